Context: an optimization exercise on an open-source flow, tuned for a short achievable clock period and few clock cycles. The choices shown serve that exercise and are no tape-out recipe. In this exercise RTL edits were held to simulation tests only and were not proved equivalent to the original. Order is by start time. A run may have started before the one above it ended, and the first run may already hold edits. Some runs may be left out. An edit can pass the tests and still lose a function that they never use. Power figures rest on the tool's default switching activity, not on a simulated workload.

**flow/constraint.sdc**
```tcl
create_clock -name core_clock -period 10.0 [get_ports {clk_in}]
set_input_delay 2.0000 -clock core_clock [delete_from_list [all_inputs] [get_ports {clk_in}]]
set_output_delay 2.0000 -clock core_clock [all_outputs]
set_load 0.01 [all_outputs]
```
**flow/config.mk**
```make
export PLATFORM = sky130hd
export DESIGN_NAME = cpu
export DESIGN_NICKNAME = cpu
export VERILOG_FILES = /design/flow/design.v
export SDC_FILE = /design/flow/constraint.sdc
export NUM_CORES = 4
export LEC_CHECK = 0
export CAP_MARGIN = 20
export CORE_MARGIN = 2
export CORE_UTILIZATION = 40
export SLEW_MARGIN = 20
```
**flow/run.sh**
```bash
#!/bin/bash
# synth_recipe.tcl (not shown) runs the flow's synth.tcl, then flattens the netlist and writes it again
# the make line also repeats each setting of config.mk as NAME=value (left out here)
make -C /OpenROAD-flow-scripts/flow DESIGN_CONFIG=/design/flow/config.mk WORK_HOME=/design/flow/orfs CLKGATE_MAP_FILE= SYNTH_SCRIPT=/design/flow/synth_recipe.tcl finish
```
**flow/design.v**
```verilog
module pc_if(
    input wire clk,
    input wire rst,
    input wire rdy,
    input wire if_done_i,
    output wire if_o,
    output wire[31:0] pc_o,
    input wire mem_busy_i,
    input wire finish_i,
    input wire jump_i,
    input wire[31:0] pc_i
);
localparam S_REQ = 3'd0, S_FETCH = 3'd1, S_ID = 3'd2, S_EX = 3'd3, S_MEM = 3'd4;
reg[2:0] state;
reg[31:0] pc;
reg jump;
reg[31:0] pc_jump;
assign if_o = (state == S_REQ);
assign pc_o = pc;
    always@(posedge clk) begin
        if(rst == 1'b1) begin
            state <= S_REQ;
            pc <= 32'h0;
            jump <= 1'b0;
            pc_jump <= 32'h0;
        end else if(rdy == 1'b1) begin
            if(jump_i == 1'b1) begin
                jump <= 1'b1;
                pc_jump <= pc_i;
            end
            case(state)
            S_REQ: state <= S_FETCH;
            S_FETCH: if(if_done_i == 1'b1) state <= S_ID;
            S_ID: state <= S_EX;
            S_EX: state <= S_MEM;
            S_MEM: begin
                if(mem_busy_i == 1'b0 || finish_i == 1'b1) begin
                    state <= S_REQ;
                    jump <= 1'b0;
                    if(jump == 1'b1) begin
                        pc <= pc_jump;
                    end else begin
                        pc <= pc + 32'h4;
                    end
                end
            end
            default: state <= S_REQ;
            endcase
        end
    end
endmodule
module mem_controller(
    input wire clk,
    input wire rst,
    input wire rdy,
    input wire[7:0] mem_data_i,
    output reg[31:0] mem_addr_o,
    output reg[7:0] mem_data_o,
    output wire mem_wr_o,
    input wire if_i,
    input wire[31:0] if_addr_i,
    output reg if_done_o,
    output reg[31:0] if_data_o,
    input wire[2:0] read_i,          
    input wire[1:0] write_i,         
    input wire[31:0] addr_i,
    input wire[31:0] write_data_i,
    output reg finish,
    output reg[31:0] read_data_o
);
localparam IDLE = 2'd0, FETCH = 2'd1, READ = 2'd2, WRITE = 2'd3;
reg[1:0] op;
reg[2:0] cnt;        
reg[2:0] len;        
reg[31:0] base;
reg[31:0] data_reg;
reg wr_q;
assign mem_wr_o = wr_q & rdy;
wire[2:0] read_len = (read_i == 3'b001 || read_i == 3'b100) ? 3'd1 :
                     (read_i == 3'b010 || read_i == 3'b101) ? 3'd2 : 3'd4;
wire[2:0] write_len = (write_i == 2'b01) ? 3'd1 : (write_i == 2'b10) ? 3'd2 : 3'd4;
    always@(posedge clk) begin
        if(rst == 1'b1) begin
            op <= IDLE;
            cnt <= 3'd0;
            len <= 3'd0;
            base <= 32'h0;
            data_reg <= 32'h0;
            wr_q <= 1'b0;
            mem_addr_o <= 32'h0;
            mem_data_o <= 8'h0;
            if_done_o <= 1'b0;
            if_data_o <= 32'h0;
            finish <= 1'b0;
            read_data_o <= 32'h0;
        end else if(rdy == 1'b1) begin
            if_done_o <= 1'b0;
            finish <= 1'b0;
            case(op)
            IDLE: begin
                wr_q <= 1'b0;
                if(read_i != 3'b0) begin
                    op <= READ;
                    len <= read_len;
                    base <= addr_i;
                    mem_addr_o <= addr_i;
                    cnt <= 3'd1;
                    data_reg <= 32'h0;
                end else if(write_i != 2'b0) begin
                    op <= WRITE;
                    len <= write_len;
                    base <= addr_i;
                    data_reg <= write_data_i;
                    mem_addr_o <= addr_i;
                    mem_data_o <= write_data_i[7:0];
                    wr_q <= 1'b1;
                    cnt <= 3'd1;
                end else if(if_i == 1'b1) begin
                    op <= FETCH;
                    len <= 3'd4;
                    base <= if_addr_i;
                    mem_addr_o <= if_addr_i;
                    cnt <= 3'd1;
                    data_reg <= 32'h0;
                end
            end
            FETCH, READ: begin
                case(cnt)
                3'd2: data_reg[7:0] <= mem_data_i;
                3'd3: data_reg[15:8] <= mem_data_i;
                3'd4: data_reg[23:16] <= mem_data_i;
                default: ;
                endcase
                if(cnt < len) begin
                    mem_addr_o <= base + {29'h0, cnt};
                end
                if(cnt <= len) begin
                    cnt <= cnt + 3'd1;
                end else begin
                    op <= IDLE;
                    cnt <= 3'd0;
                    if(op == FETCH) begin
                        if_done_o <= 1'b1;
                        if_data_o <= {mem_data_i, data_reg[23:0]};
                    end else begin
                        finish <= 1'b1;
                        case(len)
                        3'd1: read_data_o <= {24'h0, mem_data_i};
                        3'd2: read_data_o <= {16'h0, mem_data_i, data_reg[7:0]};
                        default: read_data_o <= {mem_data_i, data_reg[23:0]};
                        endcase
                    end
                end
            end
            WRITE: begin
                if(cnt < len) begin
                    mem_addr_o <= base + {29'h0, cnt};
                    case(cnt)
                    3'd1: mem_data_o <= data_reg[15:8];
                    3'd2: mem_data_o <= data_reg[23:16];
                    default: mem_data_o <= data_reg[31:24];
                    endcase
                    cnt <= cnt + 3'd1;
                end else begin
                    wr_q <= 1'b0;
                    op <= IDLE;
                    cnt <= 3'd0;
                    finish <= 1'b1;
                end
            end
            endcase
        end
    end
endmodule
module if_id(
    input wire clk,
    input wire rst,
    input wire rdy,
    input wire if_done_i,
    input wire[31:0] if_pc,
    input wire[31:0] if_inst,
    output reg[31:0] id_pc,
    output reg[31:0] id_inst
);
    always@(posedge clk) begin
        if(rst == 1'b1) begin
            id_pc <= 32'h0;
            id_inst <= 32'h0;
        end else if(rdy == 1'b1) begin
            if(if_done_i == 1'b1) begin
                id_pc <= if_pc;
                id_inst <= if_inst;
            end else begin
                id_pc <= 32'h0;
                id_inst <= 32'h0;
            end
        end
    end
endmodule
module id(
    input wire rst,
    input wire[31:0] pc_i,
    input wire[31:0] inst_i,
    input wire[31:0] reg1_data_i,
    input wire[31:0] reg2_data_i,
    output reg reg1_read_o,
    output reg[4:0] reg1_addr_o,
    output reg reg2_read_o,
    output reg[4:0] reg2_addr_o,
    output reg[31:0] pc_o,
    output reg[31:0] reg1_o,
    output reg[31:0] reg2_o,
    output reg[6:0] opcode,
    output reg[2:0] funct,
    output reg wreg_o,
    output reg[4:0] wd_o,
    output reg[31:0] imm_o,
    input wire jump_i,
    output reg jump_o,
    output reg[31:0] jump_addr_o
);
integer i;
reg[31:0] imm_reg;
    always@(*) begin
        if(rst == 1'b1) begin
            reg1_read_o = 1'b0;
            reg1_addr_o = 5'h0;
            reg2_read_o = 1'b0;
            reg2_addr_o = 5'h0;
            opcode = 7'h0;
            funct = 3'h0;
            wreg_o = 1'b0;
            wd_o = 5'h0;
            imm_reg = 32'h0;
            imm_o = 32'h0;
        end else begin
            reg1_read_o = 1'b0;
            reg1_addr_o = inst_i[19:15];
            reg2_read_o = 1'b0;
            reg2_addr_o = inst_i[24:20];
            opcode = inst_i[6:0];
            funct = inst_i[14:12];
            wreg_o = 1'b0;
            wd_o = inst_i[11:7];
            imm_reg = 32'h0;
            imm_o = 32'h0;
            case(opcode)
            7'b0110111: begin
                reg1_read_o = 1'b0;
                reg2_read_o = 1'b0;
                wreg_o = 1'b1;
                imm_reg = {inst_i[31:12] , 12'h0};
            end
            7'b0010111: begin
                reg1_read_o = 1'b0;
                reg2_read_o = 1'b0;
                wreg_o = 1'b1;
                imm_reg = {inst_i[31:12] , 12'h0};
            end
            7'b1101111: begin 
                reg1_read_o = 1'b0;
                reg2_read_o = 1'b0;
                wreg_o = 1'b1;
                imm_reg = {{11{inst_i[31]}} , inst_i[31] , inst_i[19:12] , inst_i[20] , inst_i[30:21] , 1'b0};
            end
            7'b1100111: begin
                reg1_read_o = 1'b1;
                reg2_read_o = 1'b0;
                wreg_o = 1'b1;
                imm_reg = {{20{inst_i[31]}} , inst_i[31:20]};
            end
            7'b1100011: begin
                reg1_read_o = 1'b1;
                reg2_read_o = 1'b1;
                wreg_o = 1'b0;
                imm_reg = {{19{inst_i[31]}} , inst_i[31] , inst_i[7] , inst_i[30:25] , inst_i[11:8] , 1'b0};
            end
            7'b0000011: begin
                reg1_read_o = 1'b1;
                reg2_read_o = 1'b0;
                wreg_o = 1'b1;
                imm_reg = {{20{inst_i[31]}} , inst_i[31:20]};
            end
            7'b0100011: begin
                reg1_read_o = 1'b1;
                reg2_read_o = 1'b1;
                wreg_o = 1'b0;
                imm_reg = {{20{inst_i[31]}} , inst_i[31:25] , inst_i[11:7]};
            end
            7'b0010011: begin
                reg1_read_o = 1'b1;
                reg2_read_o = 1'b0;
                wreg_o = 1'b1;
                imm_reg = {{20{inst_i[31]}} , inst_i[31:20]};
            end
            7'b0110011: begin
                reg1_read_o = 1'b1;
                reg2_read_o = 1'b1;
                wreg_o = 1'b1;
                imm_reg = {25'h0 , inst_i[31:26]};
            end
            endcase
            imm_o = imm_reg;
        end
    end
    always@(*) begin
        if(rst == 1'b1) begin 
            jump_o = 1'b0;
            jump_addr_o = 32'h0;
            reg1_o = 32'h0;
            reg2_o = 32'h0;
            pc_o = 32'h0;
        end else begin
            jump_o = 1'b0;
            jump_addr_o = 32'h0;
            reg1_o = 32'h0;
            reg2_o = 32'h0;
            pc_o = pc_i;
            if(reg1_read_o == 1'b1) begin
                reg1_o = reg1_data_i;
            end
            if(reg2_read_o == 1'b1) begin
                reg2_o = reg2_data_i;
            end
            if(jump_i == 1'b1) begin 
                if(opcode == 7'b1101111) begin
                    jump_o = 1'b1;
                    jump_addr_o = pc_i + imm_reg;
                end
                if(opcode == 7'b1100111) begin
                    jump_o = 1'b1;
                    jump_addr_o = reg1_o + imm_reg;
                    jump_addr_o[0] = 1'b0;
                end
                if(opcode == 7'b1100011) begin
                    if(funct == 3'b000) begin
                        if(reg1_o == reg2_o) begin
                            jump_o = 1'b1;
                            jump_addr_o = pc_i + imm_reg;
                        end else begin
                            jump_o = 1'b0;
                            jump_addr_o = 32'h0;
                        end
                    end
                    if(funct == 3'b001) begin 
                        if(reg1_o != reg2_o) begin 
                            jump_o = 1'b1;
                            jump_addr_o = pc_i + imm_reg;
                        end else begin
                            jump_o = 1'b0;
                            jump_addr_o = 32'h0;
                        end
                    end
                    if(funct == 3'b100) begin
                       if($signed(reg1_o) < $signed(reg2_o)) begin
                            jump_o = 1'b1;
                            jump_addr_o = pc_i + imm_reg;
                        end else begin
                            jump_o = 1'b0;
                            jump_addr_o = 32'h0;
                        end
                    end
                    if(funct == 3'b110) begin
                        if(reg1_o < reg2_o) begin
                             jump_o = 1'b1;
                             jump_addr_o = pc_i + imm_reg;
                        end else begin
                             jump_o = 1'b0;
                             jump_addr_o = 32'h0;
                        end
                    end
                    if(funct == 3'b101) begin
                        if($signed(reg1_o) < $signed(reg2_o)) begin
                            jump_o = 1'b0;
                            jump_addr_o = 32'h0;
                        end else begin
                            jump_o = 1'b1;
                            jump_addr_o = pc_i + imm_reg;
                        end
                    end
                    if(funct == 3'b111) begin
                       if(reg1_o < reg2_o) begin
                            jump_o = 1'b0;
                            jump_addr_o = 32'h0;
                        end else begin
                            jump_o = 1'b1;
                            jump_addr_o = pc_i + imm_reg;
                        end
                    end
                end
            end else begin
                jump_o = 1'b0;
                jump_addr_o = 32'h0;
            end
        end
    end
endmodule
module regfile(
    input wire clk,
    input wire rst,
    input wire rdy,
    input wire we,
    input wire[4:0] waddr,
    input wire[31:0] wdata,
    input wire re1,
    input wire[4:0] raddr1,
    output reg[31:0] rdata1,
    input wire re2,
    input wire[4:0] raddr2,
    output reg[31:0] rdata2
);
integer i;
reg[31:0] regs[31:0];
    always@(posedge clk) begin
        if(rst == 1'b0) begin
            if(rdy == 1'b1 && we != 1'b0 && waddr != 5'b0) begin
                regs[waddr] <= wdata;
            end
        end else begin
            for(i = 0 ; i < 32 ; i = i + 1) begin
                regs[i] <= 32'h0;
            end
        end
    end
    always@(*) begin
        if(rst == 1'b1) begin
            rdata1 = 32'h0;
        end else if((raddr1 == waddr) && (re1 == 1'b1) && (we == 1'b1)) begin
            rdata1 = wdata;
        end else if(re1 == 1'b1) begin
            rdata1 = regs[raddr1];
        end else begin
            rdata1 = 32'h0;
        end
    end
    always@(*) begin
        if(rst == 1'b1) begin
            rdata2 = 32'h0;
        end else if((raddr2 == waddr) && (re2 == 1'b1) && (we == 1'b1)) begin
            rdata2 = wdata;
        end else if(re2 == 1'b1) begin
            rdata2 = regs[raddr2];
        end else begin
            rdata2 = 32'h0;
        end
    end
endmodule
module id_ex(
    input wire clk,
    input wire rst,
    input wire rdy,
    input wire[31:0] id_pc,
    input wire[31:0] id_reg1,
    input wire[31:0] id_reg2,
    input wire[6:0] id_opcode,
    input wire[2:0] id_funct,
    input wire[4:0] id_wd,
    input wire id_wreg,
    input wire[31:0] id_imm,
    output reg[31:0] ex_pc,
    output reg[31:0] ex_reg1,
    output reg[31:0] ex_reg2,
    output reg[6:0] ex_opcode,
    output reg[2:0] ex_funct,
    output reg[4:0] ex_wd,
    output reg ex_wreg,
    output reg[31:0] ex_imm
);
    always @(posedge clk) begin
        if(rst == 1'b1) begin
            ex_pc <= 32'h0;
            ex_reg1 <= 32'h0;
            ex_reg2 <= 32'h0;
            ex_opcode <= 7'b0;
            ex_funct <= 3'b0;
            ex_wd <= 5'b0;
            ex_wreg <= 1'b0;
            ex_imm <= 32'h0;
        end else if(rdy == 1'b1) begin
            ex_pc <= id_pc;
            ex_reg1 <= id_reg1;
            ex_reg2 <= id_reg2;
            ex_opcode <= id_opcode;
            ex_funct <= id_funct;
            ex_wd <= id_wd;
            ex_wreg <= id_wreg;
            ex_imm <= id_imm;
        end
    end
endmodule
module ex(
    input wire rst,
    input wire[31:0] pc_i,
    input wire[31:0] reg1_i,
    input wire[31:0] reg2_i,
    input wire[6:0] opcode_i,
    input wire[2:0] funct_i,
    input wire[4:0] wd_i,
    input wire wreg_i,
    input wire[31:0] imm_i,
    output reg[2:0] read_o, 
    output reg[1:0] write_o, 
    output reg[4:0] wd_o,
    output reg wreg_o,
    output reg[31:0] waddr_o, 
    output reg[31:0] wdata_o
);
    always@(*) begin
        if(rst == 1'b1) begin
            wd_o = 5'b0;
            wreg_o = 1'b0;
            waddr_o = 32'h0;
            wdata_o = 32'h0;
            read_o = 3'b0;
            write_o = 2'b0;
        end else begin
            wd_o = wd_i;
            wreg_o = wreg_i;
            waddr_o = 32'h0;
            wdata_o = 32'h0;
            read_o = 3'b0;
            write_o = 2'b0;
            case(opcode_i)
            7'b0110111:
                wdata_o = imm_i;
            7'b0010111:
                wdata_o = imm_i + pc_i;
            7'b1101111: 
                wdata_o = pc_i + 4'h4;
            7'b1100111: 
                wdata_o = pc_i + 4'h4;
            7'b0000011:begin
                waddr_o = imm_i + reg1_i;
                wdata_o = 32'h0;
                case(funct_i)
                3'b000:
                    read_o = 3'b001;
                3'b001:
                    read_o = 3'b010;
                3'b010:
                    read_o = 3'b011;
                3'b100:
                    read_o = 3'b100;
                3'b101:
                    read_o = 3'b101;
                endcase
            end
            7'b0100011:begin
                wdata_o = reg2_i;
                waddr_o = imm_i + reg1_i;
                case(funct_i)
                3'b000:
                    write_o = 2'b01;
                3'b001:
                    write_o = 2'b10;
                3'b010:
                    write_o = 2'b11;
                endcase
            end
            7'b0010011: begin
                case(funct_i)
                3'b000:
                    wdata_o = imm_i + reg1_i;
                3'b010:
                    if($signed(reg1_i) < $signed(imm_i)) begin
                        wdata_o = 32'h1;
                    end else begin 
                        wdata_o = 32'h0;
                    end
                3'b011:
                   if(reg1_i < imm_i) begin
                        wdata_o = 32'h1;
                    end else begin 
                        wdata_o = 32'h0;
                    end
                3'b100:
                    wdata_o = reg1_i ^ imm_i;
                3'b110:
                    wdata_o = reg1_i | imm_i;
                3'b111:
                    wdata_o = reg1_i & imm_i;
                3'b001:begin
                    wdata_o = reg1_i << imm_i[4:0];
                end
                3'b101: begin
                    if(imm_i[10] == 1'b1) begin
                        wdata_o = $signed(reg1_i) >>> imm_i[4:0];
                    end else begin
                        wdata_o = reg1_i >> imm_i[4:0];
                    end
                end
                endcase
            end
            7'b0110011:begin
                case(funct_i)
                3'b000: begin
                    if(imm_i == 7'b0) begin
                        wdata_o = reg1_i + reg2_i;
                    end
                    if(imm_i != 7'b0) begin
                        wdata_o = reg1_i - reg2_i;
                    end
                end
                3'b001: begin
                    wdata_o = reg1_i << reg2_i[4:0];
                end
                3'b010: begin
                    wdata_o = ($signed(reg1_i) < $signed(reg2_i));
                end
                3'b011: begin
                    wdata_o = (reg1_i < reg2_i);
                end
                3'b101: begin
                    if(imm_i[4] == 1'b1) begin
                        wdata_o = $signed(reg1_i) >>> reg2_i[4:0];
                    end else begin
                        wdata_o = reg1_i >> reg2_i[4:0];
                    end
                end
                3'b111:
                    wdata_o = reg1_i & reg2_i;
                3'b110:
                    wdata_o = reg1_i | reg2_i;
                3'b100:
                    wdata_o = reg1_i ^ reg2_i;
                endcase
            end
            endcase
        end
    end
endmodule
module ex_mem(
    input wire clk,
    input wire rst,
    input wire rdy,
    input wire[2:0] ex_read,
    input wire[1:0] ex_write,
    input wire[4:0] ex_wd,
    input wire ex_wreg,
    input wire[31:0] ex_waddr,
    input wire[31:0] ex_wdata,
    output reg[2:0] mem_read,
    output reg[1:0] mem_write,
    output reg[4:0] mem_wd,
    output reg mem_wreg,
    output reg[31:0] mem_waddr,
    output reg[31:0] mem_wdata
);
    always@(posedge clk) begin
        if(rst == 1'b1) begin
            mem_read <= 3'b0;
            mem_write <= 2'b0;
            mem_wd <= 5'h0;
            mem_wreg <= 1'b0;
            mem_waddr <= 32'h0;
            mem_wdata <= 32'h0;
        end else if(rdy == 1'b1) begin
            mem_read <= ex_read;
            mem_write <= ex_write;
            mem_wd <= ex_wd;
            mem_wreg <= ex_wreg;
            mem_waddr <= ex_waddr;
            mem_wdata <= ex_wdata;
        end
    end
endmodule
module mem(
    input wire clk,
    input wire rst,
    input wire rdy,
    input wire[2:0] read_i,
    input wire[1:0] write_i,
    input wire[4:0] wd_i,
    input wire wreg_i,
    input wire[31:0] waddr_i,
    input wire[31:0] wdata_i,
    output wire[2:0] read_o,
    output wire[1:0] write_o,
    output wire[31:0] addr_o,
    output wire[31:0] write_data_o,
    input wire finish,
    input wire[31:0] read_data_i,
    output wire busy_o,
    output reg[4:0] wd_o,
    output reg wreg_o,
    output reg[31:0] wdata_o
);
reg pending;
reg[2:0] rtype;
reg[4:0] wd_reg;
reg wreg_reg;
wire request = (pending == 1'b0) && (read_i != 3'b0 || write_i != 2'b0);
assign read_o = pending ? 3'b0 : read_i;
assign write_o = pending ? 2'b0 : write_i;
assign addr_o = waddr_i;
assign write_data_o = wdata_i;
assign busy_o = pending || request;
    always@(posedge clk) begin
        if(rst == 1'b1) begin
            pending <= 1'b0;
            rtype <= 3'b0;
            wd_reg <= 5'h0;
            wreg_reg <= 1'b0;
        end else if(rdy == 1'b1) begin
            if(request == 1'b1) begin
                pending <= 1'b1;
                rtype <= read_i;
                wd_reg <= wd_i;
                wreg_reg <= wreg_i && (read_i != 3'b0);
            end else if(finish == 1'b1) begin
                pending <= 1'b0;
            end
        end
    end
    always@(*) begin
        wd_o = 5'h0;
        wreg_o = 1'b0;
        wdata_o = 32'h0;
        if(pending == 1'b1) begin
            if(finish == 1'b1) begin
                wd_o = wd_reg;
                wreg_o = wreg_reg;
                case(rtype)
                3'b001: wdata_o = {{24{read_data_i[7]}}, read_data_i[7:0]};
                3'b010: wdata_o = {{16{read_data_i[15]}}, read_data_i[15:0]};
                default: wdata_o = read_data_i;
                endcase
            end
        end else if(request == 1'b0) begin
            wd_o = wd_i;
            wreg_o = wreg_i;
            wdata_o = wdata_i;
        end
    end
endmodule
module mem_wb(
    input wire clk,
    input wire rst,
    input wire rdy,
    input wire[4:0] mem_wd,
    input wire mem_wreg,
    input wire[31:0] mem_wdata,
    output reg wb_wreg,
    output reg[4:0] wb_wd,
    output reg[31:0] wb_wdata
);
    always@(posedge clk) begin
        if(rst == 1'b1) begin
            wb_wreg <= 1'b0;
            wb_wd <= 5'b0;
            wb_wdata <= 32'h0;
        end else if(rdy == 1'b1) begin
            wb_wd <= mem_wd;
            wb_wreg <= mem_wreg;
            wb_wdata <= mem_wdata;
        end
    end
endmodule
module wb(
    input wire rst,
    input wire[4:0] wd_i,
    input wire wreg_i,
    input wire[31:0] wdata_i,
    output reg[4:0] wd_o,
    output reg wreg_o,
    output reg[31:0] wdata_o
);
    always@(*) begin
        if(rst == 1'b1) begin
            wd_o = 5'b0;
            wreg_o = 1'b0;
            wdata_o = 32'h0;
        end else begin 
            wd_o = wd_i;
            wreg_o = wreg_i;
            wdata_o = wdata_i;
        end
    end
endmodule
module cpu(
    input  wire                 clk_in,			 
    input  wire                 rst_in,			 
    input  wire                 rdy_in,			 
    input  wire [ 7:0]          mem_din,		 
    output wire [ 7:0]          mem_dout,		 
    output wire [31:0]          mem_a,			 
    output wire                 mem_wr			 
);
wire if_en_wire;
wire [31:0] if_pc_wire;
wire jump_wire;
wire [31:0] jump_pc_wire;
wire if_done_wire;
wire [31:0] if_data_wire;
wire mem_busy_wire;
wire finish_wire;
pc_if pc_if_mod(
  .clk(clk_in),
  .rst(rst_in),
  .rdy(rdy_in),
  .if_done_i(if_done_wire),
  .if_o(if_en_wire),
  .pc_o(if_pc_wire),
  .mem_busy_i(mem_busy_wire),
  .finish_i(finish_wire),
  .jump_i(jump_wire),
  .pc_i(jump_pc_wire)
);
wire[2:0] read_en_wire;
wire[1:0] write_en_wire;
wire[31:0] mem_addr_wire;
wire[31:0] write_data_wire;
wire[31:0] read_data_wire;
mem_controller mem_controller_mod(
  .clk(clk_in),
  .rst(rst_in),
  .rdy(rdy_in),
  .mem_data_i(mem_din),
  .mem_addr_o(mem_a),
  .mem_data_o(mem_dout),
  .mem_wr_o(mem_wr),
  .if_i(if_en_wire),
  .if_addr_i(if_pc_wire),
  .if_done_o(if_done_wire),
  .if_data_o(if_data_wire),
  .read_i(read_en_wire),
  .write_i(write_en_wire),
  .addr_i(mem_addr_wire),
  .write_data_i(write_data_wire),
  .finish(finish_wire),
  .read_data_o(read_data_wire)
);
wire[31:0] ifid_pc_wire;
wire[31:0] ifid_inst_wire;
if_id if_id_mod(
  .clk(clk_in),
  .rst(rst_in),
  .rdy(rdy_in),
  .if_done_i(if_done_wire),
  .if_pc(if_pc_wire),
  .if_inst(if_data_wire),
  .id_pc(ifid_pc_wire),
  .id_inst(ifid_inst_wire)
);
wire[31:0] regfile_reg1_data_wire;
wire[31:0] regfile_reg2_data_wire;
wire regfile_reg1_en_wire;
wire regfile_reg2_en_wire;
wire[4:0] regfile_reg1_addr_wire;
wire[4:0] regfile_reg2_addr_wire;
wire[31:0] id_pc_wire;
wire[31:0] id_reg1_wire;
wire[31:0] id_reg2_wire;
wire[6:0] id_opcode_wire;
wire[2:0] id_funct_wire;
wire id_wreg_wire;
wire[4:0] id_wd_wire;
wire[31:0] id_imm_wire;
wire wb_en_wire;
wire[4:0] wb_addr_wire;
id id_mod(
  .rst(rst_in),
  .pc_i(ifid_pc_wire),
  .inst_i(ifid_inst_wire),
  .reg1_data_i(regfile_reg1_data_wire),
  .reg2_data_i(regfile_reg2_data_wire),
  .reg1_read_o(regfile_reg1_en_wire),
  .reg2_read_o(regfile_reg2_en_wire),
  .reg1_addr_o(regfile_reg1_addr_wire),
  .reg2_addr_o(regfile_reg2_addr_wire),
  .pc_o(id_pc_wire),
  .reg1_o(id_reg1_wire),
  .reg2_o(id_reg2_wire),
  .opcode(id_opcode_wire),
  .funct(id_funct_wire),
  .wreg_o(id_wreg_wire),
  .wd_o(id_wd_wire),
  .imm_o(id_imm_wire),
  .jump_o(jump_wire),
  .jump_addr_o(jump_pc_wire),
  .jump_i(1'b1)
);
wire[31:0] wb_data_wire;
regfile regfile_mod(
  .clk(clk_in),
  .rst(rst_in),
  .rdy(rdy_in),
  .we(wb_en_wire),
  .waddr(wb_addr_wire),
  .wdata(wb_data_wire),
  .re1(regfile_reg1_en_wire),
  .raddr1(regfile_reg1_addr_wire),
  .rdata1(regfile_reg1_data_wire),
  .re2(regfile_reg2_en_wire),
  .raddr2(regfile_reg2_addr_wire),
  .rdata2(regfile_reg2_data_wire)
);
wire[31:0] idex_pc_wire;
wire[31:0] idex_reg1_wire;
wire[31:0] idex_reg2_wire;
wire[6:0] idex_opcode_wire;
wire[2:0] idex_funct_wire;
wire[4:0] idex_wd_wire;
wire idex_wreg_wire;
wire[31:0] idex_imm_wire;
id_ex id_ex_mod(
  .clk(clk_in),
  .rst(rst_in),
  .rdy(rdy_in),
  .id_pc(id_pc_wire),
  .id_reg1(id_reg1_wire),
  .id_reg2(id_reg2_wire),
  .id_opcode(id_opcode_wire),
  .id_funct(id_funct_wire),
  .id_wd(id_wd_wire),
  .id_wreg(id_wreg_wire),
  .id_imm(id_imm_wire),
  .ex_pc(idex_pc_wire),
  .ex_reg1(idex_reg1_wire),
  .ex_reg2(idex_reg2_wire),
  .ex_opcode(idex_opcode_wire),
  .ex_funct(idex_funct_wire),
  .ex_wd(idex_wd_wire),
  .ex_wreg(idex_wreg_wire),
  .ex_imm(idex_imm_wire)
);
wire[2:0] ex_read_wire;
wire[1:0] ex_write_wire;
wire[4:0] ex_wd_wire;
wire ex_wreg_wire;
wire[31:0] ex_waddr_wire;
wire[31:0] ex_wdata_wire;
ex ex_mod(
  .rst(rst_in),
  .pc_i(idex_pc_wire),
  .reg1_i(idex_reg1_wire),
  .reg2_i(idex_reg2_wire),
  .opcode_i(idex_opcode_wire),
  .funct_i(idex_funct_wire),
  .wd_i(idex_wd_wire),
  .wreg_i(idex_wreg_wire),
  .imm_i(idex_imm_wire),
  .read_o(ex_read_wire),
  .write_o(ex_write_wire),
  .wd_o(ex_wd_wire),
  .wreg_o(ex_wreg_wire),
  .waddr_o(ex_waddr_wire),
  .wdata_o(ex_wdata_wire)
);
wire[2:0] exmem_read_wire;
wire[1:0] exmem_write_wire;
wire[4:0] exmem_wd_wire;
wire exmem_wreg_wire;
wire[31:0] exmem_waddr_wire;
wire[31:0] exmem_wdata_wire;
ex_mem ex_mem(
  .clk(clk_in),
  .rst(rst_in),
  .rdy(rdy_in),
  .ex_read(ex_read_wire),
  .ex_write(ex_write_wire),
  .ex_wd(ex_wd_wire),
  .ex_wreg(ex_wreg_wire),
  .ex_waddr(ex_waddr_wire),
  .ex_wdata(ex_wdata_wire),
  .mem_read(exmem_read_wire),
  .mem_write(exmem_write_wire),
  .mem_wd(exmem_wd_wire),
  .mem_wreg(exmem_wreg_wire),
  .mem_waddr(exmem_waddr_wire),
  .mem_wdata(exmem_wdata_wire)
);
wire[4:0] mem_wd_wire;
wire mem_wreg_wire;
wire[31:0] mem_wdata_wire;
mem mem_mod(
  .clk(clk_in),
  .rst(rst_in),
  .rdy(rdy_in),
  .read_i(exmem_read_wire),
  .write_i(exmem_write_wire),
  .wd_i(exmem_wd_wire),
  .wreg_i(exmem_wreg_wire),
  .waddr_i(exmem_waddr_wire),
  .wdata_i(exmem_wdata_wire),
  .read_o(read_en_wire),
  .write_o(write_en_wire),
  .addr_o(mem_addr_wire),
  .write_data_o(write_data_wire),
  .finish(finish_wire),
  .read_data_i(read_data_wire),
  .busy_o(mem_busy_wire),
  .wd_o(mem_wd_wire),
  .wreg_o(mem_wreg_wire),
  .wdata_o(mem_wdata_wire)
);
wire memwb_wreg_wire;
wire[4:0] memwb_wd_wire;
wire[31:0] memwb_wdata_wire;
mem_wb me_wb_mod(
  .clk(clk_in),
  .rst(rst_in),
  .rdy(rdy_in),
  .mem_wd(mem_wd_wire),
  .mem_wreg(mem_wreg_wire),
  .mem_wdata(mem_wdata_wire),
  .wb_wreg(memwb_wreg_wire),
  .wb_wd(memwb_wd_wire),
  .wb_wdata(memwb_wdata_wire)
);
wb wb_mod(
  .rst(rst_in),
  .wd_i(memwb_wd_wire),
  .wreg_i(memwb_wreg_wire),
  .wdata_i(memwb_wdata_wire),
  .wreg_o(wb_en_wire),
  .wd_o(wb_addr_wire),
  .wdata_o(wb_data_wire)
);
endmodule
```
==> summary.txt, run 1 <==
Logic synthesis
  • Ys flop type: dfxtp_1
  • Synth async-reset ratio: 0%
  • Synthesized instance count: 12,800
  • EDFF count, synth: 0
  • Synthesis Warnings: 11
  • Synth cell types: 119
  • Syn avg cell area: 7.89 sq um
  • Seq/Total Area, Yosys: 31.9%
  • Mux cell area share after synthesis: 15.6%
  • Adder-cell share of the synthesized area: 4.28%
  • XOR/XNOR Fraction of Synth Area: 1.83%
  • Synth Area in Compound Gates: 19.9%
  • Synthesized flop and latch total: 1,602
  • Simple-gate share of the synthesized area: 21.1%
  • Synthesized area: 0.101 sq mm
  • Largest family of logic cells by synthesized area: simple AND/OR/NAND/NOR gates

Place
  • Setup Slack @ Placement: 1.26 ns
  • Area post-placement: 0.105 sq mm
  • PortBufs: 51
  • Hpwl dp: 443 mm
  • Gpl congestion: 1.07

Floorplanning
  • Die Y: 505 um
  • DIE AREA: 0.255 sq mm
  • Initial Util: 40.1%
  • Core Footprint: 0.251 sq mm
  • Die X: 505 um
  • I/O pins: 52
  • # rows: 184

Worst setup path
  • R2R Path End: pc_if_mod.pc_jump[8]
  • Critical path class: input port to register
  • CP required: 10.75 ns
  • Worst R2R Path Depth: 21
  • Worst EP arrival: 9.03 ns
  • RR Startpoint: if_id_mod.id_inst[15]
  • Worst Path Max Fanout: 54
  • Critical Path End Type: register
  • Startpoint Class: input port
  • Flop2flop setup slack: 2.41 ns

Outcome
  • Status: timing/DRC/antenna clean

Finish
  • # fillers: 24,900
  • Number of flip-flops in the largest register: 1,024
  • Layout cells sized above 1: 12.1%
  • Nets: 12,600
  • Final core occ: 44.4%
  • Final Cell Area: 0.111 sq mm
  • Layout area overhead: 10.7%
  • Most flop-heavy register: regfile_mod.regs

Global route
  • Total track usage: 45.5%
  • First-pass GRT wire length: 817 mm
  • Initial antenna violation count: 69
  • Grt total ovfl: 0
  • Vias in the first global route: 95,700
  • Largest net degree at the start of global routing: 242

Power and ir drop
  • Leakage power total: 0.0384 uW
  • Worst vdd ir: 0.176 mV
  • Flop pwr share: 44.5%
  • Combinational share of power: 5.3%
  • Pint: 10,800 uW
  • Switch Pwr: 3840 uW
  • Power Dens Cells: 131 mW/mm^2
  • Clk pwr share: 50.2%
  • Switching Fraction: 26.3%

STA
  • Period utilisation layout: 82.8%
  • Worst-margin pin slew: 1.37 ns
  • Slew Limit Fails: 0
  • Fin Setup TNS: 0 ns
  • Fmax achieved: 0.121 GHz
  • Slew HR: 8.44%
  • Worst Slack Setup Final: 1.72 ns
  • Tmin final: 8.28 ns
  • Final setup viols: 0
  • Clk_skew: 0.0801 ns
  • Worst hold slack: 0.453 ns
  • Final hold violations: 0
  • RSZ-0062 raised after global routing: no

Clock network
  • Post-CTS Setup Repair Bufs: 0
  • Clock Latency Late Sink: 0.90 ns
  • CTS Buffer Depth: 3
  • Post-CTS sizing: 0
  • Clock H-tree levels: 4
  • CTS tree: done
  • Hold_buf cts: 0
  • Num CTS Buffers: 184
  • Root Driver: clkbuf_16
  • Clock-pin slew on the worst setup and hold paths: 0.06 ns
  • TritonCTS Sinks: 1,602

Worst hold path
  • HP Class: register to register
  • Worst Hold Launch: mem_controller_mod.data_reg[25]
  • Hold Path Sink: mem_controller_mod.data_reg[25]
  • Hold depth: 2

Flow run
  • Max-cap violations: 0

Routing
  • Via density: 6.69
  • Number of DRC markers in iteration 0: 16,400
  • # DRC: 0
  • Drt first pass iters: 7
  • Routed WL per cell: 38.3 um
  • Drt total wl: 604 mm
  • Antenna viol nets, final: 0
  • Vias: 105,000
worst max path at each step:
stage	from	endpoint	cells after the start
after detailed placement	rst_in	pc_if_mod.pc_jump[30]	24
after global routing	rst_in	pc_if_mod.pc_jump[1]	21
after CTS	rst_in	pc_if_mod.pc_jump[8]	24
after global placement	rst_in	pc_if_mod.pc_jump[30]	21
final	rst_in	pc_if_mod.pc_jump[8]	21
after floorplan	rst_in	pc_if_mod.pc_jump[25]	24
metal layers:
| layer | GRT usage, % | vias to the layer above | part of all wire, % |
|---|---|---|---|
| met5 | 0 | - | 0.060 |
| met4 | 35.3 | 38 | 9.5 |
| met3 | 12.2 | 1650 | 11 |
| met2 | 66.4 | 7321 | 42 |
| met1 | 56.7 | 52200 | 37 |
| li1 | - | 44200 | - |
area by class of cell:
| cell class | instances | area [sq um] | area share, % |
|---|---|---|---|
| Timing Repair Buffer | 496 | 4240 | 3.81 |
| Antenna cell | 32 | 80.1 | 0.0719 |
| Sequential cell | 1602 | 32200 | 28.9 |
| Tap cell | 3348 | 4190 | 3.76 |
| Clock buffer | 257 | 5240 | 4.71 |
| Multi-Input combinational cell | 9752 | 63500 | 57.0 |
| Clock inverter | 78 | 1190 | 1.07 |
| Inverter | 202 | 764 | 0.686 |
placed cells by master, fill, tap and decap left out, types with 92 or more instances in the layout:
cell | netlist | layout
o21ai_0 | 403 | 401
a21o_1 | 103 | 103
inv_1 | 193 | 190
nor2_1 | 1040 | 1011
a21oi_1 | 1597 | 1596
clkbuf_16 | 0 | 185
and3_1 | 95 | 92
xnor2_1 | 146 | 146
dfxtp_1 | 1602 | 1556
mux2i_1 | 315 | 315
nand3_1 | 442 | 442
a211oi_1 | 222 | 220
ha_1 | 329 | 328
mux4_2 | 545 | 545
nand2_1 | 2922 | 2915
a22oi_1 | 156 | 156
buf_4 | 9 | 412
o211ai_1 | 101 | 101
nor3_1 | 165 | 158
stage by stage:
stage / total power, uW / cells
6_report: 14600 / 15800
5_1_grt: 14900 / 15700
4_1_cts: 14600 / 15700
3_5_place_dp: 7390 / 15400
3_3_place_gp: 7390 / 15400
2_1_floorplan: 7060 / 12800
worst max-delay path, stage by stage:
cell      delay (ns)
buf_16          0.27
nand2b_4        0.57
buf_12          0.37
mux4_2          0.57
nand2_1         0.09
nand3_1         0.69
a311oi_1        0.80
nor3_1          0.14
ha_1            0.34
nand4_1         0.09
nor4_1          0.38
nand2_1         0.18
nor3_1          0.46
nor2b_1         0.14
nor2_1          0.14
buf_4           0.16
o21ai_1         0.18
a21oi_2         0.75
buf_4           0.29
a221oi_1        0.06
nor3_1          0.21
kinds of logic (layout without fill, tap and decap cells):
family,after synthesis,count (layout)
and+or+nand+nor,5072,5072
AOI/OAI and AO/OA,3247,3247
DFF,1602,1602
buffers and inverters,1396,1033
muxes,883,883
adders and majority gates,341,341
xor gates and xnor gates,209,209
other,0,32
cell usage after synthesis (all sizes together) (197+ instances only):
cell,instances,share of area (%)
nand2,2922,11
dfxtp,1602,32
a21oi,1599,8.0
nor2,1040,3.9
clkbuf,922,3.4
mux4,545,12
nand3,442,2.2
o21ai,416,2.1
ha,329,4.1
mux2i,315,3.1
buf,272,1.2
a211oi,223,1.7
inv,197,0.74
power by group through the flow:
| stage | Clock (uW) | Combinational [uW] | Sequential [uW] |
|---|---|---|---|
| 6_report | 7330 | 779 | 6500 |
| 5_1_grt | 7590 | 805 | 6500 |
| 4_1_cts | 7360 | 752 | 6500 |
| 3_5_place_dp | 0 | 751 | 6640 |
| 3_3_place_gp | 0 | 745 | 6640 |
| 2_1_floorplan | 0 | 456 | 6600 |
Testbench counts, summed over its fixed seeds: cycles 3,339,551.
==> run 2, diff against run 1 <==
==> flow/design.v (replaced) <==
module cpu(
    input  wire                 clk_in,
    input  wire                 rst_in,
    input  wire                 rdy_in,
    input  wire [ 7:0]          mem_din,
    output wire [ 7:0]          mem_dout,
    output wire [31:0]          mem_a,
    output wire                 mem_wr
);
localparam IW = 6;               
localparam DW = 6;               
localparam IN = 1 << IW;
localparam DN = 1 << DW;
localparam ITW = 15 - IW;        
localparam DTW = 15 - DW;
localparam SBN = 4;              
localparam BW = 4;               
localparam BN = 1 << BW;
localparam BTW = 30 - BW;        
wire clk = clk_in;
wire rst = rst_in;
wire rdy = rdy_in;
reg  [31:0] pc_f;
reg         fd_v;
reg  [31:0] fd_pc;
reg  [31:0] fd_inst;
reg         fd_pred;       
reg         fd_bhit;       
reg  [1:0]  fd_ctr;
reg         de_v;
reg  [31:0] de_pc4;
reg  [31:0] de_target;
reg  [31:0] de_a;
reg  [31:0] de_b;
reg  [31:0] de_imm;
reg         de_bimm;
reg  [2:0]  de_f3;         
reg         de_sub;
reg         de_sra;
reg         de_link;       
reg         de_branch;
reg         de_jalr;
reg         de_pred;
reg  [31:0] de_pc;
reg         de_jal;
reg         de_bhit;
reg  [1:0]  de_ctr;
reg         de_load;
reg         de_store;
reg  [2:0]  de_mf3;        
reg  [4:0]  de_rd;
reg         de_wen;
reg         de_fa_m, de_fa_w, de_fb_m, de_fb_w;
reg         em_v;
reg  [31:0] em_pc;
reg  [31:0] em_addr;       
reg  [3:0]  em_bmask;      
reg         em_cross;      
reg  [DW-1:0] em_ai0, em_ai1, em_ai2, em_ai3, em_ait;
reg  [31:0] em_result;
reg  [31:0] em_sdata;
reg         em_load;
reg         em_store;
reg  [2:0]  em_f3;
reg  [4:0]  em_rd;
reg         em_wen;
reg         mw_v;
reg  [31:0] mw_result;
reg  [4:0]  mw_rd;
reg         mw_wen;
reg  [31:0] rf [1:31];
integer ri;
always @(posedge clk) begin
    if (rst) begin
        for (ri = 1; ri < 32; ri = ri + 1) rf[ri] <= 32'h0;
    end else if (mw_v && mw_wen && mw_rd != 5'd0) begin
        rf[mw_rd] <= mw_result;
    end
end
wire [32*IN-1:0]  idata;
wire [8*IN-1:0]   il0, il1, il2, il3;      
reg  [IW-1:0]     pci0, pci1, pci2, pci3;  
wire [ITW*IN-1:0] itag;
wire [IN-1:0]     ival;
wire [32*DN-1:0]  ddata;
wire [8*DN-1:0]   dl0, dl1, dl2, dl3;      
wire [DTW*DN-1:0] dtag;
wire [DN-1:0]     dval;
localparam B_IDLE = 2'd0, B_IF = 2'd1, B_LD = 2'd2, B_ST = 2'd3;
reg  [1:0]  bst;
reg  [31:0] b_base;
reg  [4:0]  b_iss;         
reg  [4:0]  b_len;         
reg  [3:0]  b_rcv;         
reg         b_v1;          
reg         b_v2;          
reg  [1:0]  b_v1i, b_v2i;  
reg  [23:0] b_buf;
reg         b_fill;        
reg         b_stale;       
reg  [31:0] mem_a_r;
reg  [7:0]  mem_dout_r;
reg         mem_wr_r;
assign mem_a = mem_a_r;
assign mem_dout = mem_dout_r;
assign mem_wr = mem_wr_r;
reg         ibuf_v;
reg  [31:0] ibuf;
reg         ldb_v;
reg  [31:0] ldb;
reg         dreq_r;        
reg  [31:0] dr_addr;
reg  [2:0]  dr_len;
reg         dr_fill;
wire        dwait = dreq_r || (bst == B_LD);
reg  [31:0] sb_addr [0:SBN-1];
reg  [31:0] sb_data [0:SBN-1];
reg  [2:0]  sb_len  [0:SBN-1];
reg  [1:0]  sb_head, sb_tail;
reg  [2:0]  sb_cnt;
wire        sb_empty = (sb_cnt == 3'd0);
wire        sb_full  = (sb_cnt == SBN);
wire [IW-1:0]  f_idx = pc_f[IW+1:2];
wire [ITW-1:0] f_tag = pc_f[16:IW+2];
wire [31:0]    f_cword = {il3[pci3*8 +: 8], il2[pci2*8 +: 8], il1[pci1*8 +: 8], il0[pci0*8 +: 8]};
wire [ITW-1:0] f_ctag = itag[f_idx*ITW +: ITW];
wire           f_chit = ival[f_idx] && (f_ctag == f_tag) && (pc_f[1:0] == 2'b00);
wire           f_hit = ibuf_v || f_chit;
wire [31:0]    f_inst = ibuf_v ? ibuf : f_cword;
reg            ireq;          
wire [BN-1:0]     bt_v;
wire [BTW*BN-1:0] bt_tag;
wire [32*BN-1:0]  bt_tgt;
wire [2*BN-1:0]   bt_ctr;
wire [BW-1:0]     fb_idx = pc_f[BW+1:2];
wire              f_bhit = bt_v[fb_idx] && (bt_tag[fb_idx*BTW +: BTW] == pc_f[31:BW+2]) && (pc_f[1:0] == 2'b00);
wire [1:0]        f_ctr = bt_ctr[fb_idx*2 +: 2];
wire              f_pred = f_bhit && f_ctr[1];
wire [31:0]       f_npc = f_pred ? bt_tgt[fb_idx*32 +: 32] : pc_f + 32'd4;
wire [31:0] inst = fd_inst;
wire [6:0]  d_op = inst[6:0];
wire [4:0]  d_rd = inst[11:7];
wire [2:0]  d_f3 = inst[14:12];
wire [4:0]  d_rs1 = inst[19:15];
wire [4:0]  d_rs2 = inst[24:20];
wire d_lui    = (d_op == 7'b0110111);
wire d_auipc  = (d_op == 7'b0010111);
wire d_jal    = (d_op == 7'b1101111);
wire d_jalr   = (d_op == 7'b1100111);
wire d_branch = (d_op == 7'b1100011);
wire d_load   = (d_op == 7'b0000011);
wire d_store  = (d_op == 7'b0100011);
wire d_opimm  = (d_op == 7'b0010011);
wire d_opreg  = (d_op == 7'b0110011);
wire d_use1 = d_jalr | d_branch | d_load | d_store | d_opimm | d_opreg;
wire d_use2 = d_branch | d_store | d_opreg;
wire d_wen  = (d_lui | d_auipc | d_jal | d_jalr | d_load | d_opimm | d_opreg) && (d_rd != 5'd0);
wire [31:0] imm_i = {{20{inst[31]}}, inst[31:20]};
wire [31:0] imm_s = {{20{inst[31]}}, inst[31:25], inst[11:7]};
wire [31:0] imm_b = {{19{inst[31]}}, inst[31], inst[7], inst[30:25], inst[11:8], 1'b0};
wire [31:0] imm_u = {inst[31:12], 12'h0};
wire [31:0] imm_j = {{11{inst[31]}}, inst[31], inst[19:12], inst[20], inst[30:21], 1'b0};
wire [31:0] d_imm = (d_lui | d_auipc) ? imm_u :
                    d_store ? imm_s : imm_i;
wire [31:0] d_target = fd_pc + (d_jal ? imm_j : imm_b);
wire        d_static = d_jal | (d_branch & inst[31] & !fd_bhit);
wire        d_pred = fd_pred ? (d_branch | d_jal) : d_static;
wire        d_fix = fd_pred ? !(d_branch | d_jal) : d_static;    
wire [31:0] d_pc4 = fd_pc + 32'd4;
wire [31:0] d_rtarget = fd_pred ? d_pc4 : d_target;
wire [31:0] rf1 = (d_rs1 == 5'd0) ? 32'h0 : rf[d_rs1];
wire [31:0] rf2 = (d_rs2 == 5'd0) ? 32'h0 : rf[d_rs2];
wire        wb1 = mw_v && mw_wen && (mw_rd == d_rs1);
wire        wb2 = mw_v && mw_wen && (mw_rd == d_rs2);
wire [31:0] r1 = wb1 ? mw_result : rf1;
wire [31:0] r2 = wb2 ? mw_result : rf2;
wire [31:0] d_a = d_lui ? 32'h0 : d_auipc ? fd_pc : r1;
wire        d_fa_m = d_use1 && de_v && de_wen && (de_rd == d_rs1);
wire        d_fa_w = d_use1 && em_v && em_wen && (em_rd == d_rs1);
wire        d_fb_m = d_use2 && de_v && de_wen && (de_rd == d_rs2);
wire        d_fb_w = d_use2 && em_v && em_wen && (em_rd == d_rs2);
wire        ld_use = fd_v && de_v && de_load && (d_fa_m || d_fb_m);
wire [31:0] e_a   = de_fa_m ? em_result : de_fa_w ? mw_result : de_a;
wire [31:0] e_rs2 = de_fb_m ? em_result : de_fb_w ? mw_result : de_b;
wire [31:0] e_b   = de_bimm ? de_imm : e_rs2;
function [32:0] ksadd;
    input [31:0] a;
    input [31:0] b;
    input        cin;
    reg   [31:0] p, gg, pp, ng, np;
    integer i, k;
    begin
        p = a ^ b;
        gg = a & b;
        gg[0] = gg[0] | (p[0] & cin);
        pp = p;
        for (k = 1; k < 32; k = k * 2) begin
            ng = gg;
            np = pp;
            for (i = k; i < 32; i = i + 1) begin
                ng[i] = gg[i] | (pp[i] & gg[i-k]);
                np[i] = pp[i] & pp[i-k];
            end
            gg = ng;
            pp = np;
        end
        ksadd[0] = p[0] ^ cin;
        for (i = 1; i < 32; i = i + 1) ksadd[i] = p[i] ^ gg[i-1];
        ksadd[32] = gg[31];
    end
endfunction
wire [32:0] e_add = ksadd(e_a, e_b ^ {32{de_sub}}, de_sub);
wire [31:0] e_sum = e_add[31:0];
wire [32:0] e_dif = ksadd(e_a, ~e_b, 1'b1);
wire        e_eq  = (e_a == e_b);
wire        e_ltu = !e_dif[32];
wire        e_lt  = (e_a[31] ^ e_b[31]) ? e_a[31] : e_dif[31];
wire [31:0] e_sll = e_a << e_b[4:0];
wire [31:0] e_srx = $signed({de_sra & e_a[31], e_a}) >>> e_b[4:0];
reg  [31:0] e_alu;
always @(*) begin
    case (de_f3)
    3'b000: e_alu = e_sum;
    3'b001: e_alu = e_sll;
    3'b010: e_alu = {31'h0, e_lt};
    3'b011: e_alu = {31'h0, e_ltu};
    3'b100: e_alu = e_a ^ e_b;
    3'b101: e_alu = e_srx;
    3'b110: e_alu = e_a | e_b;
    default: e_alu = e_a & e_b;
    endcase
end
reg e_taken;
always @(*) begin
    case (de_mf3)
    3'b000: e_taken = e_eq;
    3'b001: e_taken = !e_eq;
    3'b100: e_taken = e_lt;
    3'b101: e_taken = !e_lt;
    3'b110: e_taken = e_ltu;
    default: e_taken = !e_ltu;
    endcase
end
wire        e_redir = de_v && (de_jalr || (de_branch && (e_taken != de_pred)));
wire [31:0] e_target = de_jalr ? {e_sum[31:1], 1'b0} :
                       (e_taken ? de_target : de_pc4);
wire [31:0] e_result = de_link ? de_pc4 : e_alu;
wire [3:0]  e_bm0 = (de_mf3[1:0] == 2'b00) ? 4'b0001 : (de_mf3[1:0] == 2'b01) ? 4'b0011 : 4'b1111;
wire [3:0]  e_bmask = e_bm0 << e_sum[1:0];
wire        e_cross = (de_mf3[1:0] == 2'b01) ? (e_sum[1:0] == 2'b11) :
                      (de_mf3[1:0] == 2'b10) ? (e_sum[1:0] != 2'b00) : 1'b0;
wire [31:0]    m_addr = em_addr;
wire [DW-1:0]  m_idx = m_addr[DW+1:2];
wire [DTW-1:0] m_tag = m_addr[16:DW+2];
wire [7:0]     m_l0 = dl0[em_ai0*8 +: 8];
wire [7:0]     m_l1 = dl1[em_ai1*8 +: 8];
wire [7:0]     m_l2 = dl2[em_ai2*8 +: 8];
wire [7:0]     m_l3 = dl3[em_ai3*8 +: 8];
wire [31:0]    m_cword = {m_l3, m_l2, m_l1, m_l0};
wire [DTW-1:0] m_ctag = dtag[em_ait*DTW +: DTW];
wire           m_cable = (m_addr[17:16] != 2'b11);
wire [2:0]     m_len = (em_f3[1:0] == 2'b00) ? 3'd1 : (em_f3[1:0] == 2'b01) ? 3'd2 : 3'd4;
wire           m_cross = em_cross;
wire           m_hit = dval[em_ait] && (m_ctag == m_tag) && m_cable && !m_cross;
wire           m_ld_ok = ldb_v || m_hit;
wire           m_ld = em_v && em_load;
wire           m_miss = m_ld && !m_ld_ok;      
wire           m_stall = em_v && em_store && sb_full;
wire [1:0]     m_off = m_addr[1:0];
wire [7:0]     m_b0 = (m_off == 2'd0) ? m_l0 : (m_off == 2'd1) ? m_l1 :
                      (m_off == 2'd2) ? m_l2 : m_l3;
wire [7:0]     m_b1 = (m_off == 2'd0) ? m_l1 : (m_off == 2'd1) ? m_l2 : m_l3;
wire [7:0]     m_r0 = ldb_v ? ldb[7:0] : m_b0;
wire [7:0]     m_r1 = ldb_v ? ldb[15:8] : m_b1;
wire [15:0]    m_r23 = ldb_v ? ldb[31:16] : {m_l3, m_l2};
wire           m_isb = (em_f3[1:0] == 2'b00);
wire           m_ish = (em_f3[1:0] == 2'b01);
wire           m_sign = !em_f3[2] && (m_isb ? m_r0[7] : m_r1[7]);
wire [31:0]    m_ldata = {(m_isb || m_ish) ? {16{m_sign}} : m_r23,
                          m_isb ? {8{m_sign}} : m_r1,
                          m_r0};
wire [3:0]  m_bmask = em_bmask;
wire [31:0] m_sshift = em_sdata << {m_addr[1:0], 3'b000};
wire        m_st = em_v && em_store;
wire        m_st_upd = m_st && m_cable && !m_cross;    
wire        m_st_full = (em_f3[1:0] == 2'b10);
wire        m_st_flush = m_st && m_cross;
wire adv = !m_stall;                 
wire d_hold = ld_use || dwait;
wire d_redir = adv && !m_miss && !e_redir && !d_hold && fd_v && d_fix;
reg         rp_v;
reg  [31:0] rp_pc;
always @(posedge clk) begin
    if (rst) rp_v <= 1'b0;
    else rp_v <= m_miss;
    rp_pc <= em_pc;
end
wire [31:0] pc_nx = !adv ? pc_f :
                    rp_v ? rp_pc :
                    e_redir ? e_target :
                    d_hold ? pc_f :
                    d_redir ? d_rtarget :
                    f_hit ? f_npc : pc_f;
always @(posedge clk) begin
    pci0 <= rst ? {IW{1'b0}} : pc_nx[IW+1:2];
    pci1 <= rst ? {IW{1'b0}} : pc_nx[IW+1:2];
    pci2 <= rst ? {IW{1'b0}} : pc_nx[IW+1:2];
    pci3 <= rst ? {IW{1'b0}} : pc_nx[IW+1:2];
end
always @(posedge clk) begin
    if (rst) begin
        pc_f <= 32'h0;
        fd_v <= 1'b0;
        de_v <= 1'b0;
        em_v <= 1'b0;
        mw_v <= 1'b0;
    end else if (adv) begin
        mw_v <= em_v && !m_miss;
        em_v <= de_v && !m_miss;
        if (m_miss || rp_v) de_v <= 1'b0;
        else if (e_redir || d_hold) de_v <= 1'b0;
        else de_v <= fd_v;
        if (m_miss || rp_v || e_redir) fd_v <= 1'b0;
        else if (!d_hold) fd_v <= d_redir ? 1'b0 : f_hit;
        if (rp_v) pc_f <= rp_pc;
        else if (e_redir) pc_f <= e_target;
        else if (!d_hold) begin
            if (d_redir) pc_f <= d_rtarget;
            else if (f_hit) pc_f <= f_npc;
        end
    end
end
always @(posedge clk) begin
    if (adv) begin
        mw_result <= em_load ? m_ldata : em_result;
        mw_rd <= em_rd;
        mw_wen <= em_wen && !em_store;
        em_result <= e_result;
        em_pc <= de_pc;
        if (de_load || de_store) em_addr <= e_sum;
        em_bmask <= e_bmask;
        em_cross <= e_cross;
        if (de_load) em_ai0 <= e_sum[DW+1:2];
        em_ai1 <= e_sum[DW+1:2];
        if (de_load && de_v) em_ai2 <= e_sum[DW+1:2];
        if (de_load || de_branch) em_ai3 <= e_sum[DW+1:2];
        if (de_load || de_store || de_jalr) em_ait <= e_sum[DW+1:2];
        em_sdata <= e_rs2;
        em_load <= de_load;
        em_store <= de_store;
        em_f3 <= de_mf3;
        em_rd <= de_rd;
        em_wen <= de_wen;
        begin
            de_pc4 <= d_pc4;
            de_pc <= fd_pc;
            de_jal <= d_jal;
            de_bhit <= fd_bhit;
            de_ctr <= fd_ctr;
            de_target <= d_target;
            de_a <= d_a;
            de_b <= r2;
            de_imm <= d_imm;
            de_bimm <= !(d_opreg || d_branch);
            de_f3 <= (d_opimm || d_opreg) ? d_f3 : 3'b000;
            de_sub <= d_opreg && inst[30] && (d_f3 == 3'b000);
            de_sra <= inst[30];
            de_link <= d_jal || d_jalr;
            de_branch <= d_branch;
            de_jalr <= d_jalr;
            de_pred <= d_pred;
            de_load <= d_load;
            de_store <= d_store;
            de_mf3 <= d_f3;
            de_rd <= d_rd;
            de_wen <= d_wen;
            de_fa_m <= d_fa_m;
            de_fa_w <= d_fa_w && !d_fa_m;
            de_fb_m <= d_fb_m;
            de_fb_w <= d_fb_w && !d_fb_m;
            if (!d_hold) begin
                fd_pc <= pc_f;
                fd_inst <= f_inst;
                fd_pred <= f_pred;
                fd_bhit <= f_bhit;
                fd_ctr <= f_ctr;
            end
        end
    end
end
wire [31:0] sb_h_addr = sb_addr[sb_head];
wire [31:0] sb_h_data = sb_data[sb_head];
wire [2:0]  sb_h_len  = sb_len[sb_head];
wire        sb_push = !m_stall && m_st;
always @(posedge clk) begin
    if (rst) ireq <= 1'b0;
    else ireq <= !f_hit && (bst != B_IF) && !f_moves;
end
wire        b_pick_ld = dreq_r && sb_empty;
wire        b_pick_st = !b_pick_ld && !sb_empty && (dreq_r || sb_full || !ireq);
wire        b_pick_if = !b_pick_ld && !b_pick_st && ireq;
wire        sb_pop = rdy && (((bst == B_IDLE) && b_pick_st && sb_h_len == 3'd1) ||
                             ((bst == B_ST) && (b_iss + 5'd1 == b_len)));
wire        f_moves = adv && (rp_v || e_redir || (!d_hold && (d_redir || f_hit)));
wire        b_last_rx = b_v2 && ({1'b0, b_rcv} == b_len - 5'd1);
wire        b_wdone = b_v2 && (b_rcv[1:0] == 2'b11);    
wire [31:0] b_word = {mem_din, b_buf};
wire [31:0] b_word_sh;    
assign b_word_sh = (b_len == 5'd1) ? {24'h0, mem_din} :
                   (b_len == 5'd2) ? {16'h0, mem_din, b_buf[7:0]} :
                   {mem_din, b_buf};
wire        if_done = (bst == B_IF) && b_last_rx;
wire        ld_done = (bst == B_LD) && b_last_rx;
always @(posedge clk) begin
    if (rst) begin
        bst <= B_IDLE;
        b_iss <= 5'd0;
        b_len <= 5'd0;
        b_rcv <= 4'd0;
        b_v1 <= 1'b0;
        b_v2 <= 1'b0;
        b_fill <= 1'b0;
        mem_wr_r <= 1'b0;
        mem_a_r <= 32'h0;
        mem_dout_r <= 8'h0;
        sb_head <= 2'd0;
    end else if (rdy) begin
        b_v2 <= b_v1;
        b_v1 <= 1'b0;
        mem_wr_r <= 1'b0;
        if (b_v2) begin
            case (b_rcv[1:0])
            2'd0: b_buf[7:0] <= mem_din;
            2'd1: b_buf[15:8] <= mem_din;
            default: b_buf[23:16] <= mem_din;
            endcase
            b_rcv <= b_rcv + 4'd1;
        end
        case (bst)
        B_IDLE: begin
            b_rcv <= 4'd0;
            b_iss <= 5'd1;
            if (b_pick_ld) begin
                bst <= B_LD;
                b_fill <= dr_fill;
                if (dr_fill) begin
                    b_base <= {dr_addr[31:2], 2'b00};
                    mem_a_r <= {dr_addr[31:2], 2'b00};
                    b_len <= 5'd16 - {1'b0, dr_addr[3:2], 2'b00};
                end else begin
                    b_base <= dr_addr;
                    mem_a_r <= dr_addr;
                    b_len <= {2'b00, dr_len};
                end
                b_v1 <= 1'b1;
            end else if (b_pick_st) begin
                bst <= B_ST;
                b_base <= sb_h_addr;
                b_len <= {2'b00, sb_h_len};
                mem_a_r <= sb_h_addr;
                mem_dout_r <= sb_h_data[7:0];
                mem_wr_r <= 1'b1;
                if (sb_h_len == 3'd1) bst <= B_IDLE;
            end else if (b_pick_if) begin
                bst <= B_IF;
                b_base <= pc_f;
                b_len <= (pc_f[1:0] == 2'b00) ? 5'd16 - {1'b0, pc_f[3:2], 2'b00} : 5'd4;
                mem_a_r <= pc_f;
                b_v1 <= 1'b1;
            end
        end
        B_IF, B_LD: begin
            if (b_iss != b_len) begin
                mem_a_r <= b_base + {27'h0, b_iss};
                b_iss <= b_iss + 5'd1;
                b_v1 <= 1'b1;
            end
            if (b_last_rx) begin
                bst <= B_IDLE;
            end
        end
        default: begin  
            mem_a_r <= b_base + {27'h0, b_iss};
            case (b_iss[1:0])
            2'd1: mem_dout_r <= sb_h_data[15:8];
            2'd2: mem_dout_r <= sb_h_data[23:16];
            default: mem_dout_r <= sb_h_data[31:24];
            endcase
            mem_wr_r <= 1'b1;
            b_iss <= b_iss + 5'd1;
            if (b_iss + 5'd1 == b_len) bst <= B_IDLE;
        end
        endcase
        if (sb_pop) sb_head <= sb_head + 2'd1;
    end
end
always @(posedge clk) begin
    if (rst) begin
        b_stale <= 1'b0;
        ibuf_v <= 1'b0;
        ldb_v <= 1'b0;
        dreq_r <= 1'b0;
        sb_tail <= 2'd0;
        sb_cnt <= 3'd0;
    end else begin
        if (f_moves) begin
            b_stale <= 1'b1;
            ibuf_v <= 1'b0;
        end
        if (rdy && bst == B_IDLE && b_pick_if) b_stale <= f_moves;
        if (rdy && if_done && b_base[1:0] != 2'b00 && !b_stale && !f_moves) ibuf_v <= 1'b1;
        if (adv && m_ld) ldb_v <= 1'b0;
        if (rdy && ld_done && !b_fill) begin
            ldb_v <= 1'b1;
            ldb <= b_word_sh;
        end
        if (m_miss) dreq_r <= 1'b1;
        if (m_ld) begin
            dr_addr <= m_addr;
            dr_len <= m_len;
            dr_fill <= m_cable && !m_cross;
        end
        if (rdy && bst == B_IDLE && b_pick_ld) dreq_r <= 1'b0;
        if (sb_push) sb_tail <= sb_tail + 2'd1;
        sb_cnt <= sb_cnt + {2'd0, sb_push} - {2'd0, sb_pop};
    end
end
always @(posedge clk) begin
    if (rdy && if_done) ibuf <= b_word;
end
always @(posedge clk) begin
    if (sb_push) begin
        sb_addr[sb_tail] <= m_addr;
        sb_data[sb_tail] <= em_sdata;
        sb_len[sb_tail] <= m_len;
    end
end
wire [IW-1:0] if_widx = b_base[IW+1:2] + {{(IW-2){1'b0}}, b_rcv[3:2]};
wire          if_wr = (bst == B_IF) && b_wdone && (b_base[1:0] == 2'b00);
wire [DW-1:0] ld_widx = b_base[DW+1:2] + {{(DW-2){1'b0}}, b_rcv[3:2]};
wire          ld_wr = (bst == B_LD) && b_wdone && b_fill;
wire [1:0] e_ctr_inc = (de_ctr == 2'b11) ? 2'b11 : de_ctr + 2'd1;
wire [1:0] e_ctr_dec = (de_ctr == 2'b00) ? 2'b00 : de_ctr - 2'd1;
wire       bt_we_e = adv && de_v && (de_pc[1:0] == 2'b00) &&
                   (de_jal || (de_branch && (de_bhit || e_taken)));
wire [1:0] bt_wctr_e = de_jal ? 2'b11 : !de_bhit ? 2'b10 : e_taken ? e_ctr_inc : e_ctr_dec;
reg           bt_we;
reg  [1:0]    bt_wctr;
reg  [31:0]   bt_wpc;
reg  [31:0]   bt_wtgt;
always @(posedge clk) begin
    if (rst) bt_we <= 1'b0;
    else bt_we <= bt_we_e;
    bt_wctr <= bt_wctr_e;
    bt_wpc <= de_pc;
    bt_wtgt <= de_target;
end
wire [BW-1:0] bt_widx = bt_wpc[BW+1:2];
genvar g;
generate
for (g = 0; g < BN; g = g + 1) begin : btb
    reg           v;
    reg [BTW-1:0] t;
    reg [31:0]    a;
    reg [1:0]     c;
    assign bt_v[g] = v;
    assign bt_tag[g*BTW +: BTW] = t;
    assign bt_tgt[g*32 +: 32] = a;
    assign bt_ctr[g*2 +: 2] = c;
    always @(posedge clk) begin
        if (bt_we && bt_widx == g) begin
            t <= bt_wpc[31:BW+2];
            a <= bt_wtgt;
            c <= bt_wctr;
        end
    end
    always @(posedge clk) begin
        if (rst) v <= 1'b0;
        else if (bt_we && bt_widx == g) v <= 1'b1;
    end
end
for (g = 0; g < IN; g = g + 1) begin : icache
    reg [31:0]    d;
    reg [ITW-1:0] t;
    reg           v;
    assign idata[g*32 +: 32] = d;
    assign il0[g*8 +: 8] = d[7:0];
    assign il1[g*8 +: 8] = d[15:8];
    assign il2[g*8 +: 8] = d[23:16];
    assign il3[g*8 +: 8] = d[31:24];
    assign itag[g*ITW +: ITW] = t;
    assign ival[g] = v;
    always @(posedge clk) begin
        if (if_wr && if_widx == g) begin
            d <= b_word;
            t <= b_base[16:IW+2];
        end
    end
    always @(posedge clk) begin
        if (rst) v <= 1'b0;
        else if (if_wr && if_widx == g) v <= 1'b1;
    end
end
for (g = 0; g < DN; g = g + 1) begin : dcache
    reg [31:0]    d;
    reg [DTW-1:0] t;
    reg           v;
    assign ddata[g*32 +: 32] = d;
    assign dl0[g*8 +: 8] = d[7:0];
    assign dl1[g*8 +: 8] = d[15:8];
    assign dl2[g*8 +: 8] = d[23:16];
    assign dl3[g*8 +: 8] = d[31:24];
    assign dtag[g*DTW +: DTW] = t;
    assign dval[g] = v;
    wire fill_g = ld_wr && (ld_widx == g);
    wire st_g = m_st_upd && (m_idx == g);
    always @(posedge clk) begin
        if (fill_g) begin
            d <= b_word;
            t <= b_base[16:DW+2];
        end else if (st_g) begin
            if (m_bmask[0]) d[7:0]   <= m_sshift[7:0];
            if (m_bmask[1]) d[15:8]  <= m_sshift[15:8];
            if (m_bmask[2]) d[23:16] <= m_sshift[23:16];
            if (m_bmask[3]) d[31:24] <= m_sshift[31:24];
            if (m_st_full) t <= m_tag;
        end
    end
    always @(posedge clk) begin
        if (rst || m_st_flush) v <= 1'b0;
        else if (fill_g) v <= 1'b1;
        else if (st_g) v <= m_st_full || m_hit;
    end
end
endgenerate
endmodule
--- a/flow/config.mk
+++ b/flow/config.mk
@@ -7,2 +7,3 @@
 export LEC_CHECK = 0
+export ABC_CLOCK_PERIOD_IN_PS = 3500
 export CAP_MARGIN = 20
@@ -10,2 +11,4 @@
 export CORE_UTILIZATION = 40
+export SETUP_SLACK_MARGIN = 4.5
 export SLEW_MARGIN = 20
+export TNS_END_PERCENT = 50
==> run 2 against run 1 <==
Power rose to 5.0 times the previous value. Critical path depth is 5 lower. Synthesized cell count rose by 100%. Worst setup slack gained 2.6 ns. Sequential power increased to 6.0 times the previous value. Critical path type is now register to register.
==> summary.txt, run 2 <==
Floorplanning
  • DIE AREA: 0.971 sq mm (was 0.255 sq mm)
  • Die X: 986 um (was 505 um)
  • Initial Util: 40.1% (about the same)
  • Die Y: 986 um (was 505 um)
  • I/O pins: 52 (unchanged)
  • # rows: 360 (was 184)
  • Core Footprint: 0.961 sq mm (was 0.251 sq mm)

Place
  • Area post-placement: 0.402 sq mm (was 0.105 sq mm)
  • PortBufs: 51 (unchanged)
  • Gpl congestion: 0.968 (was 1.07)
  • Hpwl dp: 859 mm (was 443 mm)

Clock network
  • Root Driver: clkbuf_16 (unchanged)
  • Num CTS Buffers: 886 (was 184)
  • TritonCTS Sinks: 8,516 (was 1,602)
  • Clock-pin slew on the worst setup and hold paths: 0.06 ns (about the same)
  • Clock Latency Late Sink: 1.17 ns (was 0.90 ns)
  • Hold_buf cts: 0 (unchanged)
  • CTS tree: done (unchanged)
  • CTS Buffer Depth: 5 (was 3)
  • Clock H-tree levels: 6 (was 4)

Global route
  • Vias in the first global route: 230,000 (was 95,700)
  • Largest net degree at the start of global routing: 131 (was 242)
  • Total track usage: 27.6% (was 45.5%)
  • Grt total ovfl: 0 (unchanged)
  • Initial antenna violation count: 150 (was 69)
  • First-pass GRT wire length: 1880 mm (was 817 mm)

STA
  • Slew Limit Fails: 0 (unchanged)
  • Worst-margin pin slew: 1.29 ns (was 1.37 ns)
  • Tmin final: 5.68 ns (was 8.28 ns)
  • RSZ-0062 raised after global routing: yes (was no)
  • Final hold violations: 0 (unchanged)
  • Final setup viols: 0 (unchanged)
  • Clk_skew: 0.138 ns (was 0.0801 ns)
  • Fin Setup TNS: 0 ns (unchanged)
  • Slew HR: 13.6% (was 8.44%)
  • Period utilisation layout: 56.8% (was 82.8%)
  • Fmax achieved: 0.176 GHz (was 0.121 GHz)

Worst setup path
  • Worst EP arrival: 6.67 ns (was 9.03 ns)
  • Critical path class: register to register (was input port to register)
  • Critical Path End Type: register (unchanged)
  • CP max-delay cell: a221oi_1 (was a311oi_1)
  • Worst Path Max Fanout: 35 (was 54)
  • Worst path max stage delay: 0.74 ns (was 0.80 ns)
  • Startpoint Class: register (was input port)
  • CP required: 10.99 ns (was 10.75 ns)
  • CP most frequent cell: buf_4 (was nor3_1)
  • Worst-path cell chain: buf_4 -> buf_6 -> mux4_2 -> a22o_1 -> a221oi_1 -> xor2_1 -> o32a_1 -> o2111a_1 -> nand4_1 -> o21ai_4 -> buf_4 -> and2_2 -> buf_8 -> mux2_2 -> a2111o_1 -> a221oi_2 (was buf_16 -> nand2b_4 -> buf_12 -> mux4_2 -> nand2_1 -> nand3_1 -> a311oi_1 -> nor3_1 -> ha_1 -> nand4_1 -> nor4_1 -> nand2_1 -> nor3_1 -> nor2b_1 -> nor2_1 -> buf_4 -> o21ai_1 -> a21oi_2 -> buf_4 -> a221oi_1 -> nor3_1)

Logic synthesis
  • Synthesis Warnings: 1 (was 11)
  • Synth cell count leaders: edfxtp_1, nand2_1, mux4_2 (was nand2_1, dfxtp_1, a21oi_1)
  • Synth async-reset ratio: 0% (unchanged)
  • Synth top area share: 63.5% (was 31.9%)
  • Synth cell types: 107 (was 119)
  • Synthesized flop and latch total: 8,516 (was 1,602)
  • EDFF count, synth: 8,154 (was 0)
  • Seq/Total Area, Yosys: 65.4% (was 31.9%)
  • Top post-synthesis cells by area: edfxtp_1, mux4_2, nand2_1 (was dfxtp_1, mux4_2, nand2_1)
  • Synthesized instance count: 26,000 (was 12,800)
  • Synthesized area: 0.385 sq mm (was 0.101 sq mm)
  • Syn avg cell area: 14.8 sq um (was 7.89 sq um)
  • Count leader, synth: edfxtp_1 (was nand2_1)
  • Area leader, netlist: edfxtp_1 (was dfxtp_1)
  • Ys flop type: edfxtp_1 (was dfxtp_1)

Finish
  • Layout area overhead: 12.3% (was 10.7%)
  • # fillers: 83,300 (was 24,900)
  • Layout cells sized above 1: 20.5% (was 12.1%)
  • Most frequent cells in the layout: edfxtp_1, nand2_1, mux4_2, o21ai_0, nor2_1 (was nand2_1, a21oi_1, dfxtp_1, nor2_1, mux4_2)
  • Final Cell Area: 0.433 sq mm (was 0.111 sq mm)
  • Top flop regs: dcache.d x2048, icache.d x2048, rf x1024
  • Nets: 25,800 (was 12,600)
  • Area of the multi-input gates: 0.126 sq mm (was 0.0635 sq mm)
  • Leading cell type in the layout, fill and taps excluded: edfxtp_1 (was nand2_1)
  • Reg area: 0.252 sq mm (was 0.0322 sq mm)

Outcome
  • Status: timing/DRC/antenna clean (unchanged)

Routing
  • Drt first pass iters: 8 (was 7)
  • # DRC: 0 (unchanged)
  • Drt total wl: 1380 mm (was 604 mm)
  • Antenna viol nets, final: 0 (unchanged)
  • Routed WL per cell: 34.9 um (was 38.3 um)
  • Vias: 243,000 (was 105,000)
  • Number of DRC markers in iteration 0: 40,100 (was 16,400)
  • Via density: 6.18 (was 6.69)

Power and ir drop
  • Power Dens Cells: 169 mW/mm^2 (was 131 mW/mm^2)
  • Leakage power total: 0.142 uW (was 0.0384 uW)
  • Worst vdd ir: 0.173 mV (was 0.176 mV)
  • Tot Pwr: 73,000 uW (was 14,600 uW)

Worst hold path
  • HP Class: register to register (unchanged)

Flow run
  • Max-cap violations: 0 (unchanged)
[run 2: cell types whose count changed after synthesis, moves of 212 or more]
| cell | previous run | this run |
|---|---|---|
| nand3_1 | 442 | 188 |
| edfxtp_1 | 0 | 8154 |
| o21ai_0 | 403 | 2048 |
| clkbuf_1 | 920 | 1810 |
| mux2i_1 | 315 | 527 |
| a21oi_1 | 1597 | 996 |
| nand2_1 | 2922 | 4094 |
| nor2_1 | 1040 | 1471 |
| and2_1 | 60 | 1071 |
| mux4_2 | 545 | 2550 |
| dfxtp_1 | 1602 | 362 |
[run 2: worst max-delay path, delay by kind of cell, from the launching register on]
kind	cells	cell delay (ns)
buffers and inverters	4	1.36
DFF	1	0.34
muxes	2	0.98
and+or+nand+nor	2	0.46
xor gates and xnor gates	1	0.21
AOI/OAI and AO/OA	7	2.18
[run 2: path summary, 6_finish.rpt]
kind,from,end,slack (ns),depth (start not counted)
worst min register to register,em_pc[3],rp_pc[3],0.25,0
worst max-delay path,em_ait[0],pc_f[23],4.32,16
worst min-delay path,em_pc[3],rp_pc[3],0.25,0
worst max register to register,em_ait[0],pc_f[23],4.32,16
[run 2: repair_timing]
item / in CTS / in global routing
setup endpoints to repair: 107 / 53
cloned: 21 / 4
buffers inserted: 88 / 15
pin swaps: 21 / 10
resized for setup: 169 / 62
hold endpoints to repair: 0 / 0
[run 2: cell type report]
| cell class | count | share of cell area [%] |
|---|---|---|
| flip-flops and latches | 8516 | 58.3 |
| multi-input cells | 15000 | 29.1 |
| clock buffers | 1142 | 5.45 |
| well taps | 12900 | 3.72 |
| repair buffers | 1058 | 2.22 |
| clock inverters | 464 | 0.929 |
| inverters | 214 | 0.197 |
| diodes | 156 | 0.0902 |
[run 2: kinds of logic after synthesis]
logic type                 Yosys count  share of synthesized area [%]
DFF                               8516                           65.4
buffers and inverters             2554                           2.64
adders and majority gates          191                          0.631
and+or+nand+nor                   7280                           8.15
AOI/OAI and AO/OA                 3967                           5.86
muxes                             3225                           16.7
other                                1                       0.000973
xor gates and xnor gates           268                          0.609
[run 2: power breakdown]
part | internal [uW] | leakage, uW | switching (uW) | total [uW]
sequential | 38900 | 0.0791 | 185 | 39100
combinational | 512 | 0.0496 | 1200 | 1720
clock | 18000 | 0.0135 | 14300 | 32300
[run 2: routing by layer]
metal  GRT usage [%]  vias to the layer above  share of wire, %
li1                -                    98500                 -
met1            37.5                   126000                37
met2            42.2                    16000                45
met3            7.40                     2734                13
met4            11.5                       46               5.1
met5               0                        -             0.042
[run 2: per-stage QoR]
stage / hold slack [ns] / setup WS, ns / utilization (%) / instances
3_5_place_dp: 0.327 / 2.11 / 41.8 / 37500
3_3_place_gp: 0.326 / 2.09 / 41.8 / 37500
5_1_grt: 0.247 / 4.22 / 45.0 / 39200
4_1_cts: 0.239 / 4.47 / 44.9 / 39200
6_report: 0.248 / 4.32 / 45.0 / 39400
2_1_floorplan: 0.323 / 4.46 / - / 26000
Testbench counts for the RTL of run 2, summed over its fixed seeds: cycles 389,836.
==> run 3, diff against run 2 <==
--- a/flow/design.v
+++ b/flow/design.v
@@ -114,3 +114,5 @@
 reg         dr_fill;
-wire        dwait = dreq_r || (bst == B_LD);
+reg         b_w0;          
+reg         lwait;         
+wire        dwait = dreq_r || lwait || ((bst == B_LD) && (!b_fill || !b_w0));
 reg  [31:0] sb_addr [0:SBN-1];
@@ -267,3 +269,4 @@
 wire           m_miss = m_ld && !m_ld_ok;      
-wire           m_stall = em_v && em_store && sb_full;
+wire           m_stall = em_v && em_store && (sb_full || ((bst == B_LD) && b_fill));
+wire           m_line_busy = (bst == B_LD) && b_fill && (m_addr[16:4] == b_base[16:4]) && (m_addr[3:2] >= b_base[3:2]);
 wire [1:0]     m_off = m_addr[1:0];
@@ -422,2 +425,3 @@
         b_fill <= 1'b0;
+        b_w0 <= 1'b0;
         mem_wr_r <= 1'b0;
@@ -445,2 +449,3 @@
                 b_fill <= dr_fill;
+                b_w0 <= 1'b0;
                 if (dr_fill) begin
@@ -472,2 +477,3 @@
         B_IF, B_LD: begin
+            if (b_wdone) b_w0 <= 1'b1;
             if (b_iss != b_len) begin
@@ -502,2 +508,3 @@
         dreq_r <= 1'b0;
+        lwait <= 1'b0;
         sb_tail <= 2'd0;
@@ -516,3 +523,5 @@
         end
-        if (m_miss) dreq_r <= 1'b1;
+        if (m_miss && !m_line_busy) dreq_r <= 1'b1;
+        if (m_miss && m_line_busy) lwait <= 1'b1;
+        else if (bst != B_LD) lwait <= 1'b0;
         if (m_ld) begin
==> run 3 against run 2 <==
Still clean on timing, DRC and antenna. Sequential power hardly changed. Power is 0.95% higher. Cell area is 0.37% higher. Routed wire length is 0.10% lower. Maximum frequency is 3.8% lower. Via count is 0.60% lower. Critical endpoint is now pc_f[6]. Largest power group unchanged. Highest routed layer unchanged.
==> summary.txt, run 3 <==
Finish
  • Final Cell Area: 0.434 sq mm (was 0.433 sq mm)
  • Nets: 25,900 (was 25,800)
  • Leading cell type in the layout, fill and taps excluded: edfxtp_1 (unchanged)
  • Layout area overhead: 12.5% (was 12.3%)
  • Layout cells sized above 1: 20.6% (was 20.5%)
  • Final core occ: 45.2% (was 45.0%)
  • Most frequent cells in the layout: edfxtp_1, nand2_1, mux4_2, o21ai_0, nor2_1 (unchanged)
  • Reg area: 0.252 sq mm (about the same)
  • # fillers: 82,900 (was 83,300)
  • Top flop regs: dcache.d x2048, icache.d x2048, rf x1024 (unchanged)
  • Area of the multi-input gates: 0.127 sq mm (was 0.126 sq mm)

Global route
  • Total track usage: 27.7% (was 27.6%)
  • Vias in the first global route: 230,000 (about the same)
  • Grt total ovfl: 0 (unchanged)
  • Initial antenna violation count: 101 (was 150)
  • First-pass GRT wire length: 1880 mm (about the same)
  • Largest net degree at the start of global routing: 131 (unchanged)

Logic synthesis
  • Count leader, synth: edfxtp_1 (unchanged)
  • Synth async-reset ratio: 0% (unchanged)
  • Syn avg cell area: 14.8 sq um (about the same)
  • EDFF count, synth: 8,154 (unchanged)
  • Synth cell count leaders: edfxtp_1, nand2_1, mux4_2 (unchanged)
  • Ys flop type: edfxtp_1 (unchanged)
  • Seq/Total Area, Yosys: 65.3% (was 65.4%)
  • Synth cell types: 101 (was 107)
  • Synthesized area: 0.386 sq mm (was 0.385 sq mm)
  • Synthesized instance count: 26,100 (was 26,000)
  • Synth top area share: 63.4% (was 63.5%)
  • Synthesized flop and latch total: 8,518 (was 8,516)
  • Top post-synthesis cells by area: edfxtp_1, mux4_2, nand2_1 (unchanged)
  • Area leader, netlist: edfxtp_1 (unchanged)
  • Synthesis Warnings: 1 (unchanged)

Routing
  • Routed WL per cell: 34.9 um (about the same)
  • Antenna viol nets, final: 0 (unchanged)
  • Vias: 242,000 (was 243,000)
  • Drt total wl: 1370 mm (was 1380 mm)
  • # DRC: 0 (unchanged)
  • Via density: 6.15 (was 6.18)
  • Drt first pass iters: 7 (was 8)
  • Number of DRC markers in iteration 0: 38,600 (was 40,100)

Clock network
  • Clock Latency Late Sink: 1.24 ns (was 1.17 ns)
  • Hold_buf cts: 0 (unchanged)
  • Clock H-tree levels: 6 (unchanged)
  • Num CTS Buffers: 895 (was 886)
  • CTS Buffer Depth: 5 (unchanged)
  • TritonCTS Sinks: 8,518 (was 8,516)
  • Root Driver: clkbuf_16 (unchanged)
  • Clock-pin slew on the worst setup and hold paths: 0.06 ns (about the same)
  • CTS tree: done (unchanged)

Worst hold path
  • Hold depth: 0 (unchanged)
  • HP Class: register to register (unchanged)
  • Hold Path Sink: rp_pc[17] (was rp_pc[3])
  • Worst Hold Launch: em_pc[17] (was em_pc[3])

Place
  • Area post-placement: 0.403 sq mm (was 0.402 sq mm)
  • Hpwl dp: 856 mm (was 859 mm)
  • Setup Slack @ Placement: 2.45 ns (was 2.11 ns)
  • Gpl congestion: 0.990 (was 0.968)
  • PortBufs: 51 (unchanged)

Floorplanning
  • DIE AREA: 0.973 sq mm (was 0.971 sq mm)
  • Die Y: 986 um (about the same)
  • Initial Util: 40.1% (about the same)
  • Die X: 986 um (about the same)
  • # rows: 360 (unchanged)
  • Core Footprint: 0.962 sq mm (was 0.961 sq mm)
  • I/O pins: 52 (unchanged)

Worst setup path
  • Worst Path Max Fanout: 6 (was 35)
  • R2R Path End: pc_f[6] (was pc_f[23])
  • Critical Path End Type: register (unchanged)
  • CP max-delay cell: edfxtp_1 (was a221oi_1)
  • Worst path max stage delay: 0.39 ns (was 0.74 ns)
  • Worst path buffer plus inverter count: 8 (was 4)
  • RR Startpoint: de_fb_w (was em_ait[0])
  • Worst EP arrival: 6.98 ns (was 6.67 ns)
  • Startpoint Class: register (unchanged)
  • CP required: 11.07 ns (was 10.99 ns)
  • Worst R2R Path Depth: 30 (was 16)
  • Flop2flop setup slack: 4.09 ns (was 4.32 ns)
  • Largest delay share family, worst path: compound AO/OA/AOI/OAI gates (unchanged)
  • CP most frequent cell: buf_12 (was buf_4)
  • Critical path class: register to register (unchanged)

Power and ir drop
  • Leakage power total: 0.143 uW (was 0.142 uW)
  • Power Dens Cells: 170 mW/mm^2 (was 169 mW/mm^2)
  • Worst vdd ir: 0.159 mV (was 0.173 mV)

STA
  • Final hold violations: 0 (unchanged)
  • Slew HR: 16.3% (was 13.6%)
  • Slew Limit Fails: 0 (unchanged)
  • Tmin final: 5.91 ns (was 5.68 ns)
  • Worst-margin pin slew: 1.25 ns (was 1.29 ns)
  • Period utilisation layout: 59.1% (was 56.8%)
  • RSZ-0062 raised after global routing: yes (unchanged)
  • Fmax achieved: 0.169 GHz (was 0.176 GHz)
  • Final setup viols: 0 (unchanged)
  • Worst Slack Setup Final: 4.09 ns (was 4.32 ns)
  • Fin Setup TNS: 0 ns (unchanged)
  • Clk_skew: 0.177 ns (was 0.138 ns)

Flow run
  • Max-cap violations: 0 (unchanged)

Outcome
  • Status: timing/DRC/antenna clean (unchanged)
## run 3: changes by cell type after synthesis, sizes merged, moves of 18 or more
cell	change
nand2	+260
nor2	-195
mux2i	+104
mux2	-92
o21a	+89
clkbuf	+64
o21ai	-56
a21oi	-48
a221oi	-40
a21o	-26
xor2	+20
a22o	-19
a31oi	+18
## run 3: how the worst max path moves through the flow
stage / startpoint / to / slack [ns] / cells after the start
floorplan: bst[0] / pc_f[30] / 1.73 / 14
global placement: mw_result[1] / pc_f[25] / 2.51 / 24
detailed placement: mw_result[1] / pc_f[25] / 2.45 / 24
CTS: de_fb_w / pc_f[28] / 4.22 / 32
global route: de_fb_w / pc_f[9] / 3.96 / 31
finish: de_fb_w / pc_f[6] / 4.09 / 30
## run 3: where the power goes
group,total (uW),switching (uW),internal (uW)
clock network,32900,14200,18700
registers,39100,175,38900
logic,1780,1260,515
total,73700,15600,58100
## run 3: final cells by class
cell class	instances	share of cell area [%]
Tap cell	12900	3.70
Clock inverter	448	0.976
Inverter	216	0.199
Timing Repair inverter	1	0.00202
Multi-Input combinational cell	15000	29.3
Timing Repair Buffer	1080	2.22
Antenna cell	68	0.0392
Sequential cell	8518	58.1
Clock buffer	1143	5.50
## run 3: metal layers
metal | global-route usage, % | vias to the layer above | routed length, um
li1 | - | 98600 | -
met1 | 36.9 | 125000 | 510000
met2 | 42.1 | 15600 | 618000
met3 | 7.32 | 2781 | 163000
met4 | 13.9 | 30 | 82300
met5 | 0 | - | 195
## run 3: logic make-up (layout without fill, tap and decap cells)
kind of cell | count (synthesis) | count (layout) | synth area share [%]
other | 1 | 100 | 0.000971
AOI/OAI and AO/OA | 3863 | 3864 | 5.68
and+or+nand+nor | 7399 | 7399 | 8.31
xor gates and xnor gates | 286 | 286 | 0.649
adders and majority gates | 193 | 193 | 0.637
buffers and inverters | 2619 | 2888 | 2.67
DFF | 8518 | 8518 | 65.3
muxes | 3249 | 3249 | 16.7
## run 3: what timing repair did
| action | CTS | global route |
|---|---|---|
| gates cloned | 20 | 4 |
| resized for setup | 217 | 82 |
| pin swaps | 37 | 28 |
| endpoints found under the setup margin | 170 | 125 |
| buffers inserted | 89 | 24 |
## run 3: per-stage QoR
stage | hold slack (ns) | instances | power [uW]
after floorplan | 0.323 | 26200 | 40600
after global placement | 0.326 | 37500 | 41500
after detailed placement | 0.327 | 37600 | 41500
after CTS | 0.338 | 39300 | 73900
after global routing | 0.345 | 39300 | 75300
final | 0.337 | 39300 | 73700
## run 3: worst register-to-register path, delay by kind of cell (launching register included)
kind                     cells  cell delay (ns)
AND/OR/NAND/NOR              2             0.48
adder cells (fa/ha/maj)      2             0.41
flip-flops                   1             0.39
buffers and inverters        8             1.21
XOR/XNOR                     1             0.18
multiplexers                 1             0.20
AO/OA/AOI/OAI               16             2.98
Testbench counts for the RTL of run 3, summed over its fixed seeds: cycles 382,762.

[afterwards: timing with drivers on the ports]
In the flow no input, the clock included, has a driving cell. The finished layouts below were timed again as built, in two steps. Step 1 sets driving cells, clkbuf_16 on the clock port and buf_2 on the other inputs (assumed; they add their load-dependent delay and slew). Step 2 moves the port delays by t, midway between the first and last clock arrival at a register: inputs arrive t later, outputs are due t later. That takes back most of the time a late clock gives input paths. a / b / c = no drivers / after step 1 / after step 2; a / b = the first two.
run	t, ns	setup WS [ns]	worst setup path at the end	pins driven straight from the clock port
run 1	0.965	1.717 / 1.589 / 0.624	input to register	1
run 2	1.267	4.316 / 4.316 / 4.091	input to register	1
run 3	1.325	4.088 / 4.088 / 4.088	register to register	1
After both steps setup and hold are still met in every run listed. For run 1, which loses most, drivers alone change the setup slack by -0.128 ns; drivers and shift together by -1.093 ns.
